What follows belongs to an exercise in optimizing a design on an open flow for a short achievable clock period and few clock cycles; a production flow would make more cautious choices. At most, simulation tests tie the RTL to the original design; equivalence was not proved. Runs are listed by start time; runs that overlapped did not see each other's results, and the first one shown may already differ from the original design. The series may have gaps, and a smaller design here may also do less where the tests do not look. For run 1, only the layout was checked, not whether the RTL still works.

--- flow/run.sh ---
#!/bin/bash
# synth_recipe.tcl (not shown) runs the flow's synth.tcl, then flattens the netlist and writes it again
# the make line also repeats each setting of config.mk as NAME=value (left out here)
make -C /OpenROAD-flow-scripts/flow DESIGN_CONFIG=/design/flow/config.mk WORK_HOME=/design/flow/orfs CLKGATE_MAP_FILE= SYNTH_SCRIPT=/design/flow/synth_recipe.tcl finish
--- flow/config.mk ---
export PLATFORM = sky130hd
export DESIGN_NAME = processor1
export DESIGN_NICKNAME = processor1
export VERILOG_FILES = /design/flow/design.v
export SDC_FILE = /design/flow/constraint.sdc
export NUM_CORES = 4
export LEC_CHECK = 0
export CAP_MARGIN = 20
export CORE_MARGIN = 2
export CORE_UTILIZATION = 40
export SLEW_MARGIN = 20
--- flow/constraint.sdc ---
create_clock -name core_clock -period 135.0 [get_ports {clk}]
set_input_delay 27.0000 -clock core_clock [delete_from_list [all_inputs] [get_ports {clk}]]
set_output_delay 27.0000 -clock core_clock [all_outputs]
set_load 0.01 [all_outputs]
--- flow/design.v ---
module adder(
	output logic [15:0] S,
	output logic Cout,
 	input logic [15:0] A, BB,
 	input logic Cin 
	);
  always_comb
     {Cout, S} = A + BB + Cin;
endmodule
module twoTOone_mux
	(
	input logic [15:0] a0,
	input logic [15:0] a1,
	input logic sel,
	output logic [15:0] out
	);
	assign out = sel ? a1 : a0;
endmodule
module fourTOone_mux
	(
	input logic [3:0] a0,
	input logic [3:0] a1,
	input logic [3:0] a2,
	input logic [3:0] a3,
	input logic [1:0] sel,
	output logic [3:0] out
	);
	assign out = sel[1] ? (sel[0] ? a3 : a2) : (sel[0] ? a1 : a0); 
endmodule
module fourTOone_mux2
	(
	input logic [15:0] a0,
	input logic [15:0] a1,
	input logic [15:0] a2,
	input logic [15:0] a3,
	input logic [1:0] sel,
	output logic [15:0] out
	);
	assign out = sel[1] ? (sel[0] ? a3 : a2) : (sel[0] ? a1 : a0); 
endmodule
module sixteenTOone_mux
	(
	input logic [15:0] a0,
	input logic [15:0] a1,
	input logic [15:0] a2,
	input logic [15:0] a3,	
	input logic [15:0] a4,
	input logic [15:0] a5,
	input logic [15:0] a6,
	input logic [15:0] a7,
	input logic [15:0] a8,
	input logic [15:0] a9,
	input logic [15:0] a10,
	input logic [15:0] a11,
	input logic [15:0] a12,
	input logic [15:0] a13,
	input logic [15:0] a14,
	input logic [15:0] a15,
	input logic [3:0] sel,
	output logic [15:0] out
	);
	assign out = sel[3] ? (sel[2] ? (sel[1] ? (sel[0] ? a15 : a14) : (sel[0] ? a13 : a12)) : (sel[1] ? (sel[0] ? a11 : a10) : (sel[0] ? a9 : a8))) : (sel[2] ? (sel[1] ? (sel[0] ? a7 : a6) : (sel[0] ? a5 : a4)) : (sel[1] ? (sel[0] ? a3 : a2) : (sel[0] ? a1 : a0)));  
endmodule
module zeroextender(
	input logic nextended,
	output logic [15:0] extended
	);
	wire [14:0] extend = 15'b000000000000000;
	assign extended =  {extend,nextended};
endmodule
module zeroextender_immediate(
	input logic [3:0] nextended,
	output logic [15:0] extended
	);
	wire [11:0] extend = 12'b000000000000;
	assign extended =  {extend,nextended};
endmodule
module zeroextender_j(
	input logic [11:0] nextended,
	output logic [15:0] extended
	);
	wire [3:0] extend = 4'b0000;
	assign extended =  {extend,nextended};
endmodule
module sign_extension (
		input logic signed [3:0] imm,
		output logic signed [15:0] signimm
		);
	assign signimm = imm;
endmodule
module arithematicshiftright(
	input logic [15:0] in,
	output logic [15:0] out
	);
	wire MSB = in[15];
	assign out = {MSB,in[15:1]};
endmodule
module logicalshiftleftVARIABLE(
	input logic [15:0] in,
	input logic [15:0] rfread,  
	output logic [15:0] out
	);
	assign out = in << rfread[3:0];
endmodule
module logicalshiftrightVARIABLE(
	input logic [15:0] in,
	input logic [15:0] rfread,  
	output logic [15:0] out
	);
	assign out = in >> rfread[3:0];
endmodule
module ALU(
	input logic [15:0] a, 
	input logic [15:0] b,
	input logic [4:0] ALUcontrol,
	output logic [15:0] y,
	output logic Cout,
	output logic zeroflag
	);
	wire[15:0] BB;
	wire[15:0] adderout;
	wire[15:0] zeroexout;
	wire[15:0] firstAND = a&BB;
	wire[15:0] firstOR = a|BB;
	wire[15:0] NOTfirstAND = ~firstAND;
	wire[15:0] NOTfirstOR = ~firstOR;
	wire[15:0] ASRout; 
	wire[15:0] LSLVout;
	wire[15:0] LSRVout;
	wire ALUcontrolMSB = ALUcontrol[4];
	wire [3:0] ALUcontrolLSB = ALUcontrol[3:0];
	adder ALU_adder(
	.A(a),.Cout(Cout),.BB(BB),.Cin(ALUcontrolMSB), .S(adderout)
	);
	twoTOone_mux ALU_input_mux(
	.a0(b),
	.a1(~b),
	.sel(ALUcontrolMSB),
	.out(BB)
	);
	zeroextender ALU_zeroextender(
	.nextended(adderout[15]),.extended(zeroexout)
	);
	arithematicshiftright ALU_ASR(
	.in(BB),
	.out(ASRout)
	);
	logicalshiftleftVARIABLE ALU_LSLV(
	.in(BB),.rfread(a),.out(LSLVout)
	);
	logicalshiftrightVARIABLE ALU_LSRV(
	.in(BB),.rfread(a),.out(LSRVout)
	);
	sixteenTOone_mux ALU_mux(
	.a0(NOTfirstOR|firstAND),
	.a1(NOTfirstOR|firstAND),
	.a2(NOTfirstAND&firstOR),
	.a3(NOTfirstAND&firstOR),
	.a4(NOTfirstAND),
	.a5(NOTfirstAND),
	.a6(NOTfirstOR),
	.a7(NOTfirstOR),
	.a8(firstAND),
	.a9(LSRVout),
	.a10(firstOR),
	.a11(firstOR),
	.a12(adderout),
	.a13(LSLVout),
	.a14(zeroexout),
	.a15(ASRout),
	.sel(ALUcontrolLSB),
	.out(y)
	);
	assign zeroflag = y ? 0 : 1;
endmodule
module PC(
	input logic clk,
	input logic rst,
	input logic [15:0] pcnext,
	output logic [15:0] pcout
	);
	reg [15:0] pc;
	always_ff@(posedge clk) begin
		if (rst)
			pc <= 16'b0000000000000000;
		else
			pc <= pcnext;
	end
	assign pcout = pc;
endmodule
module PCinputselectmux(
	output logic [1:0] out,
	input logic branch,
	input logic j,
	input logic jr
	);
	assign out = branch ? 2'b01 : (j ? 2'b10 : (jr ? 2'b11 : 2'b00));
endmodule
module branchcircuit(
	input logic [1:0] branch,  
	input logic zeroflag,  
	output logic PCsrc
	);
	always_comb
	case({branch,zeroflag})
		3'b000 :PCsrc = 0;
		3'b001 :PCsrc = 1;
		3'b010 :PCsrc = 1;
		3'b011 :PCsrc = 0;
		3'b100 :PCsrc = 0;
		3'b101 :PCsrc = 0;
		3'b110 :PCsrc = 0;
		3'b111 :PCsrc = 0;
	endcase
endmodule
module registerfile(
	output logic [15:0]rd1,rd2,  
	input logic clk,we3,  
	input logic [3:0]ra1,ra2,wa3,  
	input logic [15:0]wd3  
	);
	reg [15:0] rf[15:0];
	always_ff@(posedge clk)begin
		if(we3)begin 
			rf[wa3] <= wd3;
		end
	end
	assign rd1 = (ra1 != 0) ? rf[ra1] : 0;
	assign rd2 = (ra2 != 0) ? rf[ra2] : 0;
endmodule
module hiloreg(
	output logic [15:0]rd,  
	input logic clk,wehilo,  
	input logic [15:0]wd  
	);
	reg [15:0] rf;
	always_ff@(posedge clk)begin
		if(wehilo)begin 
			rf <= wd;
		end
	end 
	assign rd = rf;
endmodule
module multiply #(parameter N=16)
	(
	input logic [N-1:0] a,b,
	output logic [2*N-1:0] y
	);
	assign y  = a*b;
endmodule
module divide#(parameter N=16)
	(
	input logic [N-1:0] a,b,
	output logic [2*N-1:0] y,
	output logic [N-1:0] mod
	);
	assign y  = (b == 0) ? 32'h0000FFFF : a/b;
	assign mod = (b == 0) ? a : a%b;
endmodule
module control_unit(
	input logic [5:0] opcode,
	output logic we3,
	output logic ALUsrc,
	output logic [4:0] ALUcontrol,
	output logic we,
	output logic [1:0] regdata,
	output logic [1:0] regwrite,
	output logic j,
	output logic wehilo,
	output logic jr,
	output logic multdiv,
	output logic [1:0] branch,
	output logic mod
	);
	logic [18:0] signals;
	assign {multdiv,ALUsrc,ALUcontrol,j,jr,regwrite,branch,we,regdata,we3,wehilo,mod} = signals;
	always_comb
	case(opcode)
		6'b000000  :signals = 19'b0001100000110000100;  
		6'b000001  :signals = 19'b0011100000110000100;  
		6'b000010  :signals = 19'b0101100000010001100;  
		6'b000011  :signals = 19'b0101100000010100000;  
		6'b000100  :signals = 19'b0001000000110000100;  
		6'b000101  :signals = 19'b0001010000110000100;  
		6'b000110  :signals = 19'b0000100000110000100;  
		6'b000111  :signals = 19'b0000110000110000100;  
		6'b001000  :signals = 19'b0000010000110000100;  
		6'b001001  :signals = 19'b0000000000110000100;  
		6'b001010  :signals = 19'b0011000000110000100;  
		6'b001011  :signals = 19'b0011010000110000100;  
		6'b001100  :signals = 19'b0010100000110000100;  
		6'b001101  :signals = 19'b0010110000110000100;  
		6'b001110  :signals = 19'b0010000000110000100;  
		6'b001111  :signals = 19'b0010010000110000100;  
		6'b010000  :signals = 19'b0011110000110000100;  
		6'b010001  :signals = 19'b0011100000000000000;  
		6'b010010  :signals = 19'b0011100000001000000;  
		6'b110011  :signals = 19'b0101100000010000100;  
		6'b010100  :signals = 19'b0000000000010000010;  
		6'b010101  :signals = 19'b1000000000010000010;  
		6'b010110  :signals = 19'b0000000000010010100;  
		6'b010111  :signals = 19'b0000000000010011100;  
		6'b011010  :signals = 19'b0001111000110000100;  
		6'b011011  :signals = 19'b0001101000110000100;  
		6'b011100  :signals = 19'b0001001000110000100;  
		6'b011101  :signals = 19'b0000000100010000000;  
		6'b011110  :signals = 19'b0000000010010000000;  
		6'b011111  :signals = 19'b0000000000110000101;  
		default    :signals = 19'b0000000000010000000;  
	endcase
endmodule
module datapath(
	input logic clk,
	input logic we3,  
	input logic ALUsrc,  
	input logic [4:0] ALUcontrol,  
	output logic ALUcout,  
	input logic we,  
	input logic [1:0] regdata,  
	input logic [1:0] regwrite,  
	input logic j,  
	input logic wehilo,  
	input logic jr,  
	input logic multdiv,  
	input logic [1:0] branch,  
	output logic [5:0] opcode,  
	input logic mod,
	input logic rst,
	output logic [15:0] imem_addr,
	input logic [17:0] imem_rdata,
	output logic [15:0] dmem_addr,
	output logic [15:0] dmem_wdata,
	output logic dmem_we,
	input logic [15:0] dmem_rdata
	);
	wire [15:0] pcinput;
	wire [15:0] pcoutput;
	wire [17:0] instructionmemoryoutput;  
	wire [3:0] rfreadaddress1;  
	wire [3:0] rfreadaddress2;  
	assign rfreadaddress1 = instructionmemoryoutput[11:8];
	assign rfreadaddress2 = instructionmemoryoutput[7:4];
	wire [3:0] rfwriteaddress;  
	wire [3:0] rfwriteaddressoption1;
	assign rfwriteaddressoption1 = instructionmemoryoutput[7:4];
	wire [3:0] rfwriteaddressoption2; 
	assign rfwriteaddressoption2 = instructionmemoryoutput[3:0];
	wire [15:0] rfwritedata;  
	wire [15:0] rfreadoutput1;  
	wire [15:0] rfreadoutput2;  
	wire zeroflag;
	wire [15:0] ALUinputA;  
	wire [15:0] signx_immediate;  
	wire [15:0] ALUoutput;  
	wire [15:0] dataoutput;  
	wire branchsrc;  
	wire [15:0] J_MUX_INPUT;  
	wire [15:0] hiregout;  
	wire [15:0] loregout;  
	wire [15:0] hiregin;  
	wire [15:0] loregin;  
	wire [31:0] multout;  
	wire [31:0] divout;  
	wire [15:0] lslout;  
	wire [15:0] lsrout;  
	wire [15:0] asrout;  
	wire [15:0] lslVout;  
	wire [15:0] lsrVout;  
	wire [15:0] zerox_immediate;  
	wire [1:0] pcinputmuxsel;  
	wire [15:0] modout;  
	wire [15:0] modmuxout;  
	assign opcode = instructionmemoryoutput[17:12];
	zeroextender_j data_zeroextender_j(
	.nextended(instructionmemoryoutput[11:0]),.extended(J_MUX_INPUT)
	);
	logic jism;
	assign jism = j;
	logic jrism;
	assign jrism = jr;
	PCinputselectmux data_PCinputselectmux(
	.out(pcinputmuxsel),.branch(branchsrc),.j(jism),.jr(jrism)
	);
	fourTOone_mux2 PCinputmux(
	.a0(16'b0000000000000001+pcoutput),.a1(16'b0000000000000001+pcoutput+zerox_immediate),.a2(J_MUX_INPUT),.a3(rfreadoutput1),.sel(pcinputmuxsel),.out(pcinput)
	);
	PC data_PC(
	.clk(clk),.rst(rst),.pcnext(pcinput),.pcout(pcoutput)
	);
	assign imem_addr = pcoutput;
	assign instructionmemoryoutput = imem_rdata;
	registerfile data_rf(
	.rd1(rfreadoutput1),.rd2(rfreadoutput2),.clk(clk),.we3(we3),.ra1(rfreadaddress1),
	.ra2(rfreadaddress2),.wa3(rfwriteaddress),.wd3(modmuxout)
	);
	ALU data_ALU(
	.a(ALUinputA),.b(rfreadoutput1),.ALUcontrol(ALUcontrol),.y(ALUoutput),.Cout(ALUcout),.zeroflag(zeroflag)
	);	
	twoTOone_mux ALUinputselectmux(
	.a0(rfreadoutput2),.a1(signx_immediate),.sel(ALUsrc),.out(ALUinputA)
	);
	zeroextender_immediate data_zeroextender_immediate(
	.nextended(instructionmemoryoutput[3:0]),.extended(zerox_immediate)
	);
	sign_extension data_signx_immediate(
	.imm(instructionmemoryoutput[3:0]),.signimm(signx_immediate)
	);
	assign dmem_addr = ALUoutput;
	assign dmem_wdata = rfreadoutput2;
	assign dmem_we = we;
	assign dataoutput = dmem_rdata;
	fourTOone_mux2 data_rfwritedata_mux(
	.a0(ALUoutput),.a1(dataoutput),.a2(hiregout),.a3(loregout),.sel(regdata),.out(rfwritedata)
	);
	fourTOone_mux data_rfwriteaddress_mux(
	.a0(rfwriteaddressoption1),.a1(rfwriteaddressoption2),.a2(4'b0000),.a3(4'b0000),.sel(regwrite),.out(rfwriteaddress)
	);
	twoTOone_mux hiMUX(
	.a0(multout[31:16]),.a1(divout[31:16]),.sel(multdiv),.out(hiregin)
	);
	twoTOone_mux loMUX(
	.a0(multout[15:0]),.a1(divout[15:0]),.sel(multdiv),.out(loregin)
	);	
	hiloreg data_hi(
	.rd(hiregout),.clk(clk),.wehilo(wehilo),.wd(hiregin)
	);
	hiloreg data_lo(
	.rd(loregout),.clk(clk),.wehilo(wehilo),.wd(loregin)
	);
	branchcircuit data_branchcircuit(
	.branch(branch),.zeroflag(zeroflag),.PCsrc(branchsrc)	
	);
	multiply data_multiply(
	.a(rfreadoutput1),.b(rfreadoutput2),.y(multout)
	);
	divide data_divide(
	.a(rfreadoutput1),.b(rfreadoutput2),.y(divout),.mod(modout)
	);
	twoTOone_mux data_modmux(
	.a0(rfwritedata),.a1(modout),.sel(mod),.out(modmuxout)
	);
endmodule
module processor1(
	input logic clk,
	input logic rst,  
	output logic [15:0] imem_addr,  
	input logic [17:0] imem_rdata,  
	output logic [15:0] dmem_addr,  
	output logic [15:0] dmem_wdata,  
	output logic dmem_we,  
	input logic [15:0] dmem_rdata  
	);
	wire we3;
	wire ALUsrc;
	wire [4:0] ALUcontrol;
	wire we;
	wire [1:0] regdata;
	wire [1:0] regwrite;
	wire j;
	wire wehilo;
	wire jr;
	wire multdiv;
	wire [1:0] branch;
	wire [5:0] opcode;
	wire ALUcout;
	wire mod;
	control_unit processor1_control(
	.we3(we3),.ALUsrc(ALUsrc),.ALUcontrol(ALUcontrol),.we(we),.regdata(regdata),
	.regwrite(regwrite),.j(j),.wehilo(wehilo),.jr(jr),.multdiv(multdiv),.branch(branch),
	.opcode(opcode),.mod(mod)
	);
	datapath processor1_datapath(
	.we3(we3),.ALUsrc(ALUsrc),.ALUcontrol(ALUcontrol),.we(we),.regdata(regdata),
	.regwrite(regwrite),.j(j),.wehilo(wehilo),.jr(jr),.multdiv(multdiv),.branch(branch),
	.clk(clk),.ALUcout(ALUcout),.opcode(opcode),.mod(mod),
	.rst(rst),.imem_addr(imem_addr),.imem_rdata(imem_rdata),.dmem_addr(dmem_addr),
	.dmem_wdata(dmem_wdata),.dmem_we(dmem_we),.dmem_rdata(dmem_rdata)
	);
endmodule
==> results.json, run 1 <==
{
  "status": "complete, no violations",
  "antenna_found_initial": 12,
  "fin_cells": 8377,
  "period_share": 0.9449,
  "start_util": 0.4031,
  "synth_ff_type": "edfxtp_1",
  "ff2ff_setup_slack_ps": 34220,
  "drtAntennaViolNets": 0,
  "detail_route.drc_violations": 0,
  "area_growth_syn_to_layout_pct": 9.249,
  "cp-end-kind": "register",
  "mostFrequentLayoutCells": "693 x nand2_1, 678 x ha_1, 570 x nor2_1",
  "critPathMostFrequentCell": "o21a_1",
  "finalSetupTns_ps": 0,
  "max_freq_ghz": 0.007840,
  "postSynthCellCount": 6512,
  "required_ps": 135310,
  "synth_area_per_cell_um2": 8.395,
  "gp_congestion": 0.9717,
  "synth_edf_count": 288,
  "layout_commonest_cell": "nand2_1",
  "r2r-end": "processor1_datapath.data_lo.rf[0]",
  "drtIter0Drc": 5077,
  "holdBufCountCts": 0,
  "nNetsFinal": 7473,
  "path_class": "primary input to register",
  "vias": 52460,
  "dp.cells": 8288,
  "rows": 135,
  "slowest_stage": "or4_4",
  "syn_area_mm2": 0.05467,
  "htree_levels": 2,
  "cts-buffers-inserted": 36,
  "maxSlewViolCount": 0,
  "first_pass_iters": 8,
  "crit_arrival_ps": 127870,
  "fin_skew_ps": 29.67,
  "min_path_type": "register to register",
  "synth_cell_types": 129,
  "ys_ff_latch": 304,
  "grt_pass1_wl_um": 315200,
  "wirelength_um": 212300,
  "setup_viol": 0,
  "drive_above_1_share": 0.1097,
  "grt_pass1_vias": 49900,
  "viasPerCell": 6.263,
  "slew_headroom": 0.1880,
  "ys_warn_count": 6,
  "root_buffer": "clkbuf_16",
  "dp_hpwl_um": 159400,
  "reg2reg_depth": 455,
  "hold_viol": 0,
  "r2r_start": "processor1_datapath.data_rf.rf[0][13]",
  "grt_usage": 0.2947,
  "max_stage_delay_ps": 710,
  "grt_start_max_net_pins": 85,
  "tightestPinTransition_ps": 1205,
  "die_h_um": 373.7,
  "wl_per_cell_um": 25.34,
  "die-area_mm2": 0.1396,
  "cts_tree": "built",
  "synth_seq_area_share": 0.1641,
  "dpl_worst_slack_ps": 928.1,
  "worst_slack_ps": 7442,
  "grt.overflow.total": 0,
  "clk_pin_slew_ps": 60,
  "n_fill_cell": 13280,
  "port_buffers": 84,
  "clock_latency_ps": 590,
  "async_flop_share": 0,
  "start_kind": "primary input",
  "coreArea_mm2": 0.1356,
  "die_x_um": 373.7,
  "drv_cap": 0,
  "finish.utilization": 0.4403,
  "cts_buffer_depth": 3,
  "critPathLaunch": "imem_rdata[5]",
  "crit_path_max_fanout": 40,
  "period_needed_ps": 127560,
  "crit_end": "processor1_datapath.data_lo.rf[0]",
  "cts.sinks": 304,
  "pin_count": 85
}
-- what timing repair did --
action | in CTS | in global routing
setup buffers | 0 | 14
setup endpoints to repair | 0 | 2
hold endpoints to repair | 0 | 0
resized for setup | 0 | 72
-- critical path: cells and delay by family --
kind | cells | cell delay [ps]
compound gates | 273 | 57630
mux | 7 | 2320
buf+inv | 15 | 3770
fa+ha+maj | 31 | 9360
simple gates | 131 | 27580
-- how the worst min path moves through the flow --
stage	startpoint	to	slack, ps	depth (start not counted)
floorplan	processor1_datapath.data_PC.pc[7]	processor1_datapath.data_PC.pc[7]	650	3
global placement	processor1_datapath.data_PC.pc[8]	processor1_datapath.data_PC.pc[9]	660	4
detailed placement	processor1_datapath.data_PC.pc[7]	processor1_datapath.data_PC.pc[7]	660	3
CTS	processor1_datapath.data_PC.pc[7]	processor1_datapath.data_PC.pc[7]	680	3
global route	processor1_datapath.data_PC.pc[9]	processor1_datapath.data_PC.pc[9]	730	3
finish	processor1_datapath.data_PC.pc[9]	processor1_datapath.data_PC.pc[9]	680	3
-- area by class of cell --
type	instances	area (µm²)	area share
inverter	386	1449	0.02426
sequential	304	8969	0.1502
clock inverter	22	220.2	0.003687
timing repair buffer	257	2173	0.03639
antenna	7	17.52	0.0002933
tap	1781	2228	0.03731
multi-input combinational	5577	43740	0.7324
clock buffer	43	927.1	0.01552
-- metal layers --
| layer | track usage | part of all wire |
|---|---|---|
| met5 | 0 | 0.00037 |
| met4 | 0.1089 | 0.042 |
| met1 | 0.4019 | 0.43 |
| met2 | 0.4696 | 0.44 |
| met3 | 0.04621 | 0.081 |
-- synthesized netlist by cell type, drive strengths merged (17+ instances only) --
cell    number  area share
a211oi      49      0.0072
o21ai      289       0.026
nor2b       64      0.0073
nand2b      75      0.0087
nor2       594       0.041
or4         22      0.0031
a31oi       54      0.0063
a21o       128       0.018
a21oi      400       0.037
o21a       284       0.039
a221oi      22      0.0036
fa         197       0.072
or2         48      0.0055
and2        68      0.0078
o21bai      42      0.0058
clkbuf     191       0.013
edfxtp     288        0.16
buf         72      0.0069
a21boi      17      0.0023
nor4        26      0.0040
nand2      702       0.048
a22oi       67      0.0092
mux2i       60       0.011
mux4       133       0.055
xor2       103       0.017
nand3       94      0.0086
inv        381       0.026
o211ai      78       0.011
or3         54      0.0065
mux2       118       0.025
o221ai      24      0.0038
nor3       331       0.031
xnor2      204       0.033
ha         678        0.16
o31ai      188       0.027
nand4       47      0.0055
o22ai       24      0.0030
and3        25      0.0029
-- registers in the layout (all words and copies together) (netlist names) --
signal,flops
processor1_datapath.data_hi.rf,16
processor1_datapath.data_PC.pc,16
processor1_datapath.data_lo.rf,16
processor1_datapath.data_rf.rf,256
-- through the flow --
step	hold slack (ps)	cell area, µm²
final	682.0	59720
after global routing	730.1	59710
after CTS	684.6	59260
after detailed placement	661.5	58110
after global placement	661.1	58100
after floorplan	647.2	54730
-- kinds of logic (layout without fill, tap and decap cells) --
logic type,count (synthesis),after routing,synth area share
AOI/OAI and AO/OA,1861,1861,0.2331
xor gates and xnor gates,307,307,0.04946
adders and majority gates,876,876,0.2275
buffers and inverters,649,708,0.04653
DFF,304,304,0.1641
muxes,311,311,0.09036
other,1,23,0.00006860
and+or+nand+nor,2203,2206,0.1889
Power of run 1 is left out: the tool's default activity adds up to more than one toggle a clock period on the data nets, which glitch-free logic cannot reach.
==> run 2, diff against run 1 <==
--- a/flow/design.v
+++ b/flow/design.v
@@ -441,39 +441,179 @@
 	);
 endmodule
 module processor1(
-	input logic clk,
-	input logic rst,  
-	output logic [15:0] imem_addr,  
-	input logic [17:0] imem_rdata,  
-	output logic [15:0] dmem_addr,  
-	output logic [15:0] dmem_wdata,  
-	output logic dmem_we,  
-	input logic [15:0] dmem_rdata  
-	);
-	wire we3;
-	wire ALUsrc;
-	wire [4:0] ALUcontrol;
-	wire we;
-	wire [1:0] regdata;
-	wire [1:0] regwrite;
-	wire j;
-	wire wehilo;
-	wire jr;
-	wire multdiv;
-	wire [1:0] branch;
-	wire [5:0] opcode;
-	wire ALUcout;
-	wire mod;
-	control_unit processor1_control(
-	.we3(we3),.ALUsrc(ALUsrc),.ALUcontrol(ALUcontrol),.we(we),.regdata(regdata),
-	.regwrite(regwrite),.j(j),.wehilo(wehilo),.jr(jr),.multdiv(multdiv),.branch(branch),
-	.opcode(opcode),.mod(mod)
-	);
-	datapath processor1_datapath(
-	.we3(we3),.ALUsrc(ALUsrc),.ALUcontrol(ALUcontrol),.we(we),.regdata(regdata),
-	.regwrite(regwrite),.j(j),.wehilo(wehilo),.jr(jr),.multdiv(multdiv),.branch(branch),
-	.clk(clk),.ALUcout(ALUcout),.opcode(opcode),.mod(mod),
-	.rst(rst),.imem_addr(imem_addr),.imem_rdata(imem_rdata),.dmem_addr(dmem_addr),
-	.dmem_wdata(dmem_wdata),.dmem_we(dmem_we),.dmem_rdata(dmem_rdata)
+	input  logic        clk,
+	input  logic        rst,
+	output logic [15:0] imem_addr,
+	input  logic [17:0] imem_rdata,
+	output logic [15:0] dmem_addr,
+	output logic [15:0] dmem_wdata,
+	output logic        dmem_we,
+	input  logic [15:0] dmem_rdata
 	);
+	localparam logic [5:0] OP_ADD=6'h00, OP_SUB=6'h01, OP_LW=6'h02, OP_SW=6'h03,
+		OP_AND=6'h04, OP_OR=6'h05, OP_NAND=6'h06, OP_NOR=6'h07, OP_XOR=6'h08,
+		OP_XNOR=6'h09, OP_ANDN=6'h0a, OP_ORN=6'h0b, OP_NANDN=6'h0c, OP_NORN=6'h0d,
+		OP_XNORN=6'h0e, OP_XORN=6'h0f, OP_SLT=6'h10, OP_BEQ=6'h11, OP_BNE=6'h12,
+		OP_ADDI=6'h33, OP_MULT=6'h14, OP_DIV=6'h15, OP_MFHI=6'h16, OP_MFLO=6'h17,
+		OP_ASR=6'h1a, OP_LSLV=6'h1b, OP_LSRV=6'h1c, OP_J=6'h1d, OP_JR=6'h1e,
+		OP_MOD=6'h1f;
+	logic [15:0] pc_f;
+	assign imem_addr = pc_f;
+	wire [5:0]  f_op  = imem_rdata[17:12];
+	wire        f_j   = (f_op == OP_J);
+	wire        f_feq = (imem_rdata[11:8] == imem_rdata[7:4]);
+	wire        f_pred = ((f_op == OP_BEQ) & f_feq) | ((f_op == OP_BNE) & ~f_feq);
+	wire [15:0] pc_inc = pc_f + 16'd1;
+	wire [15:0] f_next = f_j ? {4'b0000, imem_rdata[11:0]} :
+	                     f_pred ? pc_inc + {12'b0, imem_rdata[3:0]} : pc_inc;
+	logic [17:0] ir;
+	logic [15:0] ir_pc;
+	logic        ir_pred;
+	logic        ir_valid;
+	logic        use_hold;
+	logic [17:0] h_ir;
+	logic [15:0] h_pc;
+	logic        h_pred;
+	wire [17:0] e_ir    = use_hold ? h_ir   : ir;
+	wire [15:0] e_pc    = use_hold ? h_pc   : ir_pc;
+	wire        e_pred  = use_hold ? h_pred : ir_pred;
+	wire        e_valid = use_hold | ir_valid;
+	wire [5:0] op = e_ir[17:12];
+	wire [3:0] ra = e_ir[11:8];
+	wire [3:0] rb = e_ir[7:4];
+	wire [3:0] rc = e_ir[3:0];
+	wire [15:0] simm = {{12{rc[3]}}, rc};
+	wire [15:0] zimm = {12'b0, rc};
+	logic [15:0] rf [1:15];
+	logic [15:0] hi, lo;
+	logic        ld_m_valid;    
+	logic [3:0]  ld_m_dst;
+	logic        ld_w_valid;    
+	logic [3:0]  ld_w_dst;
+	logic [15:0] ldr;
+	wire [15:0] rf_a = (ra == 4'd0) ? 16'd0 : rf[ra];
+	wire [15:0] rf_b = (rb == 4'd0) ? 16'd0 : rf[rb];
+	wire [15:0] A = (ld_w_valid && ld_w_dst == ra && ra != 4'd0) ? ldr : rf_a;
+	wire [15:0] B = (ld_w_valid && ld_w_dst == rb && rb != 4'd0) ? ldr : rf_b;
+	logic reads_a, reads_b;
+	always_comb begin
+		reads_a = 1'b1;
+		reads_b = 1'b1;
+		case (op)
+			OP_LW, OP_ADDI, OP_ASR, OP_JR: reads_b = 1'b0;
+			OP_J, OP_MFHI, OP_MFLO: begin reads_a = 1'b0; reads_b = 1'b0; end
+			default: ;
+		endcase
+	end
+	wire stall = e_valid & ld_m_valid &
+	             ((reads_a & (ra == ld_m_dst)) | (reads_b & (rb == ld_m_dst)));
+	wire e_go = e_valid & ~stall;
+	wire [15:0] sum  = B + A;
+	wire [15:0] diff = B - A;
+	logic [15:0] alu;
+	always_comb begin
+		case (op)
+			OP_ADD:   alu = sum;
+			OP_SUB:   alu = diff;
+			OP_AND:   alu = B & A;
+			OP_OR:    alu = B | A;
+			OP_NAND:  alu = ~(B & A);
+			OP_NOR:   alu = ~(B | A);
+			OP_XOR:   alu = B ^ A;
+			OP_XNOR:  alu = ~(B ^ A);
+			OP_ANDN:  alu = B & ~A;
+			OP_ORN:   alu = B | ~A;
+			OP_NANDN: alu = ~(B & ~A);
+			OP_NORN:  alu = ~(B | ~A);
+			OP_XNORN: alu = ~(B ^ ~A);
+			OP_XORN:  alu = B ^ ~A;
+			OP_SLT:   alu = {15'b0, diff[15]};
+			OP_ASR:   alu = {A[15], A[15:1]};
+			OP_LSLV:  alu = A << B[3:0];
+			OP_LSRV:  alu = A >> B[3:0];
+			default:  alu = 16'd0;
+		endcase
+	end
+	wire [31:0] prod = A * B;
+	logic [15:0] quo, rem;
+	always_comb begin
+		logic [16:0] r;
+		r = 17'd0;
+		for (int i = 15; i >= 0; i--) begin
+			r = {r[15:0], A[i]};
+			if (r >= {1'b0, B}) begin
+				r = r - {1'b0, B};
+				quo[i] = 1'b1;
+			end else
+				quo[i] = 1'b0;
+		end
+		rem = r[15:0];
+	end
+	logic        e_wen;
+	logic [3:0]  e_wdst;
+	logic [15:0] e_wdata;
+	always_comb begin
+		e_wen = 1'b0;
+		e_wdst = rc;
+		e_wdata = alu;
+		case (op)
+			OP_ADD, OP_SUB, OP_AND, OP_OR, OP_NAND, OP_NOR, OP_XOR, OP_XNOR,
+			OP_ANDN, OP_ORN, OP_NANDN, OP_NORN, OP_XNORN, OP_XORN, OP_SLT,
+			OP_ASR, OP_LSLV, OP_LSRV: e_wen = 1'b1;
+			OP_ADDI: begin e_wen = 1'b1; e_wdst = rb; e_wdata = A + simm; end
+			OP_MOD:  begin e_wen = 1'b1; e_wdata = rem; end
+			OP_MFHI: begin e_wen = 1'b1; e_wdst = rb; e_wdata = hi; end
+			OP_MFLO: begin e_wen = 1'b1; e_wdst = rb; e_wdata = lo; end
+			default: ;
+		endcase
+	end
+	wire e_we = e_go & e_wen & (e_wdst != 4'd0);
+	wire is_br   = (op == OP_BEQ) | (op == OP_BNE);
+	wire eq      = (A == B);
+	wire taken   = ((op == OP_BEQ) & eq) | ((op == OP_BNE) & ~eq);
+	wire br_miss = is_br & (taken != e_pred) & (rc != 4'd0);
+	wire [15:0] e_pc_inc = e_pc + 16'd1;
+	wire redirect = e_go & (br_miss | (op == OP_JR));
+	wire [15:0] redirect_pc = (op == OP_JR) ? A : (taken ? e_pc_inc + zimm : e_pc_inc);
+	wire [15:0] mem_addr = A + simm;
+	always_ff @(posedge clk) begin
+		if (rst)
+			pc_f <= 16'd0;
+		else if (redirect)
+			pc_f <= redirect_pc;
+		else if (!stall)
+			pc_f <= f_next;
+		ir       <= imem_rdata;
+		ir_pc    <= pc_f;
+		ir_pred  <= f_pred;
+		ir_valid <= ~rst & ~redirect;
+		use_hold <= ~rst & stall;
+		if (stall) begin
+			h_ir   <= e_ir;
+			h_pc   <= e_pc;
+			h_pred <= e_pred;
+		end
+		for (int i = 1; i < 16; i++) begin
+			if (e_we && e_wdst == i)
+				rf[i] <= e_wdata;
+			else if (ld_w_valid && ld_w_dst == i)
+				rf[i] <= ldr;
+		end
+		if (e_go && op == OP_MULT) begin
+			hi <= prod[31:16];
+			lo <= prod[15:0];
+		end
+		if (e_go && op == OP_DIV) begin
+			hi <= 16'd0;
+			lo <= quo;
+		end
+		dmem_addr  <= mem_addr;
+		dmem_wdata <= B;
+		dmem_we    <= ~rst & e_go & (op == OP_SW);
+		ld_m_valid <= ~rst & e_go & (op == OP_LW) & (rb != 4'd0);
+		ld_m_dst   <= rb;
+		ldr        <= dmem_rdata;
+		ld_w_valid <= ~rst & ld_m_valid & ~(e_we & (e_wdst == ld_m_dst));
+		ld_w_dst   <= ld_m_dst;
+	end
 endmodule
==> run 2 against run 1 <==
Worst hold slack lost 280 ps. Clock skew grew 30 ps. Die area shrank 11%. Worst setup slack gained 64000 ps. Critical endpoint is now rf[4][15].
==> results.json, run 2 <==
{
  "status": "complete, no violations",
  "nNetsFinal": 6419,
  "min_path_type": "register to register",
  "setup_viol": 0,
  "hold_depth": 0,
  "grt_pass1_wl_um": 305600,
  "critPathMostFrequentCell": "o21ai_0",
  "pin_count": 85,
  "grt_start_max_net_pins": 65,
  "post_cts_buffers": 0,
  "synth_cell_types": 120,
  "fin_skew_ps": 59.48,
  "holdBufCountCts": 0,
  "drtIter0Drc": 5685,
  "ys_warn_count": 18,
  "start_util": 0.4039,
  "grt_usage": 0.3273,
  "largest_reg_flops": 240,
  "area_growth_syn_to_layout_pct": 10.76,
  "crit_arrival_ps": 64400,
  "synth_edf_count": 291,
  "die_h_um": 352.5,
  "slowest_stage": "a221oi_2",
  "grt_pass1_vias": 45060,
  "syn_area_mm2": 0.04859,
  "ys_ff_latch": 419,
  "ff2ff_setup_slack_ps": 71100,
  "synth_top_cells_by_area": "edfxtp_1 18%, ha_1 12%, fa_1 8.8%, mux2_2 6.2%, dfxtp_1 5.3%",
  "port_buffers": 84,
  "whs_endpoint": "ir_pc[15]",
  "clock_latency_ps": 660,
  "layout_commonest_cell": "nand2_1",
  "synth.most_common_cell": "nand2_1",
  "yosysTopAreaCellShare": 0.1799,
  "drv_cap": 0,
  "top_register": "rf",
  "root_buffer": "clkbuf_16",
  "synth_area_per_cell_um2": 8.590,
  "cts_resized": 0,
  "detail_route.drc_violations": 0,
  "period_needed_ps": 63900,
  "grt.overflow.total": 0,
  "coreArea_mm2": 0.1203,
  "first_pass_iters": 7,
  "top_regs": "rf x240, h_ir x18, ir x18",
  "max_freq_ghz": 0.01565,
  "clk_pin_slew_ps": 60,
  "vias": 46380,
  "hold_viol": 0,
  "cts_buffer_depth": 3,
  "synth_common_cells": "632 x nand2_1, 478 x nor2_1, 477 x inv_1, 464 x ha_1, 395 x a21oi_1",
  "num_antenna_cells": 0,
  "start_kind": "register",
  "die_x_um": 352.5,
  "max_stage_delay_ps": 950,
  "antenna_found_initial": 6,
  "rsz0062_at_grt": "no",
  "wirelength_um": 209900,
  "crit_path_max_fanout": 50,
  "cp-end-kind": "register",
  "r2r-end": "rf[4][15]",
  "async_flop_share": 0,
  "reg2reg_depth": 278,
  "synth_seq_area_share": 0.2326,
  "drive_above_1_share": 0.1188,
  "mostFrequentLayoutCells": "632 x nand2_1, 475 x inv_1, 474 x nor2_1",
  "worstHoldStart": "pc_f[15]",
  "maxSlewViolCount": 0,
  "finalSetupTns_ps": 0,
  "postSynthCellCount": 5656,
  "r2r_start": "use_hold",
  "cts_tree": "built",
  "cts.sinks": 419,
  "cts-buffers-inserted": 52,
  "drtAntennaViolNets": 0,
  "gp_congestion": 1.036,
  "required_ps": 135490,
  "netlist.top_cell.by_area": "edfxtp_1",
  "htree_levels": 2,
  "period_share": 0.4733,
  "rows": 127,
  "tightestPinTransition_ps": 1227,
  "die-area_mm2": 0.1243,
  "slew_headroom": 0.1743,
  "dp_hpwl_um": 151700,
  "finish.utilization": 0.4474,
  "viasPerCell": 6.301,
  "path_class": "register to register",
  "wl_per_cell_um": 28.51,
  "synth_ff_type": "edfxtp_1"
}
run 2: how the worst max path moves through the flow:
stage	from	end	slack, ps
after floorplan	h_ir[7]	rf[10][6]	78000
after CTS	use_hold	rf[15][12]	71910
final	use_hold	rf[4][15]	71100
after global routing	use_hold	rf[8][15]	64940
after global placement	use_hold	rf[14][6]	73580
after detailed placement	use_hold	rf[15][12]	72220
run 2: worst max-delay path, delay by kind of cell, from the launching register on:
| family | cells | cell delay, ps |
|---|---|---|
| AND/OR/NAND/NOR | 65 | 10760 |
| buffers and inverters | 10 | 3240 |
| adder cells (fa/ha/maj) | 16 | 5110 |
| AO/OA/AOI/OAI | 176 | 38900 |
| flip-flops | 1 | 700 |
| multiplexers | 11 | 4880 |
run 2: routing by layer:
layer  global-route usage  vias up  wire [µm]
li1                     -    20530          -
met1               0.4232    22490      83620
met2               0.5154     2638      92660
met3              0.06018      707      19570
met4               0.1809       10      13950
met5                    0        -         66
run 2: per-stage QoR:
step / setup slack, ps / instance area (µm²) / instances / hold WS, ps
after floorplan: 78000 / 48590 / 5656 / 396.7
after CTS: 71910 / 53760 / 7358 / 410.0
after detailed placement: 72220 / 51960 / 7260 / 392.7
after global placement: 73580 / 51930 / 7258 / 402.8
final: 71100 / 53810 / 7361 / 406.1
after global routing: 64940 / 53810 / 7361 / 417.6
run 2: area by class of cell:
type                       instances  area [µm²]
multi-input combinational       4501       34780
clock buffer                      58        1365
fill                           11880       66480
clock inverter                    40       434.2
inverter                         483        1813
tap                             1612        2017
timing repair buffer             248        2100
sequential                       419       11300
run 2: logic make-up after synthesis:
| group | count (synthesis) | share of synthesized area |
|---|---|---|
| mux | 335 | 0.07643 |
| fa+ha+maj | 678 | 0.2077 |
| compound gates | 1527 | 0.2131 |
| buf+inv | 736 | 0.05931 |
| simple gates | 1667 | 0.1576 |
| flops | 419 | 0.2326 |
| xor+xnor | 294 | 0.05331 |
Testbench counts for the RTL of run 2, summed over its fixed seeds: cycles 21,034.
Power of run 2 is left out for the same reason.
==> run 3, diff against run 2 <==
--- a/flow/design.v
+++ b/flow/design.v
@@ -459,25 +459,18 @@
 		OP_MOD=6'h1f;
 	logic [15:0] pc_f;
 	assign imem_addr = pc_f;
-	wire [5:0]  f_op  = imem_rdata[17:12];
-	wire        f_j   = (f_op == OP_J);
-	wire        f_feq = (imem_rdata[11:8] == imem_rdata[7:4]);
-	wire        f_pred = ((f_op == OP_BEQ) & f_feq) | ((f_op == OP_BNE) & ~f_feq);
-	wire [15:0] pc_inc = pc_f + 16'd1;
-	wire [15:0] f_next = f_j ? {4'b0000, imem_rdata[11:0]} :
-	                     f_pred ? pc_inc + {12'b0, imem_rdata[3:0]} : pc_inc;
 	logic [17:0] ir;
 	logic [15:0] ir_pc;
-	logic        ir_pred;
 	logic        ir_valid;
+	logic        ir_pred;
 	logic        use_hold;
 	logic [17:0] h_ir;
 	logic [15:0] h_pc;
 	logic        h_pred;
-	wire [17:0] e_ir    = use_hold ? h_ir   : ir;
-	wire [15:0] e_pc    = use_hold ? h_pc   : ir_pc;
-	wire        e_pred  = use_hold ? h_pred : ir_pred;
+	wire [17:0] e_ir    = use_hold ? h_ir : ir;
+	wire [15:0] e_pc    = use_hold ? h_pc : ir_pc;
 	wire        e_valid = use_hold | ir_valid;
+	wire        e_pred  = use_hold ? h_pred : ir_pred;
 	wire [5:0] op = e_ir[17:12];
 	wire [3:0] ra = e_ir[11:8];
 	wire [3:0] rb = e_ir[7:4];
@@ -491,6 +484,11 @@
 	logic        ld_w_valid;    
 	logic [3:0]  ld_w_dst;
 	logic [15:0] ldr;
+	logic        d1_valid;
+	logic        d1_mod;
+	logic [3:0]  d1_dst;
+	logic [7:0]  d1_a, d1_q;
+	logic [15:0] d1_b, d1_r;
 	wire [15:0] rf_a = (ra == 4'd0) ? 16'd0 : rf[ra];
 	wire [15:0] rf_b = (rb == 4'd0) ? 16'd0 : rf[rb];
 	wire [15:0] A = (ld_w_valid && ld_w_dst == ra && ra != 4'd0) ? ldr : rf_a;
@@ -505,110 +503,114 @@
 			default: ;
 		endcase
 	end
-	wire stall = e_valid & ld_m_valid &
-	             ((reads_a & (ra == ld_m_dst)) | (reads_b & (rb == ld_m_dst)));
-	wire e_go = e_valid & ~stall;
-	wire [15:0] sum  = B + A;
-	wire [15:0] diff = B - A;
-	logic [15:0] alu;
-	always_comb begin
-		case (op)
-			OP_ADD:   alu = sum;
-			OP_SUB:   alu = diff;
-			OP_AND:   alu = B & A;
-			OP_OR:    alu = B | A;
-			OP_NAND:  alu = ~(B & A);
-			OP_NOR:   alu = ~(B | A);
-			OP_XOR:   alu = B ^ A;
-			OP_XNOR:  alu = ~(B ^ A);
-			OP_ANDN:  alu = B & ~A;
-			OP_ORN:   alu = B | ~A;
-			OP_NANDN: alu = ~(B & ~A);
-			OP_NORN:  alu = ~(B | ~A);
-			OP_XNORN: alu = ~(B ^ ~A);
-			OP_XORN:  alu = B ^ ~A;
-			OP_SLT:   alu = {15'b0, diff[15]};
-			OP_ASR:   alu = {A[15], A[15:1]};
-			OP_LSLV:  alu = A << B[3:0];
-			OP_LSRV:  alu = A >> B[3:0];
-			default:  alu = 16'd0;
-		endcase
-	end
-	wire [31:0] prod = A * B;
-	logic [15:0] quo, rem;
-	always_comb begin
-		logic [16:0] r;
-		r = 17'd0;
-		for (int i = 15; i >= 0; i--) begin
-			r = {r[15:0], A[i]};
-			if (r >= {1'b0, B}) begin
-				r = r - {1'b0, B};
-				quo[i] = 1'b1;
-			end else
-				quo[i] = 1'b0;
-		end
-		rem = r[15:0];
-	end
 	logic        e_wen;
 	logic [3:0]  e_wdst;
-	logic [15:0] e_wdata;
 	always_comb begin
 		e_wen = 1'b0;
 		e_wdst = rc;
-		e_wdata = alu;
 		case (op)
 			OP_ADD, OP_SUB, OP_AND, OP_OR, OP_NAND, OP_NOR, OP_XOR, OP_XNOR,
 			OP_ANDN, OP_ORN, OP_NANDN, OP_NORN, OP_XNORN, OP_XORN, OP_SLT,
 			OP_ASR, OP_LSLV, OP_LSRV: e_wen = 1'b1;
-			OP_ADDI: begin e_wen = 1'b1; e_wdst = rb; e_wdata = A + simm; end
-			OP_MOD:  begin e_wen = 1'b1; e_wdata = rem; end
-			OP_MFHI: begin e_wen = 1'b1; e_wdst = rb; e_wdata = hi; end
-			OP_MFLO: begin e_wen = 1'b1; e_wdst = rb; e_wdata = lo; end
+			OP_ADDI, OP_MFHI, OP_MFLO: begin e_wen = 1'b1; e_wdst = rb; end
 			default: ;
 		endcase
 	end
+	wire is_mf = (op == OP_MFHI) | (op == OP_MFLO);
+	wire ld_a = ld_m_valid & reads_a & (ra == ld_m_dst);
+	wire ld_b = ld_m_valid & reads_b & (rb == ld_m_dst);
+	wire jr_fwd = (op == OP_JR) & ld_a;
+	wire sw_fwd = (op == OP_SW) & ld_b;
+	wire ld_hazard = (ld_a & (op != OP_JR)) | (ld_b & (op != OP_SW));
+	wire d1_hazard = d1_valid &
+	                 (d1_mod ? ((d1_dst != 4'd0) &
+	                            ((reads_a & (ra == d1_dst)) | (reads_b & (rb == d1_dst))))
+	                         : is_mf);
+	wire stall = e_valid & (ld_hazard | d1_hazard);
+	wire e_go = e_valid & ~stall;
+	logic [15:0] alu;
+	alu u_alu(.op(op), .a(A), .b(B), .simm(simm), .hi(hi), .lo(lo), .y(alu));
 	wire e_we = e_go & e_wen & (e_wdst != 4'd0);
+	wire [31:0] prod = A * B;
+	wire [15:0] e_r;
+	wire [7:0]  e_q;
+	div8 u_div_hi(.r(16'd0), .a(A[15:8]), .d(B), .q(e_q), .rout(e_r));
+	wire [15:0] d1_rem;
+	wire [7:0]  d1_qlo;
+	div8 u_div_lo(.r(d1_r), .a(d1_a), .d(d1_b), .q(d1_qlo), .rout(d1_rem));
 	wire is_br   = (op == OP_BEQ) | (op == OP_BNE);
 	wire eq      = (A == B);
 	wire taken   = ((op == OP_BEQ) & eq) | ((op == OP_BNE) & ~eq);
 	wire br_miss = is_br & (taken != e_pred) & (rc != 4'd0);
-	wire [15:0] e_pc_inc = e_pc + 16'd1;
 	wire redirect = e_go & (br_miss | (op == OP_JR));
+	wire [15:0] e_pc_inc = e_pc + 16'd1;
 	wire [15:0] redirect_pc = (op == OP_JR) ? A : (taken ? e_pc_inc + zimm : e_pc_inc);
+	logic [15:0] zk;
+	wire alu_zero = (alu == 16'd0);
+	wire rem_zero = (d1_rem == 16'd0);
+	wire ldr_zero = (ldr == 16'd0);
+	always_comb begin
+		zk[0] = 1'b1;
+		for (int i = 1; i < 16; i++) begin
+			if (e_we && e_wdst == i)
+				zk[i] = alu_zero;
+			else if (d1_valid && d1_mod && d1_dst == i)
+				zk[i] = rem_zero;
+			else if (ld_w_valid && ld_w_dst == i)
+				zk[i] = ldr_zero;
+			else
+				zk[i] = (rf[i] == 16'd0);
+			if ((ld_m_valid && ld_m_dst == i) ||
+			    (e_go && op == OP_LW && rb == i) ||
+			    (e_go && op == OP_MOD && rc == i))
+				zk[i] = 1'b0;
+		end
+	end
+	wire        pc_ov  = redirect | stall;
+	wire [15:0] pc_ovv = redirect ? redirect_pc : pc_f;
+	wire [15:0] pc_d;
+	wire        f_pred;
+	wire [15:0] pc_inc = pc_f + 16'd1;
+	pc_next u_pc_next(.ins(imem_rdata), .pc_inc(pc_inc), .pc_inc_hi1(pc_inc[15:4] + 12'd1),
+	                  .zk(zk), .ov(pc_ov), .ov_pc(pc_ovv), .ld_pc(e_go & jr_fwd),
+	                  .ld_data(dmem_rdata), .rst(rst), .pc_d(pc_d), .pred(f_pred));
 	wire [15:0] mem_addr = A + simm;
 	always_ff @(posedge clk) begin
-		if (rst)
-			pc_f <= 16'd0;
-		else if (redirect)
-			pc_f <= redirect_pc;
-		else if (!stall)
-			pc_f <= f_next;
+		pc_f     <= pc_d;
 		ir       <= imem_rdata;
 		ir_pc    <= pc_f;
-		ir_pred  <= f_pred;
 		ir_valid <= ~rst & ~redirect;
+		ir_pred  <= f_pred;
 		use_hold <= ~rst & stall;
 		if (stall) begin
-			h_ir   <= e_ir;
-			h_pc   <= e_pc;
+			h_ir <= e_ir;
+			h_pc <= e_pc;
 			h_pred <= e_pred;
 		end
 		for (int i = 1; i < 16; i++) begin
 			if (e_we && e_wdst == i)
-				rf[i] <= e_wdata;
+				rf[i] <= alu;
+			else if (d1_valid && d1_mod && d1_dst == i)
+				rf[i] <= d1_rem;
 			else if (ld_w_valid && ld_w_dst == i)
 				rf[i] <= ldr;
 		end
 		if (e_go && op == OP_MULT) begin
 			hi <= prod[31:16];
 			lo <= prod[15:0];
-		end
-		if (e_go && op == OP_DIV) begin
+		end else if (d1_valid && !d1_mod) begin
 			hi <= 16'd0;
-			lo <= quo;
+			lo <= {d1_q, d1_qlo};
 		end
+		d1_valid <= ~rst & e_go & ((op == OP_DIV) | (op == OP_MOD));
+		d1_mod   <= (op == OP_MOD);
+		d1_dst   <= rc;
+		d1_a     <= A[7:0];
+		d1_b     <= B;
+		d1_q     <= e_q;
+		d1_r     <= e_r;
 		dmem_addr  <= mem_addr;
-		dmem_wdata <= B;
+		dmem_wdata <= sw_fwd ? dmem_rdata : B;
 		dmem_we    <= ~rst & e_go & (op == OP_SW);
 		ld_m_valid <= ~rst & e_go & (op == OP_LW) & (rb != 4'd0);
 		ld_m_dst   <= rb;
@@ -617,3 +619,107 @@
 		ld_w_dst   <= ld_m_dst;
 	end
 endmodule
+module pc_next(
+	input  logic [17:0] ins,
+	input  logic [15:0] pc_inc,
+	input  logic [11:0] pc_inc_hi1,    
+	input  logic [15:0] zk,
+	input  logic        ov,
+	input  logic [15:0] ov_pc,
+	input  logic        ld_pc,
+	input  logic [15:0] ld_data,
+	input  logic        rst,
+	output logic [15:0] pc_d,
+	output logic        pred
+	);
+	wire [5:0] op   = ins[17:12];
+	wire       is_j = (op == 6'h1d);
+	wire       beq  = (op == 6'h11);
+	wire       bne  = (op == 6'h12);
+	wire       feq  = (ins[11:8] == ins[7:4]);
+	wire       a0   = (ins[11:8] == 4'd0);
+	wire       same = feq | (a0 & zk[ins[7:4]]);
+	assign pred = (beq & same) | (bne & ~same);
+	wire [4:0]  lo  = {1'b0, pc_inc[3:0]} + {1'b0, ins[3:0]};
+	wire [15:0] btgt = {lo[4] ? pc_inc_hi1 : pc_inc[15:4], lo[3:0]};
+	wire [15:0] f_pc = is_j ? {4'b0000, ins[11:0]} : (pred ? btgt : pc_inc);
+	assign pc_d = {16{~rst}} & (ld_pc ? ld_data : (ov ? ov_pc : f_pc));
+endmodule
+module div8(
+	input  logic [15:0] r,
+	input  logic [7:0]  a,
+	input  logic [15:0] d,
+	output logic [7:0]  q,
+	output logic [15:0] rout
+	);
+	function automatic logic [16:0] div_step(input logic [15:0] rr, input logic x,
+	                                         input logic [15:0] dd);
+		logic [15:0] t, g, p, gn, pn, c;
+		logic        ge;
+		t = {rr[14:0], x};
+		g = t & ~dd;
+		p = t | ~dd;
+		for (int s = 1; s < 16; s = s * 2) begin
+			gn = g;
+			pn = p;
+			for (int i = s; i < 16; i++) begin
+				gn[i] = g[i] | (p[i] & g[i-s]);
+				pn[i] = p[i] & p[i-s];
+			end
+			g = gn;
+			p = pn;
+		end
+		c[0] = 1'b1;
+		for (int i = 1; i < 16; i++)
+			c[i] = g[i-1] | p[i-1];
+		ge = rr[15] | g[15] | p[15];
+		div_step = {ge, t ^ ({16{ge}} & (~dd ^ c))};
+	endfunction
+	always_comb begin
+		logic [16:0] s;
+		rout = r;
+		for (int i = 7; i >= 0; i--) begin
+			s = div_step(rout, a[i], d);
+			q[i] = s[16];
+			rout = s[15:0];
+		end
+	end
+endmodule
+module alu(
+	input  logic [5:0]  op,
+	input  logic [15:0] a,
+	input  logic [15:0] b,
+	input  logic [15:0] simm,
+	input  logic [15:0] hi,
+	input  logic [15:0] lo,
+	output logic [15:0] y
+	);
+	wire [15:0] sum  = b + a;
+	wire [15:0] diff = b - a;
+	always_comb begin
+		case (op)
+			6'h00: y = sum;
+			6'h01: y = diff;
+			6'h04: y = b & a;
+			6'h05: y = b | a;
+			6'h06: y = ~(b & a);
+			6'h07: y = ~(b | a);
+			6'h08: y = b ^ a;
+			6'h09: y = ~(b ^ a);
+			6'h0a: y = b & ~a;
+			6'h0b: y = b | ~a;
+			6'h0c: y = ~(b & ~a);
+			6'h0d: y = ~(b | ~a);
+			6'h0e: y = ~(b ^ ~a);
+			6'h0f: y = b ^ ~a;
+			6'h10: y = {15'b0, diff[15]};
+			6'h1a: y = {a[15], a[15:1]};
+			6'h1b: y = a << b[3:0];
+			6'h1c: y = a >> b[3:0];
+			6'h33: y = a + simm;
+			6'h16: y = hi;
+			6'h17: y = lo;
+			default: y = 16'd0;
+		endcase
+	end
+endmodule
--- a/flow/config.mk
+++ b/flow/config.mk
@@ -9,3 +9,5 @@
 export CORE_MARGIN = 2
 export CORE_UTILIZATION = 40
 export SLEW_MARGIN = 20
+export SYNTH_HIERARCHICAL = 1
+export SYNTH_MINIMUM_KEEP_SIZE = 0
==> run 3 against run 2 <==
First-iteration DRC count is 32% higher. Die area is 27% higher. Utilization is 0.95 points lower. Critical path depth is 270 lower. Area after synthesis is 27% higher. Routed wire length is 34% higher. Cell area is 25% higher. Sequential share of layout area is 2.4 points lower. Still clean on timing, DRC and antenna. Worst hold slack worse by 13 ps.
==> results.json, run 3 <==
{
  "multi_input_area_mm2": 0.04555,
  "path_class": "primary input to register",
  "synth-xor-area-share": 0.08509,
  "clock_latency_ps": 690,
  "synth_seq_area_share": 0.2033,
  "largest_reg_flops": 240,
  "die_h_um": 396.7,
  "hold_depth": 0,
  "max_freq_ghz": 0.03409,
  "synth_area_per_cell_um2": 8.083,
  "pin_count": 85,
  "crit_buf_inv": 1,
  "tightestPinTransition_ps": 1325,
  "slowest_stage": "clkdlybuf4s50_1",
  "synth.most_common_cell": "nand2_1",
  "grt_usage": 0.3464,
  "die_x_um": 396.7,
  "wirelength_um": 281300,
  "async_flop_share": 0,
  "slew_headroom": 0.1084,
  "crit_arrival_ps": 29920,
  "rows": 144,
  "rsz0062_at_grt": "no",
  "drive_above_1_share": 0.09641,
  "postSynthCellCount": 7631,
  "vias": 62240,
  "finalSetupTns_ps": 0,
  "synth_edf_count": 307,
  "antenna_found_initial": 13,
  "setup_viol": 0,
  "n_fill_cell": 15220,
  "synth_top_family_by_area": "compound AO/OA/AOI/OAI gates",
  "period_needed_ps": 29330,
  "synth_mux_area_frac": 0.07807,
  "maxSlewViolCount": 0,
  "worstSetupPathDepth": 8,
  "min_path_type": "register to register",
  "detail_route.drc_violations": 0,
  "viasPerCell": 6.462,
  "syn_area_mm2": 0.06168,
  "drv_cap": 0,
  "fin_skew_ps": 50.01,
  "grt_start_max_net_pins": 58,
  "cp_cell_sequence": "clkdlybuf4s50_1, mux4_2, mux2i_1, or3_4, nand3_1, a21oi_4, a2111oi_0, nor3_1",
  "grt.overflow.total": 0,
  "holdBufCountCts": 0,
  "reg2reg_depth": 86,
  "cts_resized": 0,
  "layout_commonest_cell": "nand2_1",
  "grt_pass1_vias": 58780,
  "htree_levels": 3,
  "dp_hpwl_um": 198600,
  "yosysTopAreaCellShare": 0.1495,
  "max_stage_delay_ps": 770,
  "nNetsFinal": 7996,
  "cts-buffers-inserted": 66,
  "critical-path-top-delay-family": "compound AO/OA/AOI/OAI gates",
  "crit_path_max_fanout": 24,
  "first_pass_iters": 11,
  "synthSimpleGateAreaFrac": 0.2003,
  "top_regs": "rf x240, h_ir x18, ir x18",
  "synth_ff_type": "edfxtp_1",
  "period_share": 0.2173,
  "die-area_mm2": 0.1574,
  "top_register": "rf",
  "netlist.top_cell.by_area": "edfxtp_1",
  "wl_per_cell_um": 29.20,
  "drtIter0Drc": 7503,
  "synth_top_cells_by_area": "edfxtp_1 15%, xnor2_1 6.7%, fa_1 6.5%, mux2i_1 5.9%, dfxtp_1 5.4%",
  "ys_warn_count": 26,
  "root_buffer": "clkbuf_16",
  "hold_viol": 0,
  "mostFrequentLayoutCells": "842 x nand2_1, 564 x nor2_1, 466 x xnor2_1",
  "status": "complete, no violations",
  "start_util": 0.4014,
  "ys_ff_latch": 473,
  "coreArea_mm2": 0.1537,
  "post_cts_buffers": 0,
  "area_growth_syn_to_layout_pct": 9.103,
  "synth_common_cells": "842 x nand2_1, 573 x nor2_1, 469 x xnor2_1, 467 x o21ai_0, 431 x inv_1",
  "gp_congestion": 1.047,
  "grt_pass1_wl_um": 407500,
  "ff_latch_area_mm2": 0.01255,
  "cts_tree": "built",
  "required_ps": 135590,
  "clk_pin_slew_ps": 60,
  "cts_buffer_depth": 3,
  "cts.sinks": 473,
  "drtAntennaViolNets": 0,
  "cp-end-kind": "register",
  "start_kind": "primary input",
  "synth-compound-area-share": 0.2311,
  "synthAdderAreaFrac": 0.1338,
  "port_buffers": 84,
  "synth_cell_types": 147
}
[run 3: through the flow]
stage	instances	hold WS [ps]	instance area, µm²	utilization	setup WS, ps
2_1_floorplan	7701	329.0	61950	-	106130
3_3_place_gp	9507	373.0	64940	0.4225	105080
3_5_place_dp	9508	379.9	64960	0.4227	105050
4_1_cts	9625	388.0	67240	0.4375	105770
5_1_grt	9627	398.3	67290	0.4378	105560
6_report	9631	393.1	67300	0.4379	105670
[run 3: cell type report]
class / count / area share
diodes: 5 / 0.0001859
clock buffers: 87 / 0.02818
clock inverters: 30 / 0.005633
inverters: 472 / 0.02633
multi-input cells: 6204 / 0.6768
flip-flops and latches: 473 / 0.1864
well taps: 2044 / 0.03800
repair buffers: 316 / 0.03843
[run 3: worst reg2reg max path, delay by kind of cell, from the launching register on]
family	cells	cell delay, ps
flip-flops	1	300
AO/OA/AOI/OAI	40	11020
AND/OR/NAND/NOR	21	6840
XOR/XNOR	5	1770
adder cells (fa/ha/maj)	6	2270
multiplexers	6	1380
buffers and inverters	8	2140
[run 3: cells by family after synthesis]
| kind of cell | Yosys count |
|---|---|
| muxes | 448 |
| buffers and inverters | 1024 |
| adders and majority gates | 567 |
| DFF | 473 |
| and+or+nand+nor | 2506 |
| xor gates and xnor gates | 589 |
| other | 2 |
| AOI/OAI and AO/OA | 2022 |
[run 3: worst paths after layout]
check	startpoint	endpoint	slack, ps
worst max-delay path	imem_rdata[4]	pc_f[10]	105670
worst min-delay path	pc_f[13]	ir_pc[13]	390
worst max register to register	d1_b[15]	pc_f[10]	109160
worst min register to register	pc_f[13]	ir_pc[13]	390
[run 3: per-layer routing]
metal,routed length [µm],vias up,share of wire,global-route usage
li1,-,27460,-,-
met1,109400,30240,0.39,0.4300
met2,126300,3555,0.45,0.5582
met3,26680,981,0.095,0.07442
met4,18790,12,0.067,0.1908
met5,116,-,0.00041,0
[run 3: Yosys stat by module, one instance, submodules excluded]
module	cells	copies in the design	cell area (µm²)
pc_next	188	1	1261
div8	1432	2	9375
alu	784	1	5393
processor1	3795	1	36280
Testbench counts for the RTL of run 3, summed over its fixed seeds: cycles 20,573.
Power of run 3 is left out for the same reason.
==> run 4, diff against run 3 <==
==> flow/flow/run.sh (new file) <==
#!/bin/bash
# Layout flow: the standard layout (standard.sh) unchanged, except that
# the input and output ports are buffered with sky130_fd_sc_hd__buf_4
# instead of the cell buffer_ports picks by itself (a slow delay buffer).
set -euo pipefail
export BUFFER_PORTS_ARGS="-buffer_cell sky130_fd_sc_hd__buf_4"
bash standard.sh > standard_flow.log 2>&1
==> flow/standard.sh (new file) <==
#!/bin/bash
# synth_recipe.tcl (not shown) runs the flow's synth.tcl, then flattens the netlist and writes it again
# the make line also repeats each setting of config.mk as NAME=value (left out here)
make -C /OpenROAD-flow-scripts/flow DESIGN_CONFIG=/design/flow/config.mk WORK_HOME=/design/flow/orfs CLKGATE_MAP_FILE= SYNTH_SCRIPT=/design/flow/synth_recipe.tcl "${@:-finish}"
removed: flow/run.sh
==> run 4 against run 3 <==
Global-route usage shrank 0.66 points. Via count shrank 0.77%. Sequential share of layout area rose by 0.11 points. Worst hold slack improved by 20 ps. Count of clock-buffer cells in the layout down 10. Register-to-register slack improved by 20 ps. Routed wire length fell by 2.1%.
==> results.json, run 4 <==
{
  "grt_pass1_vias": 58480,
  "period_share": 0.2127,
  "root_buffer": "clkbuf_16",
  "status": "complete, no violations",
  "pin_count": 85,
  "ys_ff_latch": 473,
  "synth_area_per_cell_um2": 8.083,
  "postSynthCellCount": 7631,
  "grt_start_max_net_pins": 57,
  "cts_buffer_depth": 3,
  "mostFrequentLayoutCells": "841 x nand2_1, 564 x nor2_1, 467 x xnor2_1",
  "crit_arrival_ps": 29320,
  "grt_use_met1": 0.4239,
  "port_buffers": 84,
  "wirelength_um": 275500,
  "netlist.top_cell.by_area": "edfxtp_1",
  "slowest_stage": "or4b_1",
  "hold_ws_ps": 413.1,
  "dp_hpwl_um": 197700,
  "top_regs": "rf x240, h_ir x18, ir x18",
  "cts-buffers-inserted": 60,
  "die_h_um": 396.7,
  "slew_headroom": 0.1406,
  "tightestPinTransition_ps": 1277,
  "grt.overflow.total": 0,
  "htree_levels": 2,
  "start_kind": "primary input",
  "post_cts_buffers": 0,
  "synth_seq_area_share": 0.2033,
  "detail_route.drc_violations": 0,
  "maxSlewViolCount": 0,
  "die-area_mm2": 0.1574,
  "grt_pass1_wl_um": 401300,
  "wl_per_cell_um": 28.61,
  "die_x_um": 396.7,
  "coreArea_mm2": 0.1537,
  "gp_congestion": 1.034,
  "ff2ff_setup_slack_ps": 109180,
  "clock_latency_ps": 730,
  "cts_tree": "built",
  "cp-end-kind": "register",
  "rows": 144,
  "yosysTopAreaCellShare": 0.1495,
  "grtUsageMet2": 0.5396,
  "ys_warn_count": 26,
  "required_ps": 135610,
  "clk_pin_slew_ps": 60,
  "drtIter0Drc": 7579,
  "viasPerCell": 6.415,
  "max_stage_delay_ps": 600,
  "synth_edf_count": 307,
  "layout_commonest_cell": "nand2_1",
  "crit_path_max_fanout": 24,
  "setup_viol": 0,
  "synth.most_common_cell": "nand2_1",
  "nNetsFinal": 7993,
  "antenna_found_initial": 11,
  "finalSetupTns_ps": 0,
  "holdBufCountCts": 0,
  "first_pass_iters": 11,
  "path_class": "primary input to register",
  "fin_skew_ps": 52.27,
  "finish.utilization": 0.4353,
  "synth_top_cells_by_area": "edfxtp_1 15%, xnor2_1 6.7%, fa_1 6.5%, mux2i_1 5.9%, dfxtp_1 5.4%",
  "cp_cell_sequence": "buf_4, or4b_1, nor3b_1, a21bo_1, a21oi_4, nor2_2, a211o_1",
  "syn_area_mm2": 0.06168,
  "drv_cap": 0,
  "drtAntennaViolNets": 0,
  "largest_reg_flops": 240,
  "hold_viol": 0,
  "period_needed_ps": 28720,
  "vias": 61760,
  "cts.sinks": 473,
  "max_freq_ghz": 0.03482,
  "async_flop_share": 0,
  "synth_ff_type": "edfxtp_1",
  "min_path_type": "register to register",
  "grt_usage": 0.3398,
  "synth_common_cells": "842 x nand2_1, 573 x nor2_1, 469 x xnor2_1, 467 x o21ai_0, 431 x inv_1",
  "cts_resized": 0,
  "top_usage_layer": "met2",
  "rsz0062_at_grt": "no",
  "synth_cell_types": 147,
  "drive_above_1_share": 0.1071,
  "top_register": "rf",
  "grt_use_met3": 0.07684,
  "area_growth_syn_to_layout_pct": 8.464,
  "start_util": 0.4014
}
-- run 4: cell counts after synthesis --
Identical to the previous run, type by type.
-- run 4: area by class of cell --
type                       count  area [µm²]
fill                       15350       86780
timing repair buffer         319        2396
clock inverter                37       419.2
sequential                   473       12550
clock buffer                  77        1669
tap                         2044        2557
multi-input combinational   6204       45540
inverter                     472        1772
antenna                        1       2.502
-- run 4: kinds of logic (layout without fill, tap and decap cells) --
kind of cell,Yosys count,after routing,share of synthesized area
buffers and inverters,1024,905,0.06813
AOI/OAI and AO/OA,2022,2022,0.2311
other,2,73,0.0001217
adders and majority gates,567,567,0.1338
DFF,473,473,0.2033
muxes,448,448,0.07807
and+or+nand+nor,2506,2506,0.2003
xor gates and xnor gates,589,589,0.08509
-- run 4: per-stage QoR --
stage	instances	worst slack [ps]	area, µm²
global placement	9509	105610	64750
detailed placement	9511	105590	64760
floorplan	7701	106130	61950
finish	9627	106290	66910
global route	9626	106170	66900
CTS	9625	106350	66850
-- run 4: final timing paths --
| path | start | end | cells past startpoint |
|---|---|---|---|
| min reg2reg | pc_f[13] | ir_pc[13] | 0 |
| max | imem_rdata[17] | pc_f[4] | 7 |
| max reg2reg | d1_b[0] | pc_f[4] | 81 |
| min | pc_f[13] | ir_pc[13] | 0 |
-- run 4: Yosys stat by module, one instance, submodules excluded --
module | cells inside | flops+latches | area, µm² | times used
alu | 784 | 0 | 5393 | 1
div8 | 1432 | 0 | 9375 | 2
pc_next | 188 | 0 | 1261 | 1
processor1 | 3795 | 473 | 36280 | 1
-- run 4: layer usage --
metal	vias to the layer above	part of all wire
li1	27460	-
met3	979	0.096
met2	3357	0.44
met5	-	0.00027
met4	12	0.070
met1	29950	0.39
-- run 4: critical path: cells and delay by family --
family                 cells  cell delay [ps]
AO/OA/AOI/OAI              3             1150
buffers and inverters      1              120
AND/OR/NAND/NOR            3             1050
Power of run 4 is left out for the same reason.
==> run 5, diff against run 4 <==
--- a/flow/design.v
+++ b/flow/design.v
@@ -457,8 +457,8 @@
 		OP_ADDI=6'h33, OP_MULT=6'h14, OP_DIV=6'h15, OP_MFHI=6'h16, OP_MFLO=6'h17,
 		OP_ASR=6'h1a, OP_LSLV=6'h1b, OP_LSRV=6'h1c, OP_J=6'h1d, OP_JR=6'h1e,
 		OP_MOD=6'h1f;
-	logic [15:0] pc_f;
-	assign imem_addr = pc_f;
+	logic [15:0] pc_f, pc_out;
+	assign imem_addr = pc_out;
 	logic [17:0] ir;
 	logic [15:0] ir_pc;
 	logic        ir_valid;
@@ -568,15 +568,29 @@
 	end
 	wire        pc_ov  = redirect | stall;
 	wire [15:0] pc_ovv = redirect ? redirect_pc : pc_f;
-	wire [15:0] pc_d;
-	wire        f_pred;
+	wire [15:0] pc_d, pc_out_d;
+	wire [3:0]  f_preds, f_preds2;
+	wire        f_pred = f_preds[0];
 	wire [15:0] pc_inc = pc_f + 16'd1;
-	pc_next u_pc_next(.ins(imem_rdata), .pc_inc(pc_inc), .pc_inc_hi1(pc_inc[15:4] + 12'd1),
-	                  .zk(zk), .ov(pc_ov), .ov_pc(pc_ovv), .ld_pc(e_go & jr_fwd),
-	                  .ld_data(dmem_rdata), .rst(rst), .pc_d(pc_d), .pred(f_pred));
+	wire [11:0] pc_inc_hi1 = pc_inc[15:4] + 12'd1;
+	wire        ld_pc = e_go & jr_fwd;
+	genvar k;
+	generate
+		for (k = 0; k < 4; k++) begin : g_pc
+			pc_next #(.S(k)) u_pc(.ins(imem_rdata), .pc_inc(pc_inc), .pc_inc_hi1(pc_inc_hi1),
+			                      .zk(zk), .ov(pc_ov), .ov_pc(pc_ovv), .ld_pc(ld_pc),
+			                      .ld_data(dmem_rdata), .rst(rst), .pc_d(pc_d[4*k+3:4*k]),
+			                      .pred(f_preds[k]));
+			pc_next #(.S(k)) u_pc_out(.ins(imem_rdata), .pc_inc(pc_inc), .pc_inc_hi1(pc_inc_hi1),
+			                          .zk(zk), .ov(pc_ov), .ov_pc(pc_ovv), .ld_pc(ld_pc),
+			                          .ld_data(dmem_rdata), .rst(rst), .pc_d(pc_out_d[4*k+3:4*k]),
+			                          .pred(f_preds2[k]));
+		end
+	endgenerate
 	wire [15:0] mem_addr = A + simm;
 	always_ff @(posedge clk) begin
 		pc_f     <= pc_d;
+		pc_out   <= pc_out_d;
 		ir       <= imem_rdata;
 		ir_pc    <= pc_f;
 		ir_valid <= ~rst & ~redirect;
@@ -619,7 +633,7 @@
 		ld_w_dst   <= ld_m_dst;
 	end
 endmodule
-module pc_next(
+module pc_next #(parameter int S = 0) (
 	input  logic [17:0] ins,
 	input  logic [15:0] pc_inc,
 	input  logic [11:0] pc_inc_hi1,    
@@ -629,7 +643,7 @@
 	input  logic        ld_pc,
 	input  logic [15:0] ld_data,
 	input  logic        rst,
-	output logic [15:0] pc_d,
+	output logic [3:0]  pc_d,
 	output logic        pred
 	);
 	wire [5:0] op   = ins[17:12];
@@ -640,10 +654,11 @@
 	wire       a0   = (ins[11:8] == 4'd0);
 	wire       same = feq | (a0 & zk[ins[7:4]]);
 	assign pred = (beq & same) | (bne & ~same);
-	wire [4:0]  lo  = {1'b0, pc_inc[3:0]} + {1'b0, ins[3:0]};
+	wire [4:0]  lo   = {1'b0, pc_inc[3:0]} + {1'b0, ins[3:0]};
 	wire [15:0] btgt = {lo[4] ? pc_inc_hi1 : pc_inc[15:4], lo[3:0]};
-	wire [15:0] f_pc = is_j ? {4'b0000, ins[11:0]} : (pred ? btgt : pc_inc);
-	assign pc_d = {16{~rst}} & (ld_pc ? ld_data : (ov ? ov_pc : f_pc));
+	wire [15:0] jt   = {4'b0000, ins[11:0]};
+	wire [3:0]  f_pc = is_j ? jt[4*S+3:4*S] : (pred ? btgt[4*S+3:4*S] : pc_inc[4*S+3:4*S]);
+	assign pc_d = {4{~rst}} & (ld_pc ? ld_data[4*S+3:4*S] : (ov ? ov_pc[4*S+3:4*S] : f_pc));
 endmodule
 module div8(
 	input  logic [15:0] r,
==> run 5 against run 4 <==
Area after synthesis increased by 5.2%. Global-route usage down 0.68 points. Worst hold slack worse by 10 ps. Worst setup slack got worse by 200 ps. Non-clock buffer count fell by 4. First-iteration DRC count up 23%. Via count rose by 6.4%. Cell area up 5.2%.
==> results.json, run 5 <==
{
  "viasPerCell": 6.418,
  "tightestPinTransition_ps": 1270,
  "first_pass_iters": 10,
  "cts.sinks": 489,
  "syn_area_mm2": 0.06487,
  "postSynthCellCount": 8105,
  "dp_hpwl_um": 202800,
  "fin_cells": 10240,
  "min_path_type": "register to register",
  "ys_warn_count": 26,
  "grt_pass1_vias": 61390,
  "ff_latch_area_mm2": 0.01287,
  "n_fill_cell": 16120,
  "detail_route.drc_violations": 0,
  "post_cts_buffers": 0,
  "max_freq_ghz": 0.03459,
  "crit_arrival_ps": 29540,
  "grt_pass1_wl_um": 413600,
  "drtIter0Drc": 9310,
  "mostFrequentLayoutCells": "839 x nor2_1, 632 x nand2_1, 581 x a21oi_1",
  "required_ps": 135630,
  "coreArea_mm2": 0.1608,
  "area_growth_syn_to_layout_pct": 8.542,
  "cts_tree": "built",
  "largest_reg_flops": 240,
  "die_x_um": 406.7,
  "dpl_cell_area_mm2": 0.06813,
  "rows": 147,
  "antenna_found_initial": 16,
  "clk_pin_slew_ps": 60,
  "die_h_um": 406.7,
  "period_share": 0.2142,
  "multi_input_area_mm2": 0.04830,
  "drive_above_1_share": 0.1077,
  "drtAntennaViolNets": 0,
  "wl_per_cell_um": 27.65,
  "cp-end-kind": "register",
  "pin_count": 85,
  "crit_path_max_fanout": 61,
  "cts_buffer_depth": 3,
  "synth_area_per_cell_um2": 8.004,
  "root_buffer": "clkbuf_16",
  "grt_usage": 0.3330,
  "cts_resized": 0,
  "holdBufCountCts": 0,
  "clock_latency_ps": 700,
  "grt.overflow.total": 0,
  "die-area_mm2": 0.1654,
  "path_class": "primary input to register",
  "finalSetupTns_ps": 0,
  "gp_congestion": 1.039,
  "nNetsFinal": 8494,
  "top_register": "rf",
  "slew_headroom": 0.1457,
  "final_area_mm2": 0.07042,
  "vias": 65700,
  "setup_viol": 0,
  "start_kind": "primary input",
  "top_regs": "rf x240, h_ir x18, ir x18",
  "status": "complete, no violations",
  "start_util": 0.4036,
  "rsz0062_at_grt": "no",
  "dp.cells": 10100,
  "period_needed_ps": 28910,
  "port_buffers": 84,
  "cts-buffers-inserted": 69,
  "htree_levels": 3,
  "wirelength_um": 283000,
  "fin_skew_ps": 42.69,
  "maxSlewViolCount": 0,
  "hold_viol": 0,
  "layout_commonest_cell": "nor2_1",
  "grt_start_max_net_pins": 67,
  "drv_cap": 0
}
run 5: cell type report:
class | instances | area share
clock buffers | 90 | 0.02623
multi-input cells | 6618 | 0.6859
repair buffers | 315 | 0.03426
clock inverters | 38 | 0.004655
flip-flops and latches | 489 | 0.1827
inverters | 518 | 0.02763
diodes | 8 | 0.0002843
well taps | 2160 | 0.03838
run 5: path summary, 6_finish.rpt:
check                 from         end  slack, ps  cells past startpoint
max          imem_rdata[4]     pc_f[6]     106090                      8
min                pc_f[0]    ir_pc[0]        400                      0
max reg2reg        d1_b[3]  pc_out[12]     108180                     85
min reg2reg        pc_f[0]    ir_pc[0]        400                      0
run 5: per-layer routing:
metal	global-route usage	up-vias	wire, µm
li1	-	29200	-
met3	0.09449	911	33270
met1	0.4310	31660	112600
met5	0	-	70
met2	0.5051	3920	120400
met4	0.1671	10	16760
run 5: critical path, stage by stage:
cell and delay, ps:
buf_4 690, mux4_2 590, nor2_1 100, nor3_1 70, nor3_2 300, mux2_4 390, mux2_4 320, nand2_2 60
run 5: metrics by stage:
step / hold slack [ps] / utilization / worst slack [ps]
after global placement: 396.9 / 0.4237 / 105380
after detailed placement: 391.3 / 0.4238 / 105390
after global routing: 417.8 / 0.4379 / 105940
after CTS: 405.8 / 0.4373 / 106090
after floorplan: 329.0 / - / 106320
final: 402.7 / 0.4380 / 106090
Testbench counts for the RTL of run 5, summed over its fixed seeds: cycles 20,573.
Power of run 5 is left out for the same reason.
==> run 6, diff against run 5 <==
==> flow/flow/run.sh (replaced) <==
#!/bin/bash
set -euo pipefail
export BUFFER_PORTS_ARGS="-buffer_cell sky130_fd_sc_hd__buf_4"
export SETUP_SLACK_MARGIN=107
bash standard.sh > standard_flow.log 2>&1
==> run 6 against run 5 <==
Still clean on timing, DRC and antenna. Synthesized cell count is the same. Global-route usage grew 0.25 points. Cell area grew 1.7%. Count of clock-buffer cells in the layout shrank 3. Clock skew grew 19 ps. Sequential share of layout area shrank 0.23 points. First-iteration DRC count shrank 5.5%. Via count grew 0.78%. Critical endpoint is now pc_f[5]. Area after synthesis is the same. Die area is the same.
==> results.json, run 6 <==
{
  "status": "complete, no violations",
  "root_buffer": "clkbuf_16",
  "viasPerCell": 6.451,
  "htree_levels": 3,
  "wirelength_um": 288200,
  "start_kind": "primary input",
  "mostFrequentLayoutCells": "831 x nor2_1, 631 x nand2_1, 577 x a21oi_1",
  "grt_pass1_vias": 61610,
  "max_freq_ghz": 0.03546,
  "holdBufCountCts": 0,
  "first_pass_iters": 10,
  "finalSetupTns_ps": 0,
  "gp_congestion": 1.051,
  "clock_latency_ps": 710,
  "cts.sinks": 489,
  "pin_count": 85,
  "drive_above_1_share": 0.1225,
  "slew_headroom": 0.1603,
  "postSynthCellCount": 8105,
  "drtIter0Drc": 8799,
  "max_stage_delay_ps": 500,
  "start_util": 0.4036,
  "vias": 66210,
  "cts_buffer_depth": 3,
  "rows": 147,
  "setup_viol": 0,
  "tightestPinTransition_ps": 1257,
  "crit_path_max_fanout": 7,
  "syn_area_mm2": 0.06487,
  "nNetsFinal": 8528,
  "wl_per_cell_um": 28.08,
  "cts-buffers-inserted": 68,
  "rsz0062_at_grt": "yes",
  "dp_hpwl_um": 204600,
  "coreArea_mm2": 0.1608,
  "top_register": "rf",
  "period_share": 0.2089,
  "grt_pass1_wl_um": 415500,
  "grt_start_max_net_pins": 67,
  "slowest_stage": "mux4_2",
  "grt_usage": 0.3355,
  "port_buffers": 84,
  "die_h_um": 406.7,
  "cts_tree": "built",
  "antenna_found_initial": 18,
  "required_ps": 135630,
  "drtAntennaViolNets": 0,
  "largest_reg_flops": 240,
  "min_path_type": "register to register",
  "top_regs": "rf x240, h_ir x18, ir x18",
  "clk_pin_slew_ps": 60,
  "crit_arrival_ps": 28840,
  "die-area_mm2": 0.1654,
  "path_class": "primary input to register",
  "layout_commonest_cell": "nor2_1",
  "area_growth_syn_to_layout_pct": 10.43,
  "cp_cell_sequence": "buf_16, mux4_2, nor2_2, nor3_2, nor3_2, mux2_4, mux2_4, nand2_2",
  "period_needed_ps": 28200,
  "cp-end-kind": "register",
  "fin_skew_ps": 61.22,
  "die_x_um": 406.7,
  "hold_viol": 0,
  "grt.overflow.total": 0,
  "maxSlewViolCount": 0,
  "synth_area_per_cell_um2": 8.004,
  "ys_warn_count": 26,
  "drv_cap": 0,
  "detail_route.drc_violations": 0
}
run 6: area by class of cell:
class	instances	area, µm²
timing repair buffer	350	3117
antenna	6	15.01
clock inverter	36	417.9
inverter	518	1946
multi-input combinational	6618	48670
sequential	489	12930
fill	16020	89110
clock buffer	87	1844
tap	2160	2703
run 6: timing repair:
item	4_1_cts	5_1_grt
endpoints found under the setup margin	82	81
setup buffers	13	28
cloned	3	3
hold endpoints to repair	0	0
pin swaps	20	41
gates resized for setup	127	55
run 6: path summary, 6_finish.rpt:
check	end	cells after the start	startpoint	slack [ps]
setup / recovery	pc_f[5]	8	imem_rdata[4]	106800
hold / removal	ir_pc[14]	0	pc_f[14]	420
setup reg to reg	pc_f[3]	84	d1_b[3]	108360
hold reg to reg	ir_pc[14]	0	pc_f[14]	420
run 6: through the flow:
stage | cells | instance area, µm² | setup WS, ps | hold slack, ps | util
detailed placement | 10090 | 68190 | 105400 | 403.0 | 0.4242
CTS | 10230 | 71040 | 106820 | 425.7 | 0.4419
finish | 10260 | 71640 | 106800 | 422.6 | 0.4457
global route | 10260 | 71630 | 106780 | 441.8 | 0.4456
global placement | 10090 | 68190 | 105390 | 408.0 | 0.4242
floorplan | 8182 | 65260 | 106340 | 329.0 | -
run 6: routing by layer:
metal / GRT usage / part of all wire
met5: 0 / 0.00012
met4: 0.1793 / 0.063
met3: 0.08422 / 0.11
met2: 0.5127 / 0.43
met1: 0.4337 / 0.40
run 6: critical path, delay by kind of cell:
kind                   cells  cell delay (ps)
and+or+nand+nor            4              510
muxes                      3             1200
buffers and inverters      1              120
Power of run 6 is left out for the same reason.
==> run 7, diff against run 6 <==
--- a/flow/design.v
+++ b/flow/design.v
@@ -547,7 +547,6 @@
 	wire [15:0] redirect_pc = (op == OP_JR) ? A : (taken ? e_pc_inc + zimm : e_pc_inc);
 	logic [15:0] zk;
 	wire alu_zero = (alu == 16'd0);
-	wire rem_zero = (d1_rem == 16'd0);
 	wire ldr_zero = (ldr == 16'd0);
 	always_comb begin
 		zk[0] = 1'b1;
@@ -555,7 +554,7 @@
 			if (e_we && e_wdst == i)
 				zk[i] = alu_zero;
 			else if (d1_valid && d1_mod && d1_dst == i)
-				zk[i] = rem_zero;
+				zk[i] = 1'b0;
 			else if (ld_w_valid && ld_w_dst == i)
 				zk[i] = ldr_zero;
 			else
==> run 7 against run 6 <==
Still clean on timing, DRC and antenna. Register-to-register slack improved by 1000 ps. Cell area decreased by 0.33%. Fmax increased by 0.14%. Sequential share of layout area increased by 0.069 points. Area after synthesis decreased by 0.56%. Die area decreased by 0.56%. Final cell count decreased by 0.28%. Global-route usage increased by 0.75 points. First-iteration DRC count increased by 1.2%. Clock skew increased by 5.8 ps. Highest routed layer unchanged.
==> results.json, run 7 <==
{
  "max_freq_ghz": 0.03551,
  "finalSetupTns_ps": 0,
  "tightestPinTransition_ps": 1251,
  "ys_warn_count": 26,
  "clock_latency_ps": 710,
  "cts-buffers-inserted": 67,
  "dpl_worst_slack_ps": 105460,
  "drtAntennaViolNets": 0,
  "largest_reg_flops": 240,
  "mostFrequentLayoutCells": "802 x nor2_1, 711 x nand2_1, 497 x a21oi_1",
  "hold_depth": 0,
  "cts.sinks": 489,
  "first_pass_iters": 8,
  "maxSlewViolCount": 0,
  "drv_cap": 0,
  "required_ps": 108000,
  "slowest_stage": "dfxtp_4",
  "status": "complete, no violations",
  "n_fill_cell": 16040,
  "critical-path-top-delay-family": "flip-flops",
  "postSynthCellCount": 8063,
  "crit_buf_inv": 1,
  "max_stage_delay_ps": 360,
  "min_path_type": "register to register",
  "grt_start_max_net_pins": 67,
  "wl_per_cell_um": 28.48,
  "cts_tree": "built",
  "top_register": "rf",
  "hold_viol": 0,
  "slew_headroom": 0.1585,
  "grt_pass1_vias": 61240,
  "crit_path_max_fanout": 1,
  "cp_cell_sequence": "buf_6",
  "drive_above_1_share": 0.1235,
  "worstSetupPathDepth": 1,
  "grt_usage": 0.3429,
  "rsz0062_at_grt": "yes",
  "period_share": 0.2086,
  "clk_pin_slew_ps": 70,
  "die_x_um": 405.6,
  "synth_area_per_cell_um2": 8.001,
  "cts_buffer_depth": 3,
  "area_growth_syn_to_layout_pct": 10.69,
  "viasPerCell": 6.420,
  "cp-end-kind": "output pin",
  "root_buffer": "clkbuf_16",
  "coreArea_mm2": 0.1604,
  "antenna_found_initial": 11,
  "worst_slack_ps": 106840,
  "grt.overflow.total": 0,
  "start_util": 0.4022,
  "setup_viol": 0,
  "port_buffers": 84,
  "wirelength_um": 291500,
  "dp_hpwl_um": 204500,
  "nNetsFinal": 8503,
  "layout_commonest_cell": "nor2_1",
  "pin_count": 85,
  "start_kind": "register",
  "fin_skew_ps": 67.01,
  "rows": 147,
  "die-area_mm2": 0.1645,
  "top_regs": "rf x240, h_ir x18, ir x18",
  "die_h_um": 405.6,
  "crit_arrival_ps": 1160,
  "path_class": "register to output pin",
  "gp_congestion": 1.028,
  "reg2reg_depth": 83,
  "detail_route.drc_violations": 0,
  "drtIter0Drc": 8906,
  "period_needed_ps": 28160,
  "vias": 65710,
  "grt_pass1_wl_um": 423000,
  "htree_levels": 3,
  "syn_area_mm2": 0.06451
}
-- run 7: worst paths after layout --
| check | startpoint | end | slack (ps) |
|---|---|---|---|
| min | pc_f[0] | ir_pc[0] | 400 |
| max | dmem_we | dmem_we | 106840 |
| min reg2reg | pc_f[0] | ir_pc[0] | 400 |
| max reg2reg | use_hold | d1_r[1] | 109410 |
-- run 7: repair_timing --
action	in CTS	in global routing
setup buffers	8	26
cloned	4	2
hold buffers	0	0
setup endpoints to repair	82	81
gates resized for setup	153	47
pin swaps	32	35
-- run 7: per-layer routing --
layer  GRT usage  part of all wire
met3     0.07779              0.11
met4      0.1702             0.058
met2      0.5077              0.42
met5           0           0.00033
met1      0.4669              0.41
-- run 7: area by class of cell --
| type | count | area (µm²) | share of cell area |
|---|---|---|---|
| sequential | 489 | 12930 | 0.1811 |
| clock inverter | 39 | 498.0 | 0.006974 |
| clock buffer | 83 | 1808 | 0.02532 |
| inverter | 521 | 1957 | 0.02741 |
| timing repair buffer | 355 | 3181 | 0.04454 |
| tap | 2160 | 2703 | 0.03785 |
| multi-input combinational | 6586 | 48320 | 0.6767 |
| antenna | 2 | 5.005 | 0.00007009 |
-- run 7: through the flow --
step | hold WS (ps) | area [µm²] | std cells | util
3_3_place_gp | 394.1 | 67860 | 10070 | 0.4231
2_1_floorplan | 329.0 | 64890 | 8140 | -
3_5_place_dp | 395.1 | 67860 | 10070 | 0.4231
5_1_grt | 405.5 | 71400 | 10230 | 0.4452
4_1_cts | 398.2 | 70870 | 10200 | 0.4419
6_report | 398.7 | 71400 | 10240 | 0.4452
Testbench counts for the RTL of run 7, summed over its fixed seeds: cycles 20,573.
Power of run 7 is left out for the same reason.
==> run 8, diff against run 7 <==
--- a/flow/config.mk
+++ b/flow/config.mk
@@ -7,7 +7,7 @@
 export LEC_CHECK = 0
 export CAP_MARGIN = 20
 export CORE_MARGIN = 2
-export CORE_UTILIZATION = 40
+export CORE_UTILIZATION = 50
 export SLEW_MARGIN = 20
 export SYNTH_HIERARCHICAL = 1
 export SYNTH_MINIMUM_KEEP_SIZE = 0
==> run 8 against run 7 <==
Still clean on timing, DRC and antenna. Synthesized cell count unchanged. Area after synthesis unchanged. Register-to-register slack better by 620 ps. Cell area down 0.83%. Via count up 1.4%. Routed wire length down 0.26%. Count of clock-buffer cells in the layout up 2. Critical path depth unchanged. Worst setup slack worse by 86 ps. Worst hold slack better by 6.2 ps. Critical path type unchanged.
==> results.json, run 8 <==
{
  "coreArea_mm2": 0.1278,
  "mostFrequentLayoutCells": "806 x nor2_1, 712 x nand2_1, 497 x a21oi_1",
  "final_area_mm2": 0.07081,
  "cp-end-kind": "output pin",
  "start_kind": "register",
  "hold_viol": 0,
  "viasPerCell": 6.827,
  "die_x_um": 363.2,
  "period_share": 0.2093,
  "required_ps": 108000,
  "max_freq_ghz": 0.03540,
  "synth_area_per_cell_um2": 8.001,
  "drive_above_1_share": 0.1239,
  "wirelength_um": 290800,
  "first_pass_iters": 13,
  "clk_pin_slew_ps": 60,
  "slew_headroom": 0.09558,
  "pin_count": 85,
  "cts_tree": "built",
  "fin_skew_ps": 58.79,
  "path_class": "register to output pin",
  "gp_congestion": 1.046,
  "area_growth_syn_to_layout_pct": 9.770,
  "finalSetupTns_ps": 0,
  "period_needed_ps": 28250,
  "vias": 66630,
  "setup_viol": 0,
  "status": "complete, no violations",
  "die_h_um": 363.2,
  "holdBufCountCts": 0,
  "port_buffers": 84,
  "clock_latency_ps": 710,
  "grt_start_max_net_pins": 67,
  "rows": 131,
  "critical-path-top-delay-family": "flip-flops",
  "layout_commonest_cell": "nor2_1",
  "cts-buffers-inserted": 66,
  "start_util": 0.5046,
  "top_regs": "rf x240, h_ir x18, ir x18",
  "maxSlewViolCount": 0,
  "crit_arrival_ps": 1250,
  "ys_warn_count": 26,
  "reg2reg_depth": 85,
  "grt_pass1_wl_um": 420300,
  "crit_path_max_fanout": 1,
  "root_buffer": "clkbuf_16",
  "grt_usage": 0.4276,
  "dpl_cell_area_mm2": 0.06734,
  "min_path_type": "register to register",
  "grt.overflow.total": 0,
  "postSynthCellCount": 8063,
  "htree_levels": 3,
  "top_register": "rf",
  "finish.utilization": 0.5539,
  "ff2ff_setup_slack_ps": 110030,
  "die-area_mm2": 0.1319,
  "r2r-end": "d1_r[1]",
  "nNetsFinal": 8528,
  "cp_cell_sequence": "buf_6",
  "detail_route.drc_violations": 0,
  "dp_hpwl_um": 206800,
  "drtAntennaViolNets": 0,
  "syn_area_mm2": 0.06451,
  "max_stage_delay_ps": 420,
  "cts_buffer_depth": 3,
  "rsz0062_at_grt": "yes",
  "antenna_found_initial": 16,
  "slowest_stage": "dfxtp_4",
  "cts.sinks": 489,
  "worstSetupPathDepth": 1,
  "crit_buf_inv": 1,
  "grt_pass1_vias": 61340,
  "critPathLaunch": "dmem_wdata[2]",
  "r2r_start": "use_hold",
  "largest_reg_flops": 240,
  "wl_per_cell_um": 29.80,
  "tightestPinTransition_ps": 1344,
  "n_fill_cell": 12030,
  "drv_cap": 0,
  "crit_end": "dmem_wdata[2]",
  "drtIter0Drc": 10310
}
run 8: final cells by class:
class                           instances  area (µm²)  area share
Antenna cell                            3       7.507   0.0001060
Clock buffer                           85        1775     0.02507
Clock inverter                         32       352.8    0.004983
Inverter                              521        1957     0.02763
Multi-Input combinational cell       6586       48290      0.6820
Sequential cell                       489       12940      0.1827
Tap cell                             1662        2079     0.02937
Timing Repair Buffer                  381        3408     0.04813
run 8: what timing repair did:
| action | CTS | global route |
|---|---|---|
| setup buffers | 17 | 27 |
| pin swaps | 27 | 35 |
| gates cloned | 5 | 1 |
| setup endpoints to repair | 82 | 81 |
| gates resized for setup | 151 | 48 |
run 8: through the flow:
| step | std cells | setup WS, ps | hold WS, ps |
|---|---|---|---|
| floorplan | 8140 | 106340 | 329.0 |
| global route | 9756 | 106750 | 411.9 |
| finish | 9759 | 106750 | 405.0 |
| CTS | 9725 | 106750 | 402.2 |
| detailed placement | 9586 | 105460 | 393.6 |
| global placement | 9586 | 105470 | 390.9 |
run 8: how the worst min path moves through the flow:
stage          depth (start not counted)     endpoint         from
2_1_floorplan                          0  ld_w_dst[2]  ld_m_dst[2]
3_3_place_gp                           0     ir_pc[5]      pc_f[5]
3_5_place_dp                           0     ir_pc[0]      pc_f[0]
4_1_cts                                0     ir_pc[0]      pc_f[0]
5_1_grt                                0     ir_pc[5]      pc_f[5]
6_report                               0     ir_pc[0]      pc_f[0]
run 8: layer usage:
layer  global-route usage  vias to the layer above  wire, µm
met1               0.5775                    32070    117000
li1                     -                    29120         -
met4               0.1986                       24     16740
met5                    0                        -       199
met2               0.6144                     4376    117700
met3               0.1406                     1034     39180
Power of run 8 is left out for the same reason.
==> run 9, diff against run 8 <==
--- a/flow/design.v
+++ b/flow/design.v
@@ -651,13 +651,17 @@
 	wire       bne  = (op == 6'h12);
 	wire       feq  = (ins[11:8] == ins[7:4]);
 	wire       a0   = (ins[11:8] == 4'd0);
-	wire       same = feq | (a0 & zk[ins[7:4]]);
-	assign pred = (beq & same) | (bne & ~same);
+	wire       p0   = (beq & feq) | (bne & ~feq);
+	wire       m    = (beq | bne) & a0 & ~feq & ~ld_pc & ~ov;
+	wire       flip = m & zk[ins[7:4]];
+	assign pred = p0 ^ flip;
 	wire [4:0]  lo   = {1'b0, pc_inc[3:0]} + {1'b0, ins[3:0]};
 	wire [15:0] btgt = {lo[4] ? pc_inc_hi1 : pc_inc[15:4], lo[3:0]};
 	wire [15:0] jt   = {4'b0000, ins[11:0]};
-	wire [3:0]  f_pc = is_j ? jt[4*S+3:4*S] : (pred ? btgt[4*S+3:4*S] : pc_inc[4*S+3:4*S]);
-	assign pc_d = {4{~rst}} & (ld_pc ? ld_data[4*S+3:4*S] : (ov ? ov_pc[4*S+3:4*S] : f_pc));
+	wire [3:0]  f0   = is_j ? jt[4*S+3:4*S] : (p0 ? btgt[4*S+3:4*S] : pc_inc[4*S+3:4*S]);
+	wire [3:0]  f1   = p0 ? pc_inc[4*S+3:4*S] : btgt[4*S+3:4*S];
+	wire [3:0]  x0   = ld_pc ? ld_data[4*S+3:4*S] : (ov ? ov_pc[4*S+3:4*S] : f0);
+	assign pc_d = {4{~rst}} & (flip ? f1 : x0);
 endmodule
 module div8(
 	input  logic [15:0] r,
--- a/flow/config.mk
+++ b/flow/config.mk
@@ -7,7 +7,7 @@
 export LEC_CHECK = 0
 export CAP_MARGIN = 20
 export CORE_MARGIN = 2
-export CORE_UTILIZATION = 50
+export CORE_UTILIZATION = 40
 export SLEW_MARGIN = 20
 export SYNTH_HIERARCHICAL = 1
 export SYNTH_MINIMUM_KEEP_SIZE = 0
==> run 9 against run 8 <==
Still clean. Worst hold slack better by 46 ps. Count of clock-buffer cells in the layout down 17. Cell area grew 3.6%. Via count rose by 0.67%. Worst setup slack worse by 42 ps. Critical path type is now primary input to register.
==> results.json, run 9 <==
{
  "clock_latency_ps": 760,
  "crit_path_max_fanout": 7,
  "hold_depth": 0,
  "dp_hpwl_um": 210500,
  "rsz0062_at_grt": "yes",
  "min_path_type": "register to register",
  "dp.cells": 10110,
  "drtIter0Drc": 8817,
  "wirelength_um": 300700,
  "antenna_found_initial": 8,
  "holdBufCountCts": 0,
  "gp_congestion": 1.034,
  "syn_area_mm2": 0.06519,
  "status": "complete, no violations",
  "top_register": "rf",
  "largest_reg_flops": 240,
  "start_kind": "primary input",
  "grt.overflow.total": 0,
  "layout_commonest_cell": "nor2_1",
  "worstHoldStart": "pc_f[0]",
  "wl_per_cell_um": 29.09,
  "clk_pin_slew_ps": 80,
  "fin_skew_ps": 100.2,
  "reg2reg_depth": 84,
  "cts-buffers-inserted": 59,
  "fin_cells": 10340,
  "finalSetupTns_ps": 0,
  "pin_count": 85,
  "n_fill_cell": 15980,
  "drv_cap": 0,
  "vias": 67070,
  "whs_endpoint": "ir_pc[0]",
  "viasPerCell": 6.489,
  "detail_route.drc_violations": 0,
  "root_buffer": "clkbuf_16",
  "crit_arrival_ps": 28930,
  "start_util": 0.4019,
  "period_needed_ps": 28290,
  "htree_levels": 2,
  "grt_pass1_wl_um": 430900,
  "postSynthCellCount": 8098,
  "tightestPinTransition_ps": 1256,
  "die_h_um": 407.7,
  "slew_headroom": 0.1547,
  "path_class": "primary input to register",
  "top_regs": "rf x240, h_ir x18, ir x18",
  "required_ps": 135640,
  "rows": 148,
  "grt_pass1_vias": 61940,
  "ff2ff_setup_slack_ps": 109070,
  "mostFrequentLayoutCells": "835 x nor2_1, 698 x nand2_1, 497 x a21oi_1",
  "cts_tree": "built",
  "setup_viol": 0,
  "synth_area_per_cell_um2": 8.050,
  "ys_warn_count": 26,
  "coreArea_mm2": 0.1622,
  "r2r_start": "use_hold",
  "hold_viol": 0,
  "nNetsFinal": 8591,
  "drtAntennaViolNets": 0,
  "grt_usage": 0.3437,
  "first_pass_iters": 11,
  "r2r-end": "d1_r[1]",
  "grt_start_max_net_pins": 64,
  "maxSlewViolCount": 0,
  "period_share": 0.2096,
  "die_x_um": 407.7,
  "port_buffers": 84,
  "area_growth_syn_to_layout_pct": 12.51,
  "die-area_mm2": 0.1662,
  "drive_above_1_share": 0.1332,
  "cts_buffer_depth": 3,
  "max_freq_ghz": 0.03535,
  "cp-end-kind": "register",
  "cts.sinks": 489
}
run 9: worst max path at each step:
stage / from / endpoint / slack [ps] / depth (start not counted)
after global placement: imem_rdata[4] / pc_f[2] / 105180 / 7
after floorplan: imem_rdata[5] / pc_out[2] / 106370 / 6
final: imem_rdata[11] / pc_f[10] / 106710 / 10
after global routing: imem_rdata[4] / pc_f[7] / 106680 / 9
after CTS: dmem_wdata[12] / dmem_wdata[12] / 106720 / 1
after detailed placement: imem_rdata[4] / pc_out[2] / 105190 / 7
run 9: cell type report:
type	instances	area (µm²)	area share
Multi-Input combinational cell	6613	49440	0.6741
Sequential cell	489	12970	0.1769
Timing Repair Buffer	424	4153	0.05662
Tap cell	2175	2721	0.03710
Inverter	521	1957	0.02668
Clock buffer	68	1584	0.02160
Clock inverter	44	510.5	0.006960
Antenna cell	3	7.507	0.0001024
run 9: critical path, cell delays in order:
cell	delay, ps
buf_16	130
buf_12	130
buf_6	120
xor2_4	150
nor4_4	380
mux2i_4	150
clkbuf_16	180
a2111o_1	360
and3_4	180
a211oi_2	140
run 9: through the flow:
stage / util / hold WS (ps) / setup WS [ps] / cell area (µm²)
after global placement: 0.4230 / 416.2 / 105180 / 68610
after floorplan: - / 329.0 / 106370 / 65660
after CTS: 0.4473 / 433.7 / 106720 / 72560
after detailed placement: 0.4230 / 410.6 / 105190 / 68620
final: 0.4522 / 451.2 / 106710 / 73350
after global routing: 0.4521 / 455.4 / 106680 / 73340
run 9: repair_timing:
| action | in CTS | in global routing |
|---|---|---|
| gates cloned | 11 | 5 |
| hold endpoints to repair | 0 | 0 |
| pin swaps | 45 | 42 |
| endpoints found under the setup margin | 82 | 82 |
| gates resized for setup | 229 | 62 |
| setup buffers | 61 | 36 |
run 9: routing by layer:
metal | vias up | share of wire | track usage
li1 | 29410 | - | -
met1 | 32520 | 0.40 | 0.4537
met2 | 4166 | 0.43 | 0.5171
met3 | 968 | 0.11 | 0.08331
met4 | 6 | 0.063 | 0.1825
met5 | - | 0.00014 | 0
Testbench counts for the RTL of run 9, summed over its fixed seeds: cycles 20,573.
Power of run 9 is left out for the same reason.

-- re-timing with driven ports --
Ports are ideal in the flow. The routed layouts listed here were re-timed in OpenROAD. Step 1: set_driving_cell puts a clkbuf_16 on clk and a buf_2 on each other input, an assumption about the parent block. Step 2 adds t to the input delays and takes it off the output delays; t is the mean of the earliest and latest rising clock arrival at the registers after step 1. Input paths then give back, and output paths get back, about the clock's delay inside the block. a / b / c = ideal ports / drivers / drivers and shift; a / b = the first two.
run	t (ns)	setup slack, ns	hold WS [ns]	slew at the worst register clock pin (ns)	worst data-port slew with drivers (ns)
run 1	0.639	7.442 / 7.479 / 6.840	0.682 / 0.682 / 0.682	0.06 / 0.06	0.06
run 2	0.699	71.098 / 71.098 / 71.098	0.406 / 0.406 / 0.406	0.07 / 0.07	0.06
run 3	0.743	105.669 / 105.723 / 104.980	0.393 / 0.393 / 0.393	0.07 / 0.07	0.09
run 4	0.782	106.285 / 106.333 / 105.550	0.413 / 0.413 / 0.413	0.09 / 0.09	0.07
run 5	0.754	106.086 / 106.123 / 105.370	0.403 / 0.403 / 0.403	0.06 / 0.06	0.04
run 6	0.757	106.796 / 106.502 / 105.745	0.423 / 0.423 / 0.423	0.07 / 0.07	0.42
run 7	0.754	106.836 / 106.547 / 105.793	0.399 / 0.399 / 0.399	0.07 / 0.07	0.42
run 8	0.758	106.750 / 106.517 / 105.759	0.405 / 0.405 / 0.405	0.07 / 0.07	0.49
run 9	0.792	106.708 / 106.658 / 105.893	0.451 / 0.451 / 0.451	0.08 / 0.08	0.27
After both steps setup and hold are still met in every run listed. For run 6, which loses most, drivers alone change the setup slack by -0.294 ns; drivers and shift together by -1.051 ns.
